Context: an optimization exercise on an open-source flow, tuned for small area. The choices shown serve that exercise and are no tape-out recipe. The RTL was checked by simulation tests, not by an equivalence proof against the original design. Order is by start time. A run may have started before the one above it ended, and the first run may already hold edits. Some runs may be left out. An edit can pass the tests and still lose a function that they never use. In run 15 the design's own scripts or RTL, not TritonCTS, make the clock network. The flow treats the clock pin as an ideal source. Dropping or thinning the clock tree relies on that and would not hold on a real chip. Power and IR drop assume default switching activity.

$ cat flow/design.v
`timescale 1ns / 1ps
module clock_divider(
    input wire CLK100MHZ,
    input wire reset,
    input wire [7:0] divide,
    input wire count_enable,
    output wire count_end
    );
reg[7:0] count;
assign count_end = (count == 8'h0);
always @(posedge CLK100MHZ) begin
    if(reset) begin
        count[7:0] <= 8'h0;
    end
    else begin
        if(count_enable == 1'b1) begin
            count[7:0] <= count[7:0] - 8'h1;
            if( count[7:0] == 8'h0 ) begin
                count[7:0] <= {1'b0,divide[7:1]} - 8'h1;
            end
        end
        else begin
            count[7:0] <= {1'b0,divide[7:1]} - 8'h1;
        end
    end
end
endmodule
`timescale 1ns / 1ps
module shift_register_out(
    input wire CLK100MHZ,
    input wire reset,
    input wire lsb_first,
    input wire data_load,
    input wire [31:0] data_in,
    input wire write,
    output wire sdo
    );
reg [33:0] data;
assign sdo = (lsb_first)? data[0]:data[33];
always @(posedge CLK100MHZ) begin
    if(reset) begin
        data[33:0] <= 34'h0;
    end
    else begin
        if(write == 1'b1) begin
            data[33:0] <= {1'b0,data_in[31:0],1'b0};
        end
        else if(data_load == 1'b1) begin
            if( lsb_first == 1'b1 ) begin
                data[33:0] <= {1'b0, data[33:1]};
            end
            else begin
                data[33:0] <= {data[32:0], 1'b0};
            end
        end
    end
end
endmodule
`timescale 1ns / 1ps
module shift_register_in(
    input wire CLK100MHZ,
    input wire reset,
    input wire lsb_first,
    input wire data_load,
    input wire sdi,
    input wire clear_register,
    output wire [31:0] data_out
    );
reg[31:0] data;
assign data_out[31:0] = data[31:0];
always@(posedge CLK100MHZ) begin
    if(reset) begin
        data[31:0] <= 32'h0;
    end
    else begin
        if( clear_register == 1'b1) begin
            data[31:0] <= 32'b0;
        end
        else if(data_load == 1'b1) begin
            if(lsb_first == 1'b1) begin
                data[31:0] <= {data[30:0], sdi};
            end
            else begin
                data[31:0] <= {sdi,data[31:1]};
            end
        end
    end
end
endmodule
`timescale 1ns / 1ps
module spi_fsm_module
#(
    parameter NUM_CS = 1
)
(
    input  wire CLK100MHZ,
    input  wire reset,
    input  wire [31:0] spi_config_in,
    input  wire spi_config_selected,
    input  wire [31:0] spi_data_in,
    input  wire spi_data_selected,
    input  wire sdi,
    output wire busy,
    output wire [31:0] spi_data_out,
    output wire data_write,
    output wire sdo,
    output wire cpha,
    output wire cpol,
    output wire cspol,
    output wire slave_en,
    output wire cs_next,
    output wire sck_next,
    output wire[NUM_CS-1:0] cs_val
);
reg config_lsb_first;
reg config_slave_en;
reg config_end_spi;
reg[4:0] config_dummy;
reg[7:0] config_cs;
reg[4:0] config_length;
reg config_cspol;
reg config_cpol;
reg config_cpha;
reg[7:0] clk_div;
reg busy_state;
reg spi_start;
reg [4:0] data_remain;
reg data_load;
reg sck_next_state;
reg cs_next_state;
reg spi_counter_state;
reg write_en;
reg initialize_reg;
reg [31:0] data_buffer;
wire spi_counter_end;
wire reduced_config_cpha;
typedef enum logic [3:0] {IDLE, LOW, HIGH, WAIT_LOW, LAST_HIGH, LAST_LOW, EXTEND_LOW} state_type;
state_type spi_fsm_state;
assign busy = busy_state;
assign cpha = config_cpha;
assign cpol = config_cpol;
assign cspol = config_cspol;
assign slave_en = config_slave_en;
assign cs_next = cs_next_state;
assign sck_next = sck_next_state;
assign cs_val[NUM_CS-1:0] = config_cs[NUM_CS-1:0];
assign reduced_config_cpha = config_cpha ^ config_slave_en;
assign data_write = write_en;
clock_divider clock_divider_0 (
    .CLK100MHZ(CLK100MHZ),
    .reset(reset),
    .divide(clk_div),
    .count_enable(spi_counter_state),
    .count_end(spi_counter_end)
);
shift_register_out shift_register_out_0(
    .CLK100MHZ(CLK100MHZ),
    .reset(reset),
    .lsb_first(config_lsb_first),
    .data_load(data_load),
    .data_in(data_buffer),
    .write(initialize_reg),
    .sdo(sdo)
);
shift_register_in shift_register_in_0(
    .CLK100MHZ(CLK100MHZ),
    .reset(reset),
    .lsb_first(config_lsb_first),
    .data_load(data_load),
    .sdi(sdi),
    .clear_register(initialize_reg),
    .data_out(spi_data_out)
);
always @(posedge CLK100MHZ) begin
    if(reset) begin
        spi_start <= 1'b0;
        data_buffer[31:0] <= 32'h0;
        {config_lsb_first, config_slave_en, config_end_spi, config_dummy, config_cs, config_length, config_cspol, config_cpol, config_cpha, clk_div} <= 32'h0;
    end
    else begin
        if( spi_config_selected & ~busy_state) begin
            {config_lsb_first, config_slave_en, config_end_spi, config_dummy, config_cs, config_length, config_cspol, config_cpol, config_cpha, clk_div} <= spi_config_in;
        end
        spi_start <= spi_data_selected & ~busy_state;
        data_buffer[31:0] <= spi_data_in[31:0];
    end
end
always @(posedge CLK100MHZ) begin
    if(reset) begin
        busy_state <= 1'b0;
        spi_fsm_state <= IDLE;
        data_remain[4:0] <= 5'h0;
        data_load <= 1'b0;
        sck_next_state <= 1'b0;
        cs_next_state <= 1'b0;
        spi_counter_state <= 1'b0;
        write_en <= 1'b0;
        initialize_reg <= 1'b0;
    end
    else begin
        case(spi_fsm_state)
            IDLE:
            begin
                data_remain[4:0] <= config_length[4:0];
                if(spi_start == 1'b1) begin
                    busy_state <= 1'b1;
                    cs_next_state <= 1'b1;
                    if(reduced_config_cpha == 1'b0) begin
                        data_load <= 1'b1;
                        spi_fsm_state <= LOW;
                    end
                    else begin
                        data_load <= 1'b0;
                        spi_fsm_state <= EXTEND_LOW;
                    end
                    spi_counter_state <= 1'b1;
                    sck_next_state <= 1'b0;
                    write_en <= 1'b0;
                    initialize_reg <= 1'b0;
                end
                else begin
                    cs_next_state <= 1'b0;
                    sck_next_state <= 1'b0;
                    busy_state <= spi_data_selected;
                    data_load <= 1'b0;
                    spi_counter_state <= 1'b0;
                    initialize_reg <= 1'b1;
                    write_en <= 1'b0;
                end
            end
            LOW:
            begin
                initialize_reg <= 1'b0;
                if(spi_counter_end == 1'b1) begin
                    if(data_remain[4:0] == 5'h0) begin
                        spi_fsm_state <= LAST_HIGH;
                        sck_next_state <= 1'b1;
                        if( reduced_config_cpha == 1'b1 ) begin
                            data_load <= 1'b1;
                        end
                        else begin
                            data_load <= 1'b0;
                        end
                    end
                    else begin
                        spi_fsm_state <= HIGH;
                        sck_next_state <= 1'b1;
                        if( reduced_config_cpha == 1'b1 ) begin
                            data_load <= 1'b1;
                        end
                        else begin
                            data_load <= 1'b0;
                        end
                    end
                end
                else begin
                    sck_next_state <= 1'b0;
                    data_load <= 1'b0;
                end
            end
            HIGH:
            begin
                if( spi_counter_end == 1'b1 ) begin
                    data_remain[4:0] <= data_remain[4:0] - 5'h1;
                    spi_fsm_state <= LOW;
                    if( reduced_config_cpha == 1'b1 ) begin
                        data_load <= 1'b0;
                    end
                    else begin
                        data_load <= 1'b1;
                    end
                    sck_next_state <= 1'b0;
                end
                else begin
                    sck_next_state <= 1'b1;
                    data_load <= 1'b0;
                end
            end
            WAIT_LOW:
            begin
                data_remain[4:0] <= config_length[4:0];
                if(spi_start == 1'b1) begin
                    busy_state <= 1'b1;
                    if(reduced_config_cpha == 1'b0) begin
                        spi_fsm_state <= LOW;
                        data_load <= 1'b1;
                    end
                    else begin
                        spi_fsm_state <= EXTEND_LOW;
                        data_load <= 1'b0;
                    end
                    write_en <= 1'b0;
                    spi_counter_state <= 1'b1;
                    initialize_reg <= 1'b0;
                    sck_next_state <= 1'b0;
                end
                else begin
                    initialize_reg <= 1'b1;
                    spi_counter_state <= 1'b0;
                    busy_state <= 1'b0;
                    data_load <= 1'b0;
                    write_en <= 1'b0;
                    sck_next_state <= 1'b0;
                end
            end
            LAST_HIGH:
            begin
                if(spi_counter_end == 1'b1) begin
                    spi_fsm_state <= LAST_LOW;
                    if( reduced_config_cpha == 1'b1 ) begin
                        data_load <= 1'b0;
                    end
                    else if( config_slave_en == 1'b0) begin
                        data_load <= 1'b1;
                    end
                    sck_next_state <= 1'b0;
                end
                else begin
                    sck_next_state <= 1'b1;
                    data_load <= 1'b0;
                end
            end
            LAST_LOW:
            begin
                if(spi_counter_end == 1'b1) begin
                    if(config_end_spi == 1'b1) begin
                        sck_next_state <= 1'b0;
                        spi_fsm_state <= IDLE;
                        data_load <= 1'b0;
                        busy_state <= 1'b1;
                        write_en <= config_slave_en;
                        cs_next_state <= 1'b0;
                    end
                    else begin
                        spi_fsm_state <= WAIT_LOW;
                        sck_next_state <= 1'b0;
                        data_load <= 1'b0;
                        busy_state <= 1'b1;
                        write_en <= config_slave_en;
                    end
                end
                else begin
                    sck_next_state <= 1'b0;
                    data_load <= 1'b0;
                end
            end
            EXTEND_LOW:
            begin
                initialize_reg <= 1'b0;
                if(spi_counter_end == 1'b1) begin
                    begin
                        spi_fsm_state <= LOW;
                        sck_next_state <= 1'b0;
                        data_load <= 1'b0;
                    end
                end
                else begin
                    sck_next_state <= 1'b0;
                    data_load <= 1'b0;
                end
            end
        endcase
    end
end
endmodule
`timescale 1ns / 1ps
module spi_multiple_single_output
#(
    parameter NUM_CS = 1
)
(
    input wire CLK100MHZ,
    input wire cpol,
    input wire cspol,
    input wire slave_en,
    input wire cs_next,
    input wire sdo,
    input wire sck_next,
    input wire [NUM_CS - 1:0]cs_val,
    output wire io_out,
    output wire io_oe,
    output wire sck,
    output wire [NUM_CS - 1:0] cs
);
genvar i;
reg sck_buffer;
reg[NUM_CS -1 :0] cs_buffer;
generate
    for (i = 0; i < NUM_CS; i = i + 1) begin : io_buf_gen
        always @(posedge CLK100MHZ) begin
            cs_buffer[i] <= ~ ( cspol ^( cs_next && cs_val[i] ));
        end
    end
endgenerate
assign io_out = sdo;
assign io_oe = ~slave_en;
assign sck = sck_buffer;
assign cs[NUM_CS-1:0] = cs_buffer[NUM_CS-1:0];
always @(posedge CLK100MHZ) begin
    sck_buffer <= sck_next ^ cpol;
end
endmodule
`timescale 1ns / 1ps
module dac8734_spi (
    input  wire        clk,
    input  wire        reset,
    input  wire [31:0] spi_config_in,
    input  wire        spi_config_selected,
    input  wire [31:0] spi_data_in,
    input  wire        spi_data_selected,
    input  wire        sdi,
    output wire        busy,
    output wire [31:0] spi_data_out,
    output wire        data_write,
    output wire        io_out,
    output wire        io_oe,
    output wire        sck,
    output wire [7:0]  cs
);
localparam NUM_CS = 8;
wire sdo;
wire cpha;
wire cpol;
wire cspol;
wire slave_en;
wire cs_next;
wire sck_next;
wire [NUM_CS-1:0] cs_val;
spi_fsm_module #(
    .NUM_CS                              (NUM_CS)
) spi_fsm_inst (
    .CLK100MHZ                           (clk),
    .reset                               (reset),
    .spi_config_in                       (spi_config_in),
    .spi_config_selected                 (spi_config_selected),
    .spi_data_in                         (spi_data_in),
    .spi_data_selected                   (spi_data_selected),
    .sdi                                 (sdi),
    .busy                                (busy),
    .spi_data_out                        (spi_data_out),
    .data_write                          (data_write),
    .sdo                                 (sdo),
    .cpha                                (cpha),
    .cpol                                (cpol),
    .cspol                               (cspol),
    .slave_en                            (slave_en),
    .cs_next                             (cs_next),
    .sck_next                            (sck_next),
    .cs_val                              (cs_val)
);
spi_multiple_single_output #(
    .NUM_CS                              (NUM_CS)
) spi_mso_inst (
    .CLK100MHZ                           (clk),
    .cpol                                (cpol),
    .cspol                               (cspol),
    .slave_en                            (slave_en),
    .cs_next                             (cs_next),
    .sdo                                 (sdo),
    .sck_next                            (sck_next),
    .cs_val                              (cs_val),
    .io_out                              (io_out),
    .io_oe                               (io_oe),
    .sck                                 (sck),
    .cs                                  (cs)
);
endmodule
$ cat flow/constraint.sdc
create_clock -name core_clock -period 10.0 [get_ports {clk}]
set_input_delay 2.0000 -clock core_clock [delete_from_list [all_inputs] [get_ports {clk}]]
set_output_delay 2.0000 -clock core_clock [all_outputs]
set_load 0.01 [all_outputs]
$ cat flow/config.mk
export PLATFORM = sky130hd
export DESIGN_NAME = dac8734_spi
export DESIGN_NICKNAME = dac8734_spi
export VERILOG_FILES = /design/flow/design.v
export SDC_FILE = /design/flow/constraint.sdc
export NUM_CORES = 4
export LEC_CHECK = 0
export CAP_MARGIN = 20
export CORE_MARGIN = 2
export CORE_UTILIZATION = 40
export SLEW_MARGIN = 20
$ cat flow/run.sh
#!/bin/bash
# synth_recipe.tcl (not shown) runs the flow's synth.tcl, then flattens the netlist and writes it again
# the make line also repeats each setting of config.mk as NAME=value (left out here)
make -C /OpenROAD-flow-scripts/flow DESIGN_CONFIG=/design/flow/config.mk WORK_HOME=/design/flow/orfs CLKGATE_MAP_FILE= SYNTH_SCRIPT=/design/flow/synth_recipe.tcl finish
==> impl_metrics.yaml, run 1 <==
power:
  clkPwrFrac_pct: 28.4
  p_switching_mw: 0.808
  ir_drop_mv: 0.130
  p_seq_share_pct: 40.1
  comb_power_share_pct: 31.5
  cellLeakagePower_nw: 2.94
  p_int_mw: 1.48
  power_density_nw_per_um2: 266
  p_sw_share_pct: 35.3
  finalPower_mw: 2.29
routing:
  drtAntennaViolNets: 0
  wl_um: 15300
  vias: 5620
  firstDrtPassIters: 4
  drt_iter0_drc: 356
  wl_per_cell_um: 14.0
  drc: 0
  viasPerCell: 5.14
job:
  maxCapViolations: 0
synthesis:
  syn_avg_cell_area_sq_um: 8.77
  yosys_warnings: 5
  synth_area_leader_cell: "dfxtp_1"
  synth_edf_count: 0
  netlist.area_leader.share_pct: 45.4
  synth_ff_type: "dfxtp_1"
  syn_nets: 864
  synthDistinctLibCells: 57
  ys_seq_elements: 157
  netlist_instances: 790
  async_flop_share_pct: 0
  ys_top_cells_by_area: "dfxtp_1 (45%), mux2i_1 (9.2%), a211oi_1 (7.6%), nor2_1 (6.3%), a21oi_1 (5.6%)"
  syn_area_sq_um: 6930
  synth.yosys.seq_area_share_pct: 45.4
final_layout:
  multi_input_area_sq_um: 3430
  area_delta_synth_final_pct: 24.4
  postLayoutCoreUtil_pct: 50.4
  seq_area_sq_um: 3150
  largest_reg_flops: 34
  regMostFlops: "spi_fsm_inst.shift_register_out_0.data"
  drive_gt1_share_pct: 6.68
  fin_cells: 1093
  layout.nets: 929
  top_regs: "spi_fsm_inst.shift_register_out_0.data x34, spi_fsm_inst.data_buffer x32, spi_fsm_inst.shift_register_in_0.data x32"
  diodes: 0
  fillCellCount: 1604
  finalInstanceArea_sq_um: 8620
grt:
  grt_use_total_pct: 17.0
  grt_pass1_vias: 5192
  antenna_found_initial: 0
  grt_max_degree: 111
  grt_pass1_wl_um: 25200
  grt_overflow_total: 0
clock_network:
  cts_tree: "yes"
  ctsLongestPathBuffers: 2
  cts_buffers: 17
  postCtsSetupRepairBufs: 0
  clk_pin_slew_ns: 0.07
  cts_hold_buf: 0
  clkSinkCount: 157
  clk_latency_ns: 0.43
  cts-root-buf: "clkbuf_16"
  cts_max_level: 4
  ctsResizeCount: 0
place:
  placed_area_sq_um: 8020
  dp_cells: 1061
  place.gp.congestion: 0.836
  dp_hpwl_um: 9900
  io_buffers: 107
  pre_cts_slack_ns: 5.96
sta:
  finalCritPeriodShare_pct: 44.9
  min_period_ns: 4.49
  worst_slew_pin_slew_ns: 1.12
  relSlewSlack_pct: 25.4
  setup_viol_count_final: 0
  hold-worst-slack_ns: 0.434
  maxSlewViolCount: 0
  finClkSkew_ns: 0.00925
  rsz0062_at_grt: "no"
  setup_slack_ns: 5.51
  tns_ns: 0
  fmax_ghz: 0.223
  hold_viol: 0
floorplan:
  rows: 48
  io_pins: 114
  die_h_um: 136
  start_util_pct: 40.5
  die_w_um: 136
  dieArea_sq_um: 18400
  core_area_sq_um: 17100
critical_path:
  arrival_ns: 2.49
  r2r_slack_ns: 7.38
  end_kind: "output port"
  crit_start: "spi_fsm_inst.config_lsb_first"
  path_class: "flop to output port"
  crit_fanout: 68
  r2r-start: "spi_fsm_inst.spi_fsm_state[1]"
  start_kind: "flop"
  critical_path_required_ns: 8.00
hold_path:
  hold_path_startpoint: "spi_fsm_inst.config_cpol"
  hp-class: "flop to flop"
outcome:
  status: "no timing/DRC/antenna violations"
[area by class of cell]
class | instances | area share [%]
clock buffer | 20 | 5.55
clock inverter | 12 | 1.47
inverter | 14 | 0.610
multi-input combinational | 554 | 39.8
sequential | 157 | 36.6
tap | 225 | 3.27
timing repair buffer | 111 | 12.7
[synthesized netlist by cell type (5+ instances only)]
cell type  number
buf_2           8
nand2_1        71
inv_1          14
nor2b_1        34
xor2_1         11
clkbuf_1       44
a21oi_1        77
nand3_1         5
nand2b_1        9
mux2i_1        64
buf_6           5
xnor2_1         8
dfxtp_1       157
o21ai_0        10
buf_1           6
nor3_1          5
nor2_1        116
nor4_1          6
nor3b_1         5
a211oi_1       70
[logic make-up (layout without fill, tap and decap cells)]
family          after synthesis  in the layout  synth area share, %
compound gates              193            193                 18.6
xor+xnor                     19             19                 2.40
fa+ha+maj                     5              5                 1.01
buf+inv                      79            157                 5.09
flops                       157            157                 45.4
mux                          65             65                 9.41
simple gates                272            272                 18.1
[power groups by stage]
| stage | Sequential, mW | Combinational [mW] | Clock [mW] |
|---|---|---|---|
| floorplan | 0.878 | 0.549 | 0 |
| finish | 0.919 | 0.723 | 0.651 |
| detailed placement | 0.932 | 0.721 | 0 |
| global placement | 0.925 | 0.703 | 0 |
| CTS | 0.919 | 0.727 | 0.670 |
| global route | 0.944 | 0.812 | 0.695 |
[final timing paths]
check                                  endpoint  cells past startpoint
hold reg to reg         spi_mso_inst.sck_buffer                      1
setup / recovery                         io_out                      2
hold / removal          spi_mso_inst.sck_buffer                      1
setup reg to reg  spi_fsm_inst.spi_fsm_state[2]                      6
[placed cells by master, fill, tap and decap left out, types with 3 or more instances in the layout]
master,synthesis,layout
dfxtp_1,157,154
nor2_1,116,116
clkdlybuf4s50_1,0,106
a21oi_1,77,77
nand2_1,71,71
a211oi_1,70,70
mux2i_1,64,64
nor2b_1,34,34
clkbuf_16,0,18
inv_1,14,14
xor2_1,11,11
o21ai_0,10,10
nand2b_1,9,9
xnor2_1,8,8
nor4_1,6,6
nor3b_1,5,5
nand3_1,5,5
nor3_1,5,5
buf_4,1,5
a311oi_1,4,4
o22ai_1,4,4
a221oi_1,4,4
ha_1,4,4
inv_6,0,4
clkinv_4,0,4
or3b_2,3,3
or3_1,3,3
and2_1,3,3
or2_2,3,3
o211a_1,3,3
[critical path, cell delays in order (launching register included)]
cell and delay [ns]:
dfxtp_4 1.07, mux2_2 0.42, clkdlybuf4s50_1 0.51
[routing by layer]
| metal | GRT usage, % | up-vias | part of all wire (%) |
|---|---|---|---|
| li1 | - | 2898 | - |
| met1 | 23.1 | 2604 | 49 |
| met3 | 3.89 | 23 | 3.7 |
| met2 | 26.0 | 95 | 45 |
| met4 | 7.23 | 0 | 1.7 |
| met5 | 0 | - | 0 |
==> run 2: changes to the inputs <==
==> flow/design.v (replaced) <==
`timescale 1ns / 1ps
module dac8734_spi (
    input  wire        clk,
    input  wire        reset,
    input  wire [31:0] spi_config_in,
    input  wire        spi_config_selected,
    input  wire [31:0] spi_data_in,
    input  wire        spi_data_selected,
    input  wire        sdi,
    output wire        busy,
    output wire [31:0] spi_data_out,
    output wire        data_write,
    output wire        io_out,
    output wire        io_oe,
    output wire        sck,
    output wire [7:0]  cs
);
localparam [3:0] IDLE0      = 4'b0000,
                 IDLE       = 4'b0010,
                 WAIT0      = 4'b0100,
                 WAIT       = 4'b0110,
                 LOW        = 4'b1000,
                 HIGH       = 4'b1100,
                 LAST_HIGH  = 4'b1110,
                 LAST_LOW   = 4'b1010,
                 EXTEND_LOW = 4'b1001;
reg [3:0] state;
reg       lsb_first, slave_en, end_spi, cspol, cpol, cpha;
reg [7:0] cs_val;
reg [4:0] length;
reg [7:1] clk_div;
reg        busy_state;
reg        spi_start;
reg        data_load;
reg  [4:0] data_remain;
reg  [7:0] count;
reg        sdo;
reg [32:1] tx;
reg [31:0] rx;
reg        sck_buffer;
reg  [7:0] cs_buffer;
wire in_frame  = state[3];
wire init      = ~state[3] & state[1];
wire cs_next   = state[3] | state[2];
wire sck_next  = state[3] & state[2];
wire start     = init & spi_start;
wire rcpha     = cpha ^ slave_en;
wire count_end = (count == 8'h0);
reg [3:0] state_n;
reg       data_load_n;
always @(*) begin
    state_n     = state;
    data_load_n = 1'b0;
    case (state)
        IDLE0, IDLE: begin
            if (start) begin
                state_n     = rcpha ? EXTEND_LOW : LOW;
                data_load_n = ~rcpha;
            end else begin
                state_n     = IDLE;
            end
        end
        WAIT0, WAIT: begin
            if (start) begin
                state_n     = rcpha ? EXTEND_LOW : LOW;
                data_load_n = ~rcpha;
            end else begin
                state_n     = WAIT;
            end
        end
        LOW: if (count_end) begin
            state_n     = (data_remain == 5'h0) ? LAST_HIGH : HIGH;
            data_load_n = rcpha;
        end
        HIGH: if (count_end) begin
            state_n     = LOW;
            data_load_n = ~rcpha;
        end
        LAST_HIGH: if (count_end) begin
            state_n     = LAST_LOW;
            data_load_n = ~rcpha & ~slave_en;
        end
        LAST_LOW: if (count_end) begin
            state_n     = end_spi ? IDLE0 : WAIT0;
        end
        EXTEND_LOW: if (count_end) begin
            state_n     = LOW;
        end
        default: ;
    endcase
end
wire init_n = ~state_n[3] & state_n[1];
always @(posedge clk) begin
    if (reset) begin
        state      <= IDLE0;
        busy_state <= 1'b0;
        data_load  <= 1'b0;
        {lsb_first, slave_en, end_spi, cs_val, length, cspol, cpol, cpha, clk_div} <= 26'h0;
    end else begin
        state     <= state_n;
        data_load <= data_load_n;
        if (~in_frame)
            busy_state <= start | (spi_data_selected & ~state[2]);
        if (spi_config_selected & ~busy_state)
            {lsb_first, slave_en, end_spi, cs_val, length, cspol, cpol, cpha, clk_div} <=
                {spi_config_in[31:29], spi_config_in[23:1]};
    end
end
always @(posedge clk) begin
    spi_start <= spi_data_selected & ~busy_state;
    if (~in_frame)
        data_remain <= length;
    else if (state == HIGH && count_end)
        data_remain <= data_remain - 5'h1;
    if (in_frame & ~count_end)
        count <= count - 8'h1;
    else
        count <= {1'b0, clk_div} - 8'h1;
    if (init_n)
        tx <= spi_data_in;
    else if (data_load)
        tx <= lsb_first ? {1'b0, tx[32:2]} : {tx[31:1], 1'b0};
    sck_buffer <= sck_next ^ cpol;
    cs_buffer  <= ~({8{cspol}} ^ ({8{cs_next}} & cs_val));
end
always @(posedge clk) begin
    if (reset | init) begin
        sdo <= 1'b0;
        rx  <= 32'h0;
    end else if (data_load) begin
        sdo <= lsb_first ? tx[1] : tx[32];
        rx  <= lsb_first ? {rx[30:0], sdi} : {sdi, rx[31:1]};
    end
end
assign busy         = busy_state;
assign spi_data_out = rx;
assign data_write   = slave_en & ~state[3] & ~state[1] & (state[2] | busy_state);
assign io_out       = sdo;
assign io_oe        = ~slave_en;
assign sck          = sck_buffer;
assign cs           = cs_buffer;
endmodule
==> run 2 against run 1 <==
Effect of this change: wire length fell by 23%; critical endpoint is now data_write; cell count decreased by 25%; still clean; critical path depth up 1.
==> impl_metrics.yaml, run 2 <==
outcome:
  status: "no timing/DRC/antenna violations"
critical_path:
  arrival_ns: 1.85
  end_kind: "output port"
  path_class: "flop to output port"
  critical_path_required_ns: 8.00
  r2r-start: "count[1]"
  crit_fanout: 13
  timing.rr.end: "tx[22]"
  start_kind: "flop"
  r2r_slack_ns: 6.86
  ff2ff_path_depth: 5
synthesis:
  synth_edf_count: 37
  syn_nets: 612
  syn_avg_cell_area_sq_um: 10.4
  synth_ff_type: "dfxtp_1"
  yosys_warnings: 1
  ys_top_cells_by_area: "dfxtp_1 (30%), edfxtp_1 (20%), mux2_2 (11%), mux2i_1 (6.4%), nand2_1 (4.6%)"
  ys_seq_elements: 120
  synth_area_leader_cell: "dfxtp_1"
  yosys-top-cells-count: "dfxtp_1 (83), nand2_1 (69), mux2_2 (56)"
  netlist.area_leader.share_pct: 29.6
  async_flop_share_pct: 0
  netlist_instances: 540
  synth.yosys.seq_area_share_pct: 49.5
  post-synth-top-count-cell: "dfxtp_1"
  syn_area_sq_um: 5600
  synthDistinctLibCells: 48
clock_network:
  cts-root-buf: "clkbuf_16"
  cts_hold_buf: 0
  cts_tree: "yes"
  clk_pin_slew_ns: 0.05
  clk_latency_ns: 0.42
  postCtsSetupRepairBufs: 0
  cts_max_level: 4
  clkSinkCount: 120
  ctsResizeCount: 0
  ctsLongestPathBuffers: 2
  cts_buffers: 17
sta:
  rsz0062_at_grt: "no"
  min_period_ns: 3.85
  finalCritPeriodShare_pct: 38.5
  finClkSkew_ns: 0.00969
  tns_ns: 0
  setup_viol_count_final: 0
  hold-worst-slack_ns: 0.449
  hold_viol: 0
  maxSlewViolCount: 0
  worst_slew_pin_slew_ns: 1.00
  relSlewSlack_pct: 33.2
  fmax_ghz: 0.260
  setup_slack_ns: 6.15
routing:
  drtAntennaViolNets: 0
  wl_um: 11800
  vias: 4196
  wl_per_cell_um: 14.4
  firstDrtPassIters: 4
  viasPerCell: 5.11
  drc: 0
  drt_iter0_drc: 198
floorplan:
  io_pins: 114
  rows: 43
  die_h_um: 122
  die_w_um: 122
  start_util_pct: 40.7
  core_area_sq_um: 13800
  dieArea_sq_um: 15000
place:
  dp_cells: 789
  dp_hpwl_um: 7860
  pre_cts_slack_ns: 6.01
  io_buffers: 107
  placed_area_sq_um: 6720
  place.gp.congestion: 0.754
grt:
  grt_max_degree: 68
  grt_pass1_wl_um: 19200
  antenna_found_initial: 0
  grt_overflow_total: 0
  grt_pass1_vias: 3987
  grt_use_total_pct: 16.4
final_layout:
  top_regs: "rx x32, tx x32"
  layout.nets: 701
  diodes: 0
  fin_cells: 821
  layout_common_cells: "clkdlybuf4s50_1 (107), dfxtp_1 (81), nand2_1 (69), mux2_2 (56), nor2_1 (48)"
  postLayoutCoreUtil_pct: 52.8
  finalInstanceArea_sq_um: 7270
  area_delta_synth_final_pct: 29.7
  seq_area_sq_um: 2780
  multi_input_area_sq_um: 2590
  fillCellCount: 1283
  final_common_cell: "clkdlybuf4s50_1"
  drive_gt1_share_pct: 14.8
hold_path:
  hp-class: "flop to flop"
  holdPathEnd: "sck_buffer"
  holdPathStages: 1
  hold_path_startpoint: "cpol"
power:
  cellLeakagePower_nw: 2.49
  finalPower_mw: 1.72
  power_density_nw_per_um2: 236
  ir_drop_mv: 0.100
job:
  maxCapViolations: 0
run 2: changes by cell type in the layout (fill, tap and decap cells not counted), moves of 28 or more:
cell | previous run | this run
nor2b_1 | 34 | 3
nor2_1 | 116 | 48
mux2_2 | 1 | 56
dfxtp_1 | 154 | 81
edfxtp_1 | 0 | 37
mux2i_1 | 64 | 36
a211oi_1 | 70 | 34
a21oi_1 | 77 | 39
run 2: critical path, stage by stage (launching register included):
cell,delay [ns]
dfxtp_1,0.56
nor2_1,0.09
nor4_1,0.18
clkdlybuf4s50_1,0.60
run 2: metal layers:
metal  routed length (um)  vias up  GRT usage, %
met4                  226        0          7.97
met3                  531       17          4.28
met1                 5420     1979          20.8
met2                 5670       89          25.9
li1                     -     2111             -
met5                    0        -             0
run 2: cell type report:
cell class                 count  share of cell area [%]
clock buffer                  28                    6.97
clock inverter                 3                   0.207
inverter                      10                   0.516
multi-input combinational    370                    35.7
sequential                   120                    38.2
tap                          180                    3.10
timing repair buffer         110                    15.3
run 2: worst max-delay path by stage:
stage / start / to / slack, ns / cells after the start
4_1_cts: state[2] / data_write / 6.11 / 3
5_1_grt: state[2] / data_write / 6.00 / 3
3_5_place_dp: reset / rx[26] / 6.01 / 4
6_report: state[2] / data_write / 6.15 / 3
3_3_place_gp: reset / rx[8] / 6.08 / 4
2_1_floorplan: state[3] / data_write / 6.90 / 4
run 2: cell families (layout without fill, tap and decap cells):
logic type,after synthesis,in the layout,synth area share [%]
flip-flops,120,120,49.5
AND/OR/NAND/NOR,151,151,11.9
buffers and inverters,50,151,4.33
AO/OA/AOI/OAI,97,97,11.4
multiplexers,100,100,19.3
XOR/XNOR,19,19,2.97
adder cells (fa/ha/maj),3,3,0.670
run 2: power by group:
part	switching, mW	internal (mW)
clock	0.198	0.340
combinational	0.188	0.239
sequential	0.0924	0.659
total	0.478	1.24
==> run 3: changes to the inputs <==
==> flow/flow/run.sh (new file) <==
#!/bin/bash
# Own layout flow: the standard ORFS flow (standard.sh, unchanged synthesis),
# with smaller port buffers and a leaner clock tree, set through the ORFS
# variables BUFFER_PORTS_ARGS and CTS_ARGS. Each tool's output goes to its own
# log file here; ORFS's per-step logs stay under orfs/logs/.
set -euo pipefail
source flow/knobs.sh
bash standard.sh > standard.log 2>&1
==> flow/flow/knobs.sh (new file) <==
export BUFFER_PORTS_ARGS="-buffer_cell sky130_fd_sc_hd__buf_1"
export CTS_ARGS="-sink_clustering_enable -repair_clock_nets -dont_use_dummy_load"
==> flow/standard.sh (new file) <==
#!/bin/bash
# synth_recipe.tcl (not shown) runs the flow's synth.tcl, then flattens the netlist and writes it again
# the make line also repeats each setting of config.mk as NAME=value (left out here)
make -C /OpenROAD-flow-scripts/flow DESIGN_CONFIG=/design/flow/config.mk WORK_HOME=/design/flow/orfs CLKGATE_MAP_FILE= SYNTH_SCRIPT=/design/flow/synth_recipe.tcl "${@:-finish}"
removed: flow/run.sh
==> run 3 against run 2 <==
Effect of this change: still clean on timing, DRC and antenna; via count is 0.24% lower; critical path depth is 2 higher; sequential share of layout area is 4.6 points higher; final area is 11% lower; first-iteration DRC count is 6.1% higher; largest power group unchanged; highest routed layer unchanged.
==> impl_metrics.yaml, run 3 <==
outcome:
  status: "no timing/DRC/antenna violations"
grt:
  grt_max_degree: 68
  antenna_found_initial: 0
  grt_pass1_vias: 4023
  grt_use_total_pct: 16.4
  grt_overflow_total: 0
  grt_pass1_wl_um: 19200
power:
  p_int_mw: 1.15
  ir_drop_mv: 0.126
  power_density_nw_per_um2: 248
  comb_power_share_pct: 24.2
  p_sw_share_pct: 28.5
  cellLeakagePower_nw: 2.16
  clkPwrFrac_pct: 29.4
  p_seq_share_pct: 46.5
  p_switching_mw: 0.458
final_layout:
  fillCellCount: 1376
  fin_cells: 807
  drive_gt1_share_pct: 14.0
  area_delta_synth_final_pct: 15.7
  top_regs: "rx x32, tx x32"
  layout.nets: 701
  diodes: 0
  final_common_cell: "buf_1"
  layout_common_cells: "buf_1 (107), dfxtp_1 (81), nand2_1 (69), mux2_2 (56), nor2_1 (48)"
clock_network:
  clk_latency_ns: 0.41
  clkSinkCount: 120
  cts_max_level: 4
  cts-root-buf: "clkbuf_16"
  cts_buffers: 17
  ctsLongestPathBuffers: 2
  cts_hold_buf: 0
  clk_pin_slew_ns: 0.05
  cts_tree: "yes"
  postCtsSetupRepairBufs: 0
  ctsResizeCount: 0
floorplan:
  core_area_sq_um: 13800
  rows: 43
  dieArea_sq_um: 15000
  start_util_pct: 40.7
  die_w_um: 122
  die_h_um: 122
  io_pins: 114
synthesis:
  synth_edf_count: 37
  ys_top_cells_by_area: "dfxtp_1 (30%), edfxtp_1 (20%), mux2_2 (11%), mux2i_1 (6.4%), nand2_1 (4.6%)"
  synthDistinctLibCells: 48
  synth_ff_type: "dfxtp_1"
  synth.yosys.seq_area_share_pct: 49.5
  syn_area_sq_um: 5600
  post-synth-top-count-cell: "dfxtp_1"
  netlist.area_leader.share_pct: 29.6
  syn_avg_cell_area_sq_um: 10.4
  netlist_instances: 540
  ys_seq_elements: 120
  synth_area_leader_cell: "dfxtp_1"
  yosys_warnings: 1
  yosys-top-cells-count: "dfxtp_1 (83), nand2_1 (69), mux2_2 (56)"
  syn_nets: 612
  async_flop_share_pct: 0
sta:
  rsz0062_at_grt: "no"
  hold_viol: 0
  maxSlewViolCount: 0
  finalCritPeriodShare_pct: 36.0
  worst_slew_pin_slew_ns: 1.05
  relSlewSlack_pct: 29.9
  tns_ns: 0
  fmax_ghz: 0.278
  min_period_ns: 3.60
  finClkSkew_ns: 0.0128
  setup_viol_count_final: 0
critical_path:
  path_delay_family: "simple AND/OR/NAND/NOR gates"
  timing.rr.end: "tx[24]"
  max_stage_delay_ns: 0.87
  start_kind: "flop"
  r2r-start: "count[1]"
  crit_fanout: 33
  path_buf_inv: 0
  ff2ff_path_depth: 5
  path_class: "flop to flop"
  arrival_ns: 3.63
  critical_path_required_ns: 10.03
  path_cells: "or4_1 > nor2_1 > a32oi_1 > a21oi_4 > or2_2"
  end_kind: "flop"
  worst_path_max_delay_cell: "a21oi_4"
  r2r_slack_ns: 6.40
place:
  io_buffers: 107
  place.gp.congestion: 0.791
  dp_hpwl_um: 7570
  dp_cells: 790
routing:
  drt_iter0_drc: 210
  drc: 0
  vias: 4186
  wl_um: 11500
  viasPerCell: 5.19
  firstDrtPassIters: 4
  drtAntennaViolNets: 0
  wl_per_cell_um: 14.2
hold_path:
  holdPathStages: 2
  hold_path_startpoint: "slave_en"
  hp-class: "flop to flop"
  holdPathEnd: "slave_en"
job:
  maxCapViolations: 0
## run 3: cell counts after synthesis
No cell type changed its count.
## run 3: final cells by class
cell class              count  area, sq um  area share [%]
flip-flops and latches    120         2780            42.8
repair buffers            110          424            6.54
multi-input cells         370         2590            40.0
inverters                  10         37.5           0.579
clock buffers              17          425            6.56
well taps                 180          225            3.47
## run 3: how the worst max path moves through the flow
stage / depth (start not counted) / slack, ns / endpoint / from
floorplan: 4 / 6.90 / data_write / state[3]
CTS: 5 / 6.39 / tx[24] / count[1]
detailed placement: 5 / 6.41 / tx[10] / count[1]
global placement: 5 / 6.46 / tx[9] / count[1]
global route: 5 / 6.17 / tx[8] / count[1]
finish: 5 / 6.40 / tx[24] / count[1]
## run 3: cells by family after synthesis
logic type / share of synthesized area [%]
AOI/OAI and AO/OA: 11.4
xor gates and xnor gates: 2.97
adders and majority gates: 0.670
buffers and inverters: 4.33
DFF: 49.5
muxes: 19.3
and+or+nand+nor: 11.9
## run 3: through the flow
stage | worst slack (ns) | util, % | hold slack [ns] | total power [mW] | cell area [sq um]
floorplan | 6.90 | - | 0.434 | 1.07 | 5600
global placement | 6.46 | 44.0 | 0.443 | 1.13 | 6060
detailed placement | 6.41 | 44.0 | 0.449 | 1.15 | 6060
CTS | 6.39 | 47.1 | 0.456 | 1.63 | 6480
global route | 6.17 | 47.1 | 0.472 | 1.71 | 6480
finish | 6.40 | 47.1 | 0.452 | 1.61 | 6480
## run 3: power by group through the flow
stage / registers (mW) / logic [mW] / clock network, mW
floorplan: 0.720 / 0.347 / 0
global placement: 0.750 / 0.380 / 0
detailed placement: 0.757 / 0.392 / 0
CTS: 0.749 / 0.395 / 0.486
global route: 0.767 / 0.436 / 0.510
finish: 0.748 / 0.389 / 0.473
## run 3: per-layer routing
layer	vias to the layer above	part of all wire, %	global-route usage, %	wire [um]
met2	86	48	25.1	5470
met3	13	4.9	5.48	558
met1	1997	46	21.1	5280
li1	2090	-	-	-
met5	-	0	0	0
met4	0	1.3	6.68	153
## run 3: tightest hold or removal path: cells and delay by family, from the launching register on
family / cells / cell delay, ns
flops: 1 / 0.30
simple gates: 1 / 0.05
compound gates: 1 / 0.05
==> run 4: changes to the inputs <==
==> flow/flow/knobs.sh (replaced) <==
export BUFFER_PORTS_ARGS="-buffer_cell sky130_fd_sc_hd__buf_1"
export CTS_ARGS="-sink_clustering_enable -repair_clock_nets -dont_use_dummy_load -buf_list sky130_fd_sc_hd__clkbuf_8 -sink_clustering_size 40 -sink_clustering_max_diameter 100"
==> run 4 against run 3 <==
Effect of this change: critical endpoint is now data_write; wire length fell by 0.84%; register-to-register slack improved by 0.25 ns; critical path type is now flop to output port; synthesized cell count did not move; final area fell by 2.5%; global-route usage fell by 0.25 points; core utilization fell by 1.2 points; still clean on timing, DRC and antenna; power fell by 9.7%; hold slack improved by 0.0013 ns; fmax rose by 3.9%; non-clock buffer count rose by 1; largest cell class unchanged; clock skew rose by 0.0069 ns.
==> impl_metrics.yaml, run 4 <==
synthesis:
  ys_top_cells_by_area: "dfxtp_1 (30%), edfxtp_1 (20%), mux2_2 (11%), mux2i_1 (6.4%), nand2_1 (4.6%)"
  synth_area_leader_cell: "dfxtp_1"
  async_flop_share_pct: 0
  ys_seq_elements: 120
  netlist_instances: 540
  synthDistinctLibCells: 48
  post-synth-top-count-cell: "dfxtp_1"
  yosys_warnings: 1
  yosys.area_share.simple_pct: 11.9
  synth_edf_count: 37
  synth_ff_type: "dfxtp_1"
  syn_avg_cell_area_sq_um: 10.4
  synth_xor_area_share_pct: 2.97
  netlist.area_leader.share_pct: 29.6
  synth_fa_ha_area_share_pct: 0.670
  yosys-top-cells-count: "dfxtp_1 (83), nand2_1 (69), mux2_2 (56)"
  syn_area_sq_um: 5600
  synth_mux_area_share_pct: 19.3
  synth_compound_area_share_pct: 11.4
  syn_nets: 612
  synth_top_family_by_area: "multiplexers"
  synth.yosys.seq_area_share_pct: 49.5
final_layout:
  finalInstanceArea_sq_um: 6320
  layout.nets: 702
  diodes: 0
  layout_common_cells: "buf_1 (107), dfxtp_1 (81), nand2_1 (69), mux2_2 (56), nor2_1 (48)"
  drive_gt1_share_pct: 14.2
  top_regs: "rx x32, tx x32"
  fillCellCount: 1379
  area_delta_synth_final_pct: 12.7
  final_common_cell: "buf_1"
clock_network:
  cts_max_level: 4
  clk_latency_ns: 0.44
  ctsLongestPathBuffers: 2
  ctsResizeCount: 0
  cts-root-buf: "clkbuf_8"
  clk_pin_slew_ns: 0.06
  cts_hold_buf: 0
  cts_tree: "yes"
  postCtsSetupRepairBufs: 0
  cts_buffers: 17
  clkSinkCount: 120
sta:
  min_period_ns: 3.46
  setup_viol_count_final: 0
  finClkSkew_ns: 0.0197
  worst_slew_pin_slew_ns: 0.991
  rsz0062_at_grt: "no"
  tns_ns: 0
  fmax_ghz: 0.289
  maxSlewViolCount: 0
  hold_viol: 0
  finalCritPeriodShare_pct: 34.6
  relSlewSlack_pct: 33.9
  setup_slack_ns: 6.54
hold_path:
  hold_path_startpoint: "slave_en"
  hp-class: "flop to flop"
routing:
  wl_per_cell_um: 14.1
  drt_iter0_drc: 259
  vias: 4156
  drc: 0
  firstDrtPassIters: 4
  drtAntennaViolNets: 0
  viasPerCell: 5.14
  wl_um: 11400
job:
  maxCapViolations: 0
place:
  placed_area_sq_um: 6060
  pre_cts_slack_ns: 6.41
  io_buffers: 107
  dp_hpwl_um: 7570
  place.gp.congestion: 0.791
floorplan:
  rows: 43
  io_pins: 114
  dieArea_sq_um: 15000
  die_w_um: 122
  start_util_pct: 40.7
  die_h_um: 122
  core_area_sq_um: 13800
critical_path:
  end_kind: "output port"
  ff2ff_path_depth: 6
  r2r_slack_ns: 6.65
  r2r-start: "count[1]"
  cp-endpoint: "data_write"
  timing.rr.end: "tx[24]"
  arrival_ns: 1.46
  critical_path_required_ns: 8.00
  crit_start: "state[2]"
  start_kind: "flop"
  crit_fanout: 13
  path_class: "flop to output port"
power:
  finalPower_mw: 1.45
  cellLeakagePower_nw: 2.08
  power_density_nw_per_um2: 230
  ir_drop_mv: 0.124
grt:
  grt_pass1_vias: 3965
  grt_overflow_total: 0
  grt_pass1_wl_um: 18900
  grt_max_degree: 68
  grt_use_total_pct: 16.1
  antenna_found_initial: 0
outcome:
  status: "no timing/DRC/antenna violations"
==> run 4: changes by cell type in the layout (fill, tap and decap cells not counted), sizes merged <==
cell,change
buf,+1
==> run 4: how the worst min path moves through the flow <==
stage,end,slack (ns),cells after the start
detailed placement,slave_en,0.45,2
finish,slave_en,0.45,2
CTS,slave_en,0.46,2
floorplan,sck_buffer,0.43,1
global route,cs_val[2],0.47,2
global placement,cs_val[2],0.44,2
==> run 4: per-stage QoR <==
stage                     hold slack, ns  std cells  utilization, %
after global placement             0.443        790            44.0
after CTS                          0.457        807            45.7
final                              0.453        808            45.9
after global routing               0.474        808            45.9
after detailed placement           0.449        790            44.0
after floorplan                    0.434        540               -
==> run 4: critical path: stages (launching register included) <==
cell and delay, ns:
dfxtp_1 0.57, nor2_1 0.09, nor4_1 0.17, buf_1 0.20
==> run 4: final cells by class <==
class | count | area [sq um] | area share [%]
inverters | 10 | 37.5 | 0.594
well taps | 180 | 225 | 3.56
clock buffers | 17 | 234 | 3.70
multi-input cells | 370 | 2590 | 41.0
repair buffers | 111 | 452 | 7.15
flip-flops and latches | 120 | 2780 | 44.0
==> run 4: cell families after synthesis <==
kind of cell | Yosys count
flops | 120
fa+ha+maj | 3
simple gates | 151
mux | 100
compound gates | 97
xor+xnor | 19
buf+inv | 50
==> run 4: per-layer routing <==
layer	vias up	GRT usage [%]	share of wire [%]
li1	2097	-	-
met1	1957	20.8	47
met2	90	24.8	46
met3	12	5.48	5.3
met4	0	6.25	1.3
met5	-	0	0
==> run 4: where the power goes <==
group / internal, mW / total [mW] / switching [mW]
registers: 0.658 / 0.746 / 0.0874
logic: 0.210 / 0.400 / 0.190
clock network: 0.149 / 0.308 / 0.159
total: 1.02 / 1.45 / 0.437
==> run 5: changes to the inputs <==
==> flow/flow/knobs.sh (replaced) <==
export BUFFER_PORTS_ARGS="-buffer_cell sky130_fd_sc_hd__buf_1"
export CTS_ARGS="-sink_clustering_enable -repair_clock_nets -dont_use_dummy_load -buf_list sky130_fd_sc_hd__clkbuf_4 -root_buf sky130_fd_sc_hd__clkbuf_8"
==> run 5 against run 4 <==
Effect of this change: still clean; critical path type is now flop to flop; flip-flop and latch count is the same; hold slack gained 0.0042 ns; largest cell class unchanged; largest power group unchanged; clock skew grew 0.012 ns.
==> impl_metrics.yaml, run 5 <==
critical_path:
  ff2ff_path_depth: 5
  path_cells: "or4_1 > nor2_1 > a32oi_1 > a21oi_4 > or2_2"
  path_class: "flop to flop"
  timing.rr.end: "tx[23]"
  cp-endpoint: "tx[23]"
  crit_fanout: 33
  start_kind: "flop"
  critical_path_required_ns: 10.01
  r2r_slack_ns: 6.39
  max_stage_delay_ns: 0.88
  crit_start: "count[1]"
  end_kind: "flop"
  arrival_ns: 3.62
  r2r-start: "count[1]"
  worst_path_max_delay_cell: "a21oi_4"
sta:
  finalCritPeriodShare_pct: 36.1
  fmax_ghz: 0.277
  tns_ns: 0
  relSlewSlack_pct: 28.5
  setup_viol_count_final: 0
  rsz0062_at_grt: "no"
  worst_slew_pin_slew_ns: 1.07
  min_period_ns: 3.61
  finClkSkew_ns: 0.0317
  hold_viol: 0
  maxSlewViolCount: 0
synthesis:
  async_flop_share_pct: 0
  netlist.area_leader.share_pct: 29.6
  synth.yosys.seq_area_share_pct: 49.5
  ys_top_cells_by_area: "dfxtp_1 (30%), edfxtp_1 (20%), mux2_2 (11%), mux2i_1 (6.4%), nand2_1 (4.6%)"
  syn_nets: 612
  ys_seq_elements: 120
  syn_avg_cell_area_sq_um: 10.4
  syn_area_sq_um: 5600
  yosys-top-cells-count: "dfxtp_1 (83), nand2_1 (69), mux2_2 (56)"
  yosys_warnings: 1
  netlist_instances: 540
  synth_area_leader_cell: "dfxtp_1"
  synth_ff_type: "dfxtp_1"
  synth_edf_count: 37
  synthDistinctLibCells: 48
  post-synth-top-count-cell: "dfxtp_1"
final_layout:
  diodes: 0
  area_delta_synth_final_pct: 10.5
  fillCellCount: 1403
  top_regs: "rx x32, tx x32"
  layout.nets: 701
  drive_gt1_share_pct: 14.0
  final_common_cell: "buf_1"
  layout_common_cells: "buf_1 (107), dfxtp_1 (81), nand2_1 (69), mux2_2 (56), nor2_1 (48)"
routing:
  drc: 0
  drtAntennaViolNets: 0
  wl_um: 11300
  vias: 4148
  wl_per_cell_um: 14.0
  viasPerCell: 5.14
  drt_iter0_drc: 244
  firstDrtPassIters: 5
hold_path:
  holdPathStages: 2
  hp-class: "flop to flop"
clock_network:
  postCtsSetupRepairBufs: 0
  clkSinkCount: 120
  ctsLongestPathBuffers: 2
  cts_tree: "yes"
  cts_hold_buf: 0
  clk_latency_ns: 0.41
  ctsResizeCount: 0
  cts-root-buf: "clkbuf_8"
  clk_pin_slew_ns: 0.08
  cts_max_level: 4
  cts_buffers: 17
grt:
  grt_max_degree: 68
  grt_pass1_vias: 3996
  grt_overflow_total: 0
  grt_pass1_wl_um: 19000
  grt_use_total_pct: 16.0
  antenna_found_initial: 0
outcome:
  status: "no timing/DRC/antenna violations"
place:
  io_buffers: 107
  dp_hpwl_um: 7570
  place.gp.congestion: 0.791
floorplan:
  die_h_um: 122
  start_util_pct: 40.7
  rows: 43
  die_w_um: 122
  core_area_sq_um: 13800
  io_pins: 114
  dieArea_sq_um: 15000
power:
  cellLeakagePower_nw: 2.03
  ir_drop_mv: 0.114
  power_density_nw_per_um2: 220
  finalPower_mw: 1.36
job:
  maxCapViolations: 0
==> run 5: where the power goes <==
group | leakage, nW | internal [mW] | switching (mW)
Combinational | 0.900 | 0.200 | 0.188
Clock | 0.0808 | 0.0833 | 0.146
Sequential | 1.05 | 0.657 | 0.0878
==> run 5: area by class of cell <==
class	count	area, sq um	area share, %
Sequential cell	120	2780	44.9
Multi-Input combinational cell	370	2590	41.9
Timing Repair Buffer	110	424	6.85
Tap cell	180	225	3.64
Clock buffer	17	134	2.16
Inverter	10	37.5	0.606
==> run 5: layer usage <==
metal	GRT usage (%)	share of wire, %	up-vias
met5	0	0	-
met4	4.74	0.72	0
met3	5.62	5.1	7
met2	25.1	47	85
met1	20.8	47	1962
li1	-	-	2094
==> run 5: per-stage QoR <==
stage	cell area (sq um)	hold WS, ns	cells	setup slack, ns	utilization (%)
floorplan	5600	0.434	540	6.90	-
global placement	6060	0.443	790	6.46	44.0
detailed placement	6060	0.449	790	6.41	44.0
CTS	6190	0.461	807	6.37	44.9
global route	6190	0.478	807	6.16	44.9
finish	6190	0.458	807	6.39	44.9
==> run 5: worst max-delay path, delay by kind of cell, from the launching register on <==
family / cells / cell delay (ns)
flip-flops: 1 / 0.38
AND/OR/NAND/NOR: 3 / 1.70
AO/OA/AOI/OAI: 2 / 1.12
==> run 5: cells by family after synthesis <==
| group | count (synthesis) | share of synthesized area [%] |
|---|---|---|
| XOR/XNOR | 19 | 2.97 |
| buffers and inverters | 50 | 4.33 |
| multiplexers | 100 | 19.3 |
| flip-flops | 120 | 49.5 |
| AND/OR/NAND/NOR | 151 | 11.9 |
| adder cells (fa/ha/maj) | 3 | 0.670 |
| AO/OA/AOI/OAI | 97 | 11.4 |
==> run 5: how the worst min path moves through the flow <==
stage               slack, ns    endpoint       from
finish                   0.46    slave_en   slave_en
global route             0.48   cs_val[2]  cs_val[2]
CTS                      0.46    slave_en   slave_en
detailed placement       0.45    slave_en   slave_en
global placement         0.44   cs_val[2]  cs_val[2]
floorplan                0.43  sck_buffer       cpol
==> run 6: changes to the inputs <==
--- a/flow/design.v
+++ b/flow/design.v
@@ -35,8 +35,8 @@
 reg  [4:0] data_remain;
 reg  [7:0] count;
 reg        sdo;
-reg [32:1] tx;
-reg [31:0] rx;
+reg [31:0] sr;
+reg  [5:0] nbits;
 reg        sck_buffer;
 reg  [7:0] cs_buffer;
 wire in_frame  = state[3];
@@ -89,7 +89,12 @@
         default: ;
     endcase
 end
-wire init_n = ~state_n[3] & state_n[1];
+wire load_sr = ~in_frame & ~start & (init | ~busy_state);
+integer i;
+reg [31:0] rx_mask;
+always @(*)
+    for (i = 0; i < 32; i = i + 1)
+        rx_mask[i] = lsb_first ? (nbits > i) : (nbits > 31 - i);
 always @(posedge clk) begin
     if (reset) begin
         state      <= IDLE0;
@@ -116,24 +121,25 @@
         count <= count - 8'h1;
     else
         count <= {1'b0, clk_div} - 8'h1;
-    if (init_n)
-        tx <= spi_data_in;
+    if (load_sr)
+        for (i = 0; i < 32; i = i + 1)
+            sr[i] <= spi_data_in[31 - i];
     else if (data_load)
-        tx <= lsb_first ? {1'b0, tx[32:2]} : {tx[31:1], 1'b0};
+        sr <= lsb_first ? {sr[30:0], sdi} : {sdi, sr[31:1]};
     sck_buffer <= sck_next ^ cpol;
     cs_buffer  <= ~({8{cspol}} ^ ({8{cs_next}} & cs_val));
 end
 always @(posedge clk) begin
     if (reset | init) begin
-        sdo <= 1'b0;
-        rx  <= 32'h0;
+        sdo   <= 1'b0;
+        nbits <= 6'h0;
     end else if (data_load) begin
-        sdo <= lsb_first ? tx[1] : tx[32];
-        rx  <= lsb_first ? {rx[30:0], sdi} : {sdi, rx[31:1]};
+        sdo   <= ~nbits[5] & (lsb_first ? sr[31] : sr[0]);
+        nbits <= nbits + 6'h1;
     end
 end
 assign busy         = busy_state;
-assign spi_data_out = rx;
+assign spi_data_out = sr & rx_mask;
 assign data_write   = slave_en & ~state[3] & ~state[1] & (state[2] | busy_state);
 assign io_out       = sdo;
 assign io_oe        = ~slave_en;
==> run 6 against run 5 <==
Effect of this change: still clean on timing, DRC and antenna; register-to-register slack better by 1.4 ns; count of clock-buffer cells in the layout fell by 8; area after synthesis fell by 9.5%; sequential power is 23% lower; non-clock buffer count increased by 2; first-iteration DRC count decreased by 28%; flip-flop and latch count is 26 lower; core utilization up 0.51 points; largest cell class is now multi-input gates; largest power group unchanged; highest routed layer unchanged.
==> impl_metrics.yaml, run 6 <==
floorplan:
  die_w_um: 117
  core_area_sq_um: 12500
  rows: 41
  start_util_pct: 40.5
  dieArea_sq_um: 13600
  io_pins: 114
  die_h_um: 117
synthesis:
  synth.yosys.seq_area_share_pct: 44.4
  ys_top_cells_by_area: "dfxtp_1 (23%), edfxtp_1 (22%), a21oi_1 (8.8%), mux2i_1 (7.7%), nand2_1 (6.3%)"
  synth_edf_count: 37
  yosys_warnings: 1
  syn_area_sq_um: 5070
  ys_seq_elements: 94
  synth_area_leader_cell: "dfxtp_1"
  netlist_instances: 599
  syn_nets: 675
  synth_ff_type: "dfxtp_1"
  post-synth-top-count-cell: "a21oi_1"
  synthDistinctLibCells: 50
  yosys-top-cells-count: "a21oi_1 (89), nand2_1 (85), nor2_1 (72)"
  netlist.area_leader.share_pct: 22.5
  syn_avg_cell_area_sq_um: 8.46
  async_flop_share_pct: 0
job:
  maxCapViolations: 0
sta:
  maxSlewViolCount: 0
  finalCritPeriodShare_pct: 46.6
  finClkSkew_ns: 0.0358
  hold_viol: 0
  setup_slack_ns: 5.34
  rsz0062_at_grt: "no"
  tns_ns: 0
  min_period_ns: 4.66
  relSlewSlack_pct: 38.4
  worst_slew_pin_slew_ns: 0.922
  fmax_ghz: 0.215
  setup_viol_count_final: 0
outcome:
  status: "no timing/DRC/antenna violations"
grt:
  gr-usage-met2_pct: 27.9
  gr-usage-met1_pct: 26.4
  grt_use_total_pct: 19.0
  grt_overflow_total: 0
  grt_use_met3_pct: 4.72
  grt_pass1_wl_um: 20000
  grt_pass1_vias: 4082
  grt.busiest_layer: "met2"
  antenna_found_initial: 0
  grt_max_degree: 66
place:
  pre_cts_slack_ns: 5.74
  dp_cells: 838
  place.gp.congestion: 0.841
  io_buffers: 107
  dp_hpwl_um: 8780
clock_network:
  cts_tree: "yes"
  cts-root-buf: "clkbuf_8"
  ctsLongestPathBuffers: 2
  clk_latency_ns: 0.40
  postCtsSetupRepairBufs: 0
  clk_pin_slew_ns: 0.11
  cts_max_level: 3
  cts_hold_buf: 0
  clkSinkCount: 94
  ctsResizeCount: 0
  cts_buffers: 9
critical_path:
  arrival_ns: 2.66
  end_kind: "output port"
  start_kind: "flop"
  crit_fanout: 23
  ff2ff_path_depth: 6
  critical_path_required_ns: 8.00
  path_class: "flop to output port"
power:
  power_density_nw_per_um2: 182
  ir_drop_mv: 0.0920
  cellLeakagePower_nw: 2.03
routing:
  drt_iter0_drc: 175
  firstDrtPassIters: 7
  drc: 0
  wl_per_cell_um: 15.0
  wl_um: 12700
  drtAntennaViolNets: 0
  vias: 4452
  viasPerCell: 5.26
hold_path:
  hp-class: "flop to flop"
  holdPathStages: 2
final_layout:
  layout_common_cells: "buf_1 (107), a21oi_1 (89), nand2_1 (85), nor2_1 (72), dfxtp_1 (56)"
  regMostFlops: "sr"
  largest_reg_flops: 32
  area_delta_synth_final_pct: 12.2
  fin_cells: 847
  diodes: 0
  final_common_cell: "buf_1"
  postLayoutCoreUtil_pct: 45.5
  drive_gt1_share_pct: 4.00
  layout.nets: 753
[run 6: area by class of cell]
cell class                 count  area, sq um
multi-input combinational    436         2570
clock buffer                   9          124
inverter                      24         90.1
sequential                    94         2250
timing repair buffer         112          439
tap                          172          215
fill                        1304         6830
[run 6: worst max-delay path: stages (launching register included)]
cell	delay, ns
dfxtp_1	0.85
clkinv_1	0.49
nand2_1	0.33
a21oi_1	0.10
mux2i_1	0.23
and2_1	0.15
buf_1	0.15
[run 6: layer usage]
| layer | part of all wire [%] | up-vias |
|---|---|---|
| met5 | 0 | - |
| met4 | 2.0 | 0 |
| met3 | 5.8 | 18 |
| met2 | 44 | 121 |
| met1 | 48 | 2085 |
| li1 | - | 2228 |
[run 6: power by group]
group	internal, mW	switching, mW
registers	0.501	0.0757
clock network	0.0808	0.123
logic	0.102	0.151
[run 6: logic make-up after synthesis]
| group | share of synthesized area (%) |
|---|---|
| compound gates | 18.6 |
| xor+xnor | 3.97 |
| fa+ha+maj | 1.73 |
| buf+inv | 5.28 |
| flops | 44.4 |
| mux | 8.14 |
| simple gates | 17.8 |
[run 6: final timing paths]
check        startpoint                to  slack, ns
max            nbits[5]  spi_data_out[13]       5.34
min           cs_val[1]      cs_buffer[1]       0.46
max reg2reg    state[3]            sr[14]       7.80
min reg2reg   cs_val[1]      cs_buffer[1]       0.46
[run 6: per-stage QoR]
stage / instance area (sq um) / total power, mW / hold WS [ns]
floorplan: 5070 / 0.754 / 0.434
global placement: 5560 / 0.828 / 0.443
detailed placement: 5560 / 0.839 / 0.450
CTS: 5690 / 1.04 / 0.466
global route: 5690 / 1.10 / 0.481
finish: 5690 / 1.03 / 0.464
==> run 7: changes to the inputs <==
--- a/flow/config.mk
+++ b/flow/config.mk
@@ -5,7 +5,8 @@
 export SDC_FILE = /design/flow/constraint.sdc
 export NUM_CORES = 4
 export LEC_CHECK = 0
+export ABC_AREA = 1
 export CAP_MARGIN = 20
 export CORE_MARGIN = 2
-export CORE_UTILIZATION = 40
+export CORE_UTILIZATION = 65
 export SLEW_MARGIN = 20
==> run 7 against run 6 <==
Effect of this change: cell count down 3.0%; critical path depth down 1; power up 32%; critical endpoint is now spi_data_out[31]; final area down 4.2%; combinational power up 96%; highest routed layer unchanged; worst setup slack better by 0.016 ns; largest power group unchanged.
==> impl_metrics.yaml, run 7 <==
sta:
  setup_viol_count_final: 0
  worst_slew_pin_slew_ns: 1.01
  tns_ns: 0
  fmax_ghz: 0.215
  hold-worst-slack_ns: 0.452
  rsz0062_at_grt: "no"
  maxSlewViolCount: 0
  relSlewSlack_pct: 31.9
  hold_viol: 0
  finClkSkew_ns: 0.0231
  setup_slack_ns: 5.35
  finalCritPeriodShare_pct: 46.5
  min_period_ns: 4.65
critical_path:
  worst_path_max_delay_cell: "clkinv_1"
  critical_path_required_ns: 8.00
  start_kind: "flop"
  end_kind: "output port"
  path_buf_inv: 4
  arrival_ns: 2.65
  max_stage_delay_ns: 0.90
  crit_fanout: 39
  path_cells: "buf_4 > clkinv_1 > o211ai_1 > inv_1 > buf_1"
  path_delay_family: "buffers and inverters"
  path_class: "flop to output port"
synthesis:
  synth_area_leader_cell: "dfxtp_1"
  async_flop_share_pct: 0
  yosys.area_share.simple_pct: 24.2
  netlist_instances: 636
  synth_mux_area_share_pct: 0
  syn_avg_cell_area_sq_um: 7.75
  synth_fa_ha_area_share_pct: 1.78
  synth_top_family_by_area: "simple AND/OR/NAND/NOR gates"
  syn_area_sq_um: 4930
  ys_seq_elements: 94
  synth_edf_count: 37
  synth.yosys.seq_area_share_pct: 45.7
  yosys_warnings: 1
  synth_ff_type: "dfxtp_1"
  post-synth-top-count-cell: "nand2_1"
  syn_nets: 712
  netlist.area_leader.share_pct: 23.1
  synth_xor_area_share_pct: 2.49
  yosys-top-cells-count: "nand2_1 (130), nor2_1 (91), dfxtp_1 (57)"
  synthDistinctLibCells: 43
  synth_compound_area_share_pct: 18.4
  ys_top_cells_by_area: "dfxtp_1 (23%), edfxtp_1 (23%), nand2_1 (9.9%), nor2_1 (6.9%), a31oi_1 (4.4%)"
routing:
  top_layer: "met4"
  m1WireLength_um: 5000
  drc: 0
  firstDrtPassIters: 8
  wl_met3_um: 556
  drt_iter0_drc: 311
  wl_per_cell_um: 14.2
  viasPerCell: 5.68
  wl_um: 11700
  dr_wl_met2_um: 5870
  vias: 4669
  drtAntennaViolNets: 0
hold_path:
  hp-class: "flop to flop"
final_layout:
  regMostFlops: "sr"
  fillCellCount: 598
  layout_common_cells: "nand2_1 (130), buf_1 (107), nor2_1 (91), dfxtp_1 (57), inv_1 (51)"
  drive_gt1_share_pct: 5.53
  largest_reg_flops: 32
  finalInstanceArea_sq_um: 5450
  postLayoutCoreUtil_pct: 74.8
  diodes: 0
  final_common_cell: "nand2_1"
  layout.nets: 801
  area_delta_synth_final_pct: 10.6
place:
  dp_hpwl_um: 8400
  place.gp.congestion: 0.938
  pre_cts_slack_ns: 5.99
  placed_area_sq_um: 5330
  io_buffers: 107
grt:
  grt_use_total_pct: 28.1
  antenna_found_initial: 0
  grt_overflow_total: 0
  grt_pass1_wl_um: 19200
  grt_pass1_vias: 4501
  grt_max_degree: 66
clock_network:
  cts_tree: "yes"
  clk_latency_ns: 0.35
  clk_pin_slew_ns: 0.09
  cts_hold_buf: 0
  ctsResizeCount: 0
  cts_buffers: 9
  cts-root-buf: "clkbuf_8"
  ctsLongestPathBuffers: 2
  postCtsSetupRepairBufs: 0
  cts_max_level: 3
  clkSinkCount: 94
job:
  maxCapViolations: 0
floorplan:
  core_area_sq_um: 7290
  die_h_um: 91.1
  start_util_pct: 67.6
  die_w_um: 91.1
  dieArea_sq_um: 8300
  rows: 31
  io_pins: 114
power:
  p_switching_mw: 0.536
  power_density_nw_per_um2: 249
  comb_power_share_pct: 36.4
  ir_drop_mv: 0.182
  clkPwrFrac_pct: 14.6
  p_int_mw: 0.824
  cellLeakagePower_nw: 2.17
  p_sw_share_pct: 39.4
  p_seq_share_pct: 49.1
outcome:
  status: "no timing/DRC/antenna violations"
==> run 7: cell count changes after synthesis, moves of 21 or more <==
cell / before / now
o22ai_1: 0 / 24
a31oi_1: 9 / 35
nand2_1: 85 / 130
o21ai_0: 22 / 43
mux2i_1: 39 / 0
clkbuf_1: 38 / 15
a21oi_1: 89 / 26
inv_1: 21 / 52
==> run 7: per-stage QoR <==
stage	std cells	power, mW
after floorplan	636	1.04
after global placement	813	1.14
after detailed placement	813	1.17
after CTS	822	1.36
after global routing	822	1.45
final	822	1.36
==> run 7: final timing paths <==
path               from                to  slack, ns  cells past startpoint
max           lsb_first  spi_data_out[31]       5.35                      5
min          busy_state         spi_start       0.45                      1
max reg2reg    state[3]            sr[15]       6.60                      8
min reg2reg  busy_state         spi_start       0.45                      1
==> run 7: layout make-up <==
| type | count | area (sq um) | area share (%) |
|---|---|---|---|
| clock buffers | 9 | 124 | 2.27 |
| multi-input cells | 454 | 2320 | 42.5 |
| inverters | 56 | 210 | 3.86 |
| well taps | 99 | 124 | 2.27 |
| repair buffers | 110 | 424 | 7.78 |
| flip-flops and latches | 94 | 2250 | 41.3 |
==> run 7: worst register-to-register path, cell delays in order, from the launching register on <==
cell and delay [ns]:
dfxtp_1 0.84, inv_1 0.41, nand3_2 0.20, inv_2 0.07, nor2_2 0.16, o21ai_4 0.07, buf_4 0.30, nand2_1 0.62
buf_4 0.38
==> run 7: logic make-up (layout without fill, tap and decap cells) <==
logic type | count (synthesis) | after routing
DFF | 94 | 94
AOI/OAI and AO/OA | 152 | 152
adders and majority gates | 7 | 7
and+or+nand+nor | 281 | 281
buffers and inverters | 88 | 175
xor gates and xnor gates | 14 | 14
==> run 7: power groups by stage <==
| stage | clock network [mW] | logic (mW) | registers [mW] |
|---|---|---|---|
| 6_report | 0.198 | 0.495 | 0.667 |
| 5_1_grt | 0.213 | 0.556 | 0.681 |
| 4_1_cts | 0.199 | 0.496 | 0.665 |
| 3_5_place_dp | 0 | 0.492 | 0.673 |
| 3_3_place_gp | 0 | 0.473 | 0.665 |
| 2_1_floorplan | 0 | 0.397 | 0.647 |
==> run 7: layer usage <==
| metal | GRT usage, % | vias to the layer above |
|---|---|---|
| li1 | - | 2331 |
| met1 | 33.3 | 2141 |
| met2 | 51.7 | 177 |
| met3 | 3.15 | 20 |
| met4 | 11.0 | 0 |
| met5 | 0 | - |
==> run 8: changes to the inputs <==
--- a/flow/config.mk
+++ b/flow/config.mk
@@ -8,5 +8,5 @@
 export ABC_AREA = 1
 export CAP_MARGIN = 20
 export CORE_MARGIN = 2
-export CORE_UTILIZATION = 65
+export CORE_UTILIZATION = 40
 export SLEW_MARGIN = 20
==> run 8 against run 7 <==
Effect of this change: wire length grew 6.1%; global-route usage decreased by 9.1 points; worst setup slack gained 0.34 ns; clock skew is 0.0068 ns higher; non-clock buffer count unchanged; register-to-register slack better by 0.02 ns; flip-flop and latch count stayed put; synthesized cell count is the same; power down 0.30%; via count is 0.71% lower; cell count increased by 5.8%; largest power group unchanged.
==> impl_metrics.yaml, run 8 <==
outcome:
  status: "no timing/DRC/antenna violations"
routing:
  wl_per_cell_um: 14.2
  drtAntennaViolNets: 0
  drt_iter0_drc: 267
  viasPerCell: 5.33
  drc: 0
  vias: 4636
  firstDrtPassIters: 5
  wl_um: 12400
place:
  dp_hpwl_um: 8980
  placed_area_sq_um: 5390
  io_buffers: 107
  place.gp.congestion: 0.856
critical_path:
  r2r-start: "state[3]"
  crit_fanout: 10
  critical_path_required_ns: 8.00
  worst_path_max_delay_cell: "dfxtp_1"
  crit_start: "nbits[1]"
  path_buf_inv: 2
  end_kind: "output port"
  arrival_ns: 2.30
  path_cells: "inv_1 > ha_1 > nor2_1 > a21oi_1 > o22ai_1 > buf_1"
  path_class: "flop to output port"
  start_kind: "flop"
  cp_num_cells: 6
  max_stage_delay_ns: 0.56
  ff2ff_path_depth: 8
  path_delay_family: "flip-flops"
clock_network:
  cts-root-buf: "clkbuf_8"
  ctsLongestPathBuffers: 2
  clkSinkCount: 94
  clk_pin_slew_ns: 0.09
  cts_tree: "yes"
  clk_latency_ns: 0.37
  cts_hold_buf: 0
  postCtsSetupRepairBufs: 0
  ctsResizeCount: 0
  cts_buffers: 9
  cts_max_level: 3
sta:
  fmax_ghz: 0.232
  relSlewSlack_pct: 47.3
  rsz0062_at_grt: "no"
  maxSlewViolCount: 0
  hold-worst-slack_ns: 0.443
  tns_ns: 0
  min_period_ns: 4.30
  worst_slew_pin_slew_ns: 0.789
  setup_viol_count_final: 0
  finClkSkew_ns: 0.0298
  hold_viol: 0
  finalCritPeriodShare_pct: 43.0
grt:
  grt_pass1_vias: 4387
  grt_use_total_pct: 19.0
  grt_max_degree: 66
  grt_overflow_total: 0
  antenna_found_initial: 0
  grt_pass1_wl_um: 20300
synthesis:
  synth_mux_area_share_pct: 0
  synth_top_family_by_area: "simple AND/OR/NAND/NOR gates"
  netlist_instances: 636
  post-synth-top-count-cell: "nand2_1"
  synth_area_leader_cell: "dfxtp_1"
  syn_area_sq_um: 4930
  synthDistinctLibCells: 43
  yosys-top-cells-count: "nand2_1 (130), nor2_1 (91), dfxtp_1 (57)"
  ys_seq_elements: 94
  syn_nets: 712
  async_flop_share_pct: 0
  yosys.area_share.simple_pct: 24.2
  synth.yosys.seq_area_share_pct: 45.7
  synth_edf_count: 37
  syn_avg_cell_area_sq_um: 7.75
  synth_xor_area_share_pct: 2.49
  yosys_warnings: 1
  ys_top_cells_by_area: "dfxtp_1 (23%), edfxtp_1 (23%), nand2_1 (9.9%), nor2_1 (6.9%), a31oi_1 (4.4%)"
  synth_compound_area_share_pct: 18.4
  synth_fa_ha_area_share_pct: 1.78
  synth_ff_type: "dfxtp_1"
  netlist.area_leader.share_pct: 23.1
power:
  p_sw_share_pct: 39.3
  p_seq_share_pct: 49.0
  cellLeakagePower_nw: 2.17
  ir_drop_mv: 0.156
  p_switching_mw: 0.533
  finalPower_mw: 1.36
  p_int_mw: 0.823
  power_density_nw_per_um2: 246
  comb_power_share_pct: 36.1
  clkPwrFrac_pct: 14.9
floorplan:
  die_h_um: 115
  start_util_pct: 41.0
  rows: 40
  io_pins: 114
  die_w_um: 115
  dieArea_sq_um: 13200
  core_area_sq_um: 12000
final_layout:
  finalInstanceArea_sq_um: 5510
  largest_reg_flops: 32
  seq_area_sq_um: 2250
  final_common_cell: "nand2_1"
  layout_common_cells: "nand2_1 (129), buf_1 (107), nor2_1 (91), dfxtp_1 (57), inv_1 (51)"
  fillCellCount: 1247
  diodes: 0
  layout.nets: 801
  multi_input_area_sq_um: 2320
  area_delta_synth_final_pct: 11.9
  drive_gt1_share_pct: 5.81
  regMostFlops: "sr"
hold_path:
  hp-class: "flop to flop"
  hold_path_startpoint: "busy_state"
  holdPathStages: 1
job:
  maxCapViolations: 0
-- run 8: layer usage --
| layer | wire [um] | share of wire [%] | GRT usage [%] |
|---|---|---|---|
| met1 | 5570 | 45 | 24.4 |
| met2 | 5860 | 47 | 31.3 |
| met3 | 703 | 5.7 | 4.27 |
| met4 | 243 | 2.0 | 7.23 |
| met5 | 0 | 0 | 0 |
-- run 8: cells by family after synthesis --
| family | count (synthesis) |
|---|---|
| and+or+nand+nor | 281 |
| AOI/OAI and AO/OA | 152 |
| adders and majority gates | 7 |
| DFF | 94 |
| buffers and inverters | 88 |
| xor gates and xnor gates | 14 |
-- run 8: worst register-to-register path, stage by stage, from the launching register on --
cell     delay (ns)
dfxtp_1        0.83
inv_1          0.39
nand3_2        0.19
inv_2          0.07
nor2_2         0.14
o21ai_4        0.07
buf_4          0.30
nand2_1        0.68
buf_4          0.39
-- run 8: layout make-up --
type | count | share of cell area [%]
Tap cell | 147 | 3.34
Multi-Input combinational cell | 454 | 42.1
Timing Repair Buffer | 110 | 7.69
Inverter | 56 | 3.81
Clock buffer | 9 | 2.25
Sequential cell | 94 | 40.8
-- run 8: final timing paths --
check / endpoint / slack, ns
setup / recovery: spi_data_out[13] / 5.70
hold / removal: spi_start / 0.44
setup reg to reg: sr[7] / 6.62
hold reg to reg: spi_start / 0.44
-- run 8: stage by stage --
stage / setup slack [ns] / util [%] / instances
5_1_grt: 5.61 / 45.9 / 870
2_1_floorplan: 6.66 / - / 636
4_1_cts: 5.76 / 45.9 / 870
3_3_place_gp: 5.84 / 44.9 / 861
6_report: 5.70 / 45.9 / 870
3_5_place_dp: 6.18 / 44.9 / 861
-- run 8: power by group through the flow --
stage               registers, mW  logic [mW]  clock network (mW)
floorplan                   0.647       0.397                   0
global placement            0.667       0.483                   0
detailed placement          0.672       0.492                   0
CTS                         0.664       0.495               0.210
global route                0.680       0.561               0.222
finish                      0.664       0.490               0.202
==> run 9: changes to the inputs <==
--- a/flow/design.v
+++ b/flow/design.v
@@ -45,7 +45,7 @@
 wire sck_next  = state[3] & state[2];
 wire start     = init & spi_start;
 wire rcpha     = cpha ^ slave_en;
-wire count_end = (count == 8'h0);
+wire count_end = (count == 8'h1);
 reg [3:0] state_n;
 reg       data_load_n;
 always @(*) begin
@@ -92,9 +92,26 @@
 wire load_sr = ~in_frame & ~start & (init | ~busy_state);
 integer i;
 reg [31:0] rx_mask;
+wire [1:0] p = nbits[4:3];
+wire [2:0] q = nbits[2:0];
+wire [3:0] g = {1'b0, p[1] & p[0], p[1], p[1] | p[0]};
+wire [3:0] e = {p[1] & p[0], p[1] & ~p[0], ~p[1] & p[0], ~p[1] & ~p[0]};
+wire [7:0] t;
+assign t[0] = |q;
+assign t[1] = q[2] | q[1];
+assign t[2] = q[2] | (q[1] & q[0]);
+assign t[3] = q[2];
+assign t[4] = q[2] & (q[1] | q[0]);
+assign t[5] = q[2] & q[1];
+assign t[6] = q[2] & q[1] & q[0];
+assign t[7] = 1'b0;
+wire [3:0] rg = nbits[5] ? 4'hf : lsb_first ? g : {g[0], g[1], g[2], g[3]};
+wire [3:0] re = lsb_first ? e : {e[0], e[1], e[2], e[3]};
+wire [7:0] ct = lsb_first ? t : {t[0], t[1], t[2], t[3], t[4], t[5], t[6], t[7]};
+wire [3:0] rge = rg | re;
 always @(*)
     for (i = 0; i < 32; i = i + 1)
-        rx_mask[i] = lsb_first ? (nbits > i) : (nbits > 31 - i);
+        rx_mask[i] = rge[i / 8] & (rg[i / 8] | ct[i % 8]);
 always @(posedge clk) begin
     if (reset) begin
         state      <= IDLE0;
@@ -120,7 +137,7 @@
     if (in_frame & ~count_end)
         count <= count - 8'h1;
     else
-        count <= {1'b0, clk_div} - 8'h1;
+        count <= {1'b0, clk_div};
     if (load_sr)
         for (i = 0; i < 32; i = i + 1)
             sr[i] <= spi_data_in[31 - i];
==> run 9 against run 8 <==
Effect of this change: still clean on timing, DRC and antenna; flip-flop and latch count did not move; power fell by 3.4%; non-clock buffer count rose by 2; first-iteration DRC count rose by 58%; fmax fell by 7.1%; via count fell by 5.5%; die area fell by 4.7%; clock power barely moved; critical path depth rose by 1; final area fell by 4.2%; critical path type unchanged; largest cell class is now registers; highest routed layer unchanged.
==> impl_metrics.yaml, run 9 <==
outcome:
  status: "no timing/DRC/antenna violations"
routing:
  wl_per_cell_um: 13.8
  wl_um: 11800
  drtAntennaViolNets: 0
  vias: 4380
  firstDrtPassIters: 5
  viasPerCell: 5.15
  drt_iter0_drc: 422
  drc: 0
place:
  placed_area_sq_um: 5160
  pre_cts_slack_ns: 5.74
  io_buffers: 107
  dp_cells: 842
  dp_hpwl_um: 8300
  place.gp.congestion: 0.879
synthesis:
  synth_edf_count: 37
  post-synth-top-count-cell: "nor2_1"
  ys_top_cells_by_area: "dfxtp_1 (24%), edfxtp_1 (24%), nor2_1 (12%), nand2_1 (9.9%), o21ai_0 (8.0%)"
  syn_avg_cell_area_sq_um: 7.63
  synth_ff_type: "dfxtp_1"
  syn_nets: 691
  yosys-top-cells-count: "nor2_1 (146), nand2_1 (124), o21ai_0 (75)"
  ys_seq_elements: 94
  yosys_warnings: 1
  syn_area_sq_um: 4690
  synthDistinctLibCells: 30
  netlist_instances: 615
  synth_area_leader_cell: "dfxtp_1"
  synth.yosys.seq_area_share_pct: 48.0
  netlist.area_leader.share_pct: 24.3
  async_flop_share_pct: 0
critical_path:
  arrival_ns: 2.63
  max_stage_delay_ns: 0.65
  end_kind: "output port"
  path_class: "flop to output port"
  crit_fanout: 43
  r2r_slack_ns: 7.50
  path_delay_family: "buffers and inverters"
  start_kind: "flop"
  path_buf_inv: 4
  worst_path_max_delay_cell: "o21ai_0"
  critical_path_required_ns: 8.00
  path_cells: "buf_4 > inv_1 > buf_4 > o21ai_0 > o21ai_0 > nor2_1 > buf_1"
sta:
  worst_slew_pin_slew_ns: 0.793
  min_period_ns: 4.63
  hold_viol: 0
  setup_slack_ns: 5.37
  setup_viol_count_final: 0
  tns_ns: 0
  rsz0062_at_grt: "no"
  finalCritPeriodShare_pct: 46.3
  maxSlewViolCount: 0
  finClkSkew_ns: 0.0174
  fmax_ghz: 0.216
  hold-worst-slack_ns: 0.459
  relSlewSlack_pct: 46.6
hold_path:
  hp-class: "flop to flop"
power:
  comb_power_share_pct: 33.2
  p_int_mw: 0.804
  p_switching_mw: 0.506
  cellLeakagePower_nw: 1.99
  clkPwrFrac_pct: 15.5
  ir_drop_mv: 0.119
  p_sw_share_pct: 38.6
  power_density_nw_per_um2: 248
  p_seq_share_pct: 51.3
floorplan:
  core_area_sq_um: 11400
  die_w_um: 112
  start_util_pct: 41.1
  die_h_um: 112
  io_pins: 114
  rows: 39
  dieArea_sq_um: 12600
final_layout:
  fin_cells: 851
  regMostFlops: "sr"
  diodes: 0
  area_delta_synth_final_pct: 12.6
  final_common_cell: "nor2_1"
  drive_gt1_share_pct: 2.97
  layout.nets: 786
  largest_reg_flops: 32
  layout_common_cells: "nor2_1 (146), nand2_1 (124), buf_1 (107), o21ai_0 (75), dfxtp_1 (57)"
  finalInstanceArea_sq_um: 5280
grt:
  grt_use_total_pct: 18.7
  grt_pass1_wl_um: 19400
  grt_overflow_total: 0
  antenna_found_initial: 0
  grt_pass1_vias: 4087
  grt_max_degree: 66
clock_network:
  cts_hold_buf: 0
  ctsResizeCount: 0
  clkSinkCount: 94
  cts_tree: "yes"
  clk_latency_ns: 0.36
  ctsLongestPathBuffers: 2
  clk_pin_slew_ns: 0.08
  postCtsSetupRepairBufs: 0
  cts_max_level: 3
  cts-root-buf: "clkbuf_8"
  cts_buffers: 9
job:
  maxCapViolations: 0
run 9: logic make-up (layout without fill, tap and decap cells):
family,count (synthesis),in the layout,share of synthesized area [%]
buf+inv,66,159,6.45
compound gates,140,140,16.3
xor+xnor,15,15,2.80
flops,94,94,48.0
simple gates,293,293,24.5
fa+ha+maj,7,7,1.87
run 9: layer usage:
| layer | vias up | global-route usage (%) | wire, um |
|---|---|---|---|
| li1 | 2220 | - | - |
| met1 | 1959 | 25.3 | 5300 |
| met2 | 181 | 29.8 | 5380 |
| met3 | 20 | 3.73 | 829 |
| met4 | 0 | 7.15 | 243 |
| met5 | - | 0 | 0 |
run 9: path summary, 6_finish.rpt:
path              start         endpoint  cells past startpoint
min          busy_state        spi_start                      1
max           lsb_first  spi_data_out[2]                      7
min reg2reg  busy_state        spi_start                      1
max reg2reg    state[3]            sr[2]                      8
run 9: per-stage QoR:
step | power, mW | utilization, %
global route | 1.42 | 46.3
finish | 1.31 | 46.3
CTS | 1.32 | 46.3
floorplan | 1.01 | -
detailed placement | 1.12 | 45.2
global placement | 1.11 | 45.2
run 9: layout make-up:
| type | count | area [sq um] |
|---|---|---|
| multi-input cells | 455 | 2140 |
| fillers | 1175 | 6140 |
| well taps | 143 | 179 |
| repair buffers | 112 | 439 |
| clock buffers | 9 | 124 |
| inverters | 38 | 143 |
| flip-flops and latches | 94 | 2250 |
run 9: power by group through the flow:
stage	clock network (mW)	registers, mW	logic [mW]
2_1_floorplan	0	0.647	0.365
3_5_place_dp	0	0.678	0.437
6_report	0.203	0.672	0.435
5_1_grt	0.223	0.688	0.505
3_3_place_gp	0	0.676	0.429
4_1_cts	0.209	0.670	0.440
run 9: worst reg2reg max path: cells and delay by family (launching register included):
| kind | cells | cell delay (ns) |
|---|---|---|
| buffers and inverters | 4 | 0.99 |
| flip-flops | 1 | 0.63 |
| AO/OA/AOI/OAI | 1 | 0.07 |
| AND/OR/NAND/NOR | 3 | 0.44 |
==> run 10: changes to the inputs <==
==> flow/flow/knobs.sh (replaced) <==
export BUFFER_PORTS_ARGS="-buffer_cell sky130_fd_sc_hd__buf_1"
export CTS_ARGS="-sink_clustering_enable -repair_clock_nets -dont_use_dummy_load -buf_list sky130_fd_sc_hd__clkbuf_4 -root_buf sky130_fd_sc_hd__clkbuf_8 -sink_clustering_size 24 -sink_clustering_max_diameter 80"
==> run 10 against run 9 <==
Effect of this change: count of clock-buffer cells in the layout unchanged; final area is the same; sequential share of layout area unchanged; clock skew is the same; synthesized cell count unchanged; first-iteration DRC count unchanged; wire length stayed put; still clean on timing, DRC and antenna; sequential power about the same; die area is the same; register-to-register slack hardly changed.
==> impl_metrics.yaml, run 10 <==
outcome:
  status: "no timing/DRC/antenna violations"
hold_path:
  hp-class: "flop to flop"
  holdPathEnd: "spi_start"
  hold_path_startpoint: "busy_state"
  holdPathStages: 1
critical_path:
  end_kind: "output port"
  timing.rr.end: "sr[2]"
  critical_path_required_ns: 8.00
  path_class: "flop to output port"
  start_kind: "flop"
  ff2ff_path_depth: 8
  arrival_ns: 2.63
  r2r-start: "state[3]"
  r2r_slack_ns: 7.50
  crit_fanout: 43
clock_network:
  clk_pin_slew_ns: 0.08
  ctsLongestPathBuffers: 2
  postCtsSetupRepairBufs: 0
  cts_tree: "yes"
  clkSinkCount: 94
  cts_buffers: 9
  clk_latency_ns: 0.36
  ctsResizeCount: 0
  cts_max_level: 3
  cts_hold_buf: 0
  cts-root-buf: "clkbuf_8"
grt:
  grt.busiest_layer: "met2"
  grt_overflow_total: 0
  grt_pass1_wl_um: 19400
  grt_max_degree: 66
  grt_use_met3_pct: 3.73
  gr-usage-met2_pct: 29.8
  grt_use_total_pct: 18.7
  gr-usage-met1_pct: 25.3
  grt_pass1_vias: 4087
  antenna_found_initial: 0
synthesis:
  syn_nets: 691
  synth_ff_type: "dfxtp_1"
  synth_edf_count: 37
  ys_seq_elements: 94
  synthDistinctLibCells: 30
  yosys-top-cells-count: "nor2_1 (146), nand2_1 (124), o21ai_0 (75)"
  ys_top_cells_by_area: "dfxtp_1 (24%), edfxtp_1 (24%), nor2_1 (12%), nand2_1 (9.9%), o21ai_0 (8.0%)"
  synth_area_leader_cell: "dfxtp_1"
  yosys_warnings: 1
  post-synth-top-count-cell: "nor2_1"
  syn_avg_cell_area_sq_um: 7.63
  netlist.area_leader.share_pct: 24.3
  async_flop_share_pct: 0
  synth.yosys.seq_area_share_pct: 48.0
  syn_area_sq_um: 4690
  netlist_instances: 615
power:
  power_density_nw_per_um2: 248
  cellLeakagePower_nw: 1.99
  ir_drop_mv: 0.119
  finalPower_mw: 1.31
floorplan:
  die_w_um: 112
  die_h_um: 112
  core_area_sq_um: 11400
  dieArea_sq_um: 12600
  rows: 39
  io_pins: 114
  start_util_pct: 41.1
routing:
  drt_iter0_drc: 422
  firstDrtPassIters: 5
  wl_um: 11800
  viasPerCell: 5.15
  drc: 0
  vias: 4380
  wl_per_cell_um: 13.8
  drtAntennaViolNets: 0
sta:
  rsz0062_at_grt: "no"
  hold_viol: 0
  fmax_ghz: 0.216
  setup_viol_count_final: 0
  worst_slew_pin_slew_ns: 0.793
  maxSlewViolCount: 0
  tns_ns: 0
  relSlewSlack_pct: 46.6
  min_period_ns: 4.63
  finClkSkew_ns: 0.0174
  finalCritPeriodShare_pct: 46.3
final_layout:
  seq_area_sq_um: 2250
  fin_cells: 851
  fillCellCount: 1175
  layout.nets: 786
  multi_input_area_sq_um: 2140
  largest_reg_flops: 32
  area_delta_synth_final_pct: 12.6
  drive_gt1_share_pct: 2.97
  regMostFlops: "sr"
  layout_common_cells: "nor2_1 (146), nand2_1 (124), buf_1 (107), o21ai_0 (75), dfxtp_1 (57)"
  diodes: 0
  final_common_cell: "nor2_1"
job:
  maxCapViolations: 0
place:
  dp_cells: 842
  dp_hpwl_um: 8300
  io_buffers: 107
  place.gp.congestion: 0.879
run 10: cell counts in the layout (fill, tap and decap cells not counted):
Identical to the previous run, type by type.
run 10: report_power, final:
part	internal, mW	switching [mW]	leakage, nW	total, mW
Clock	0.0810	0.122	0.0647	0.203
Sequential	0.572	0.100	0.842	0.672
Combinational	0.151	0.284	1.08	0.435
run 10: worst max path at each step:
stage               from  cells after the start                to  slack (ns)
3_3_place_gp   lsb_first                      7  spi_data_out[18]        5.74
4_1_cts        lsb_first                      7  spi_data_out[18]        5.34
3_5_place_dp   lsb_first                      7  spi_data_out[18]        5.74
2_1_floorplan   nbits[1]                      6  spi_data_out[13]        6.69
5_1_grt        lsb_first                      7   spi_data_out[2]        5.23
6_report       lsb_first                      7   spi_data_out[2]        5.37
run 10: metal layers:
layer / wire length [um] / up-vias
li1: - / 2220
met1: 5300 / 1959
met2: 5380 / 181
met3: 829 / 20
met4: 243 / 0
met5: 0 / -
run 10: area by class of cell:
cell class / count / area share [%]
multi-input cells: 455 / 40.6
well taps: 143 / 3.39
flip-flops and latches: 94 / 42.6
inverters: 38 / 2.70
clock buffers: 9 / 2.35
repair buffers: 112 / 8.32
run 10: stage by stage:
step / instance area, sq um / utilization, % / worst slack [ns] / hold WS [ns]
3_5_place_dp: 5160 / 45.2 / 5.74 / 0.454
3_3_place_gp: 5160 / 45.2 / 5.74 / 0.443
5_1_grt: 5280 / 46.3 / 5.23 / 0.495
4_1_cts: 5280 / 46.3 / 5.34 / 0.466
6_report: 5280 / 46.3 / 5.37 / 0.459
2_1_floorplan: 4690 / - / 6.69 / 0.429
run 10: cell families (layout without fill, tap and decap cells):
family | count (synthesis) | in the layout | synth area share (%)
buf+inv | 66 | 159 | 6.45
xor+xnor | 15 | 15 | 2.80
simple gates | 293 | 293 | 24.5
compound gates | 140 | 140 | 16.3
flops | 94 | 94 | 48.0
fa+ha+maj | 7 | 7 | 1.87
run 10: critical path, cell delays in order, from the launching register on:
cell and delay (ns):
dfxtp_1 0.32, buf_4 0.39, inv_1 0.11, buf_4 0.29, o21ai_0 0.65, o21ai_0 0.17, nor2_1 0.16, buf_1 0.17
==> run 11: changes to the inputs <==
==> flow/flow/knobs.sh (replaced) <==
export BUFFER_PORTS_ARGS="-buffer_cell sky130_fd_sc_hd__buf_1"
export CTS_ARGS="-sink_clustering_enable -repair_clock_nets -dont_use_dummy_load -buf_list sky130_fd_sc_hd__clkbuf_16 -root_buf sky130_fd_sc_hd__clkbuf_16 -sink_clustering_size 30"
==> run 11 against run 10 <==
Effect of this change: sequential share of layout area fell by 0.80 points; critical endpoint unchanged; final area up 1.9%; first-iteration DRC count rose by 16%; clock power is 42% higher; highest routed layer unchanged; core utilization is 0.89 points higher; largest power group unchanged; global-route usage up 0.27 points; area after synthesis stayed put; count of clock-buffer cells in the layout stayed put; largest cell class unchanged; wire length is essentially flat.
==> impl_metrics.yaml, run 11 <==
final_layout:
  regMostFlops: "sr"
  drive_gt1_share_pct: 2.97
  final_common_cell: "nor2_1"
  layout.nets: 786
  area_delta_synth_final_pct: 14.7
  largest_reg_flops: 32
  fillCellCount: 1174
  fin_cells: 851
  diodes: 0
  postLayoutCoreUtil_pct: 47.1
  layout_common_cells: "nor2_1 (146), nand2_1 (124), buf_1 (107), o21ai_0 (75), dfxtp_1 (57)"
critical_path:
  max_stage_delay_ns: 0.60
  r2r-start: "state[3]"
  path_class: "flop to output port"
  arrival_ns: 2.57
  r2r_slack_ns: 7.51
  cp_num_cells: 7
  path_cells: "buf_4 > inv_1 > buf_4 > o21ai_0 > o21ai_0 > nor2_1 > buf_1"
  critical_path_required_ns: 8.00
  path_delay_family: "buffers and inverters"
  crit_fanout: 43
  end_kind: "output port"
  ff2ff_path_depth: 8
  path_buf_inv: 4
  worst_path_max_delay_cell: "o21ai_0"
  start_kind: "flop"
  timing.rr.end: "sr[2]"
routing:
  viasPerCell: 5.16
  drtAntennaViolNets: 0
  firstDrtPassIters: 5
  wl_um: 11800
  wl_per_cell_um: 13.8
  drc: 0
  drt_iter0_drc: 490
  vias: 4390
place:
  io_buffers: 107
  place.gp.congestion: 0.879
  dp_hpwl_um: 8300
  dp_cells: 842
hold_path:
  holdPathStages: 1
  hp-class: "flop to flop"
  holdPathEnd: "spi_start"
  hold_path_startpoint: "busy_state"
synthesis:
  synth_top_family_by_area: "simple AND/OR/NAND/NOR gates"
  synth_xor_area_share_pct: 2.80
  syn_area_sq_um: 4690
  netlist.area_leader.share_pct: 24.3
  yosys_warnings: 1
  synth_ff_type: "dfxtp_1"
  synth_edf_count: 37
  synth_fa_ha_area_share_pct: 1.87
  synthDistinctLibCells: 30
  yosys-top-cells-count: "nor2_1 (146), nand2_1 (124), o21ai_0 (75)"
  netlist_instances: 615
  syn_nets: 691
  syn_avg_cell_area_sq_um: 7.63
  synth_compound_area_share_pct: 16.3
  ys_seq_elements: 94
  ys_top_cells_by_area: "dfxtp_1 (24%), edfxtp_1 (24%), nor2_1 (12%), nand2_1 (9.9%), o21ai_0 (8.0%)"
  yosys.area_share.simple_pct: 24.5
  synth_area_leader_cell: "dfxtp_1"
  post-synth-top-count-cell: "nor2_1"
  synth_mux_area_share_pct: 0
  async_flop_share_pct: 0
  synth.yosys.seq_area_share_pct: 48.0
sta:
  hold_viol: 0
  min_period_ns: 4.57
  finalCritPeriodShare_pct: 45.7
  relSlewSlack_pct: 47.3
  tns_ns: 0
  maxSlewViolCount: 0
  worst_slew_pin_slew_ns: 0.783
  setup_viol_count_final: 0
  fmax_ghz: 0.219
  rsz0062_at_grt: "no"
  finClkSkew_ns: 0.00925
clock_network:
  cts_hold_buf: 0
  postCtsSetupRepairBufs: 0
  clk_pin_slew_ns: 0.06
  cts_tree: "yes"
  cts_buffers: 9
  cts-root-buf: "clkbuf_16"
  cts_max_level: 3
  ctsResizeCount: 0
  ctsLongestPathBuffers: 2
  clkSinkCount: 94
  clk_latency_ns: 0.34
grt:
  grt_pass1_wl_um: 19500
  grt_pass1_vias: 4083
  grt_use_total_pct: 19.0
  grt_max_degree: 66
  antenna_found_initial: 0
  grt_overflow_total: 0
floorplan:
  dieArea_sq_um: 12600
  io_pins: 114
  die_w_um: 112
  start_util_pct: 41.1
  rows: 39
  core_area_sq_um: 11400
  die_h_um: 112
power:
  cellLeakagePower_nw: 2.04
  finalPower_mw: 1.40
  power_density_nw_per_um2: 260
  ir_drop_mv: 0.146
outcome:
  status: "no timing/DRC/antenna violations"
job:
  maxCapViolations: 0
-- run 11: changes by cell type in the layout (fill, tap and decap cells not counted) --
cell       previous run  this run
clkbuf_8              9         0
clkbuf_16             0         9
-- run 11: worst reg2reg max path, delay by kind of cell, from the launching register on --
kind / cells / cell delay (ns)
buf+inv: 4 / 0.99
flops: 1 / 0.62
simple gates: 3 / 0.45
compound gates: 1 / 0.07
-- run 11: metal layers --
metal / part of all wire [%] / GRT usage [%]
met3: 7.2 / 4.10
met1: 45 / 25.3
met2: 46 / 30.2
met5: 0 / 0
met4: 2.4 / 7.97
-- run 11: area by class of cell --
class | instances | area, sq um | share of cell area (%)
Sequential cell | 94 | 2250 | 41.8
Multi-Input combinational cell | 455 | 2140 | 39.8
Timing Repair Buffer | 112 | 439 | 8.16
Clock buffer | 9 | 225 | 4.18
Tap cell | 143 | 179 | 3.32
Inverter | 38 | 143 | 2.65
-- run 11: kinds of logic (layout without fill, tap and decap cells) --
family	count (synthesis)	after routing
XOR/XNOR	15	15
AND/OR/NAND/NOR	293	293
AO/OA/AOI/OAI	140	140
adder cells (fa/ha/maj)	7	7
buffers and inverters	66	159
flip-flops	94	94
-- run 11: where the power goes --
group          switching, mW  internal, mW  leakage, nW
clock                  0.130         0.159        0.111
sequential             0.100         0.573        0.842
combinational          0.285         0.151         1.08
-- run 11: per-stage QoR --
step / setup slack, ns / area [sq um] / hold slack [ns]
2_1_floorplan: 6.69 / 4690 / 0.429
3_3_place_gp: 5.74 / 5160 / 0.443
3_5_place_dp: 5.74 / 5160 / 0.454
4_1_cts: 5.36 / 5380 / 0.462
5_1_grt: 5.18 / 5380 / 0.490
6_report: 5.43 / 5380 / 0.455
-- run 11: worst max path at each step --
stage	endpoint	slack, ns	from
final	spi_data_out[2]	5.43	lsb_first
after global routing	spi_data_out[2]	5.18	lsb_first
after CTS	spi_data_out[18]	5.36	lsb_first
after detailed placement	spi_data_out[18]	5.74	lsb_first
after global placement	spi_data_out[18]	5.74	lsb_first
after floorplan	spi_data_out[13]	6.69	nbits[1]
==> run 12: changes to the inputs <==
==> flow/flow/knobs.sh (replaced) <==
export BUFFER_PORTS_ARGS="-buffer_cell sky130_fd_sc_hd__buf_1"
export CTS_ARGS="-sink_clustering_enable -repair_clock_nets -dont_use_dummy_load -buf_list {sky130_fd_sc_hd__clkbuf_4 sky130_fd_sc_hd__clkbuf_8} -root_buf sky130_fd_sc_hd__clkbuf_8"
==> run 12 against run 11 <==
Effect of this change: hold slack better by 0.0039 ns; synthesized cell count stayed put; clock power fell by about 30%; global-route usage decreased by 0.27 points; largest cell class unchanged; die area stayed put; first-iteration DRC count down 14%; register-to-register slack about the same; still clean on timing, DRC and antenna; sequential power is essentially flat; clock skew increased by 0.0081 ns; via count is 0.23% lower; fmax is 1.4% lower.
==> impl_metrics.yaml, run 12 <==
synthesis:
  synth_edf_count: 37
  synth_compound_area_share_pct: 16.3
  synthDistinctLibCells: 30
  synth_ff_type: "dfxtp_1"
  netlist.area_leader.share_pct: 24.3
  syn_nets: 691
  syn_avg_cell_area_sq_um: 7.63
  netlist_instances: 615
  yosys-top-cells-count: "nor2_1 (146), nand2_1 (124), o21ai_0 (75)"
  ys_seq_elements: 94
  synth_xor_area_share_pct: 2.80
  synth_area_leader_cell: "dfxtp_1"
  yosys.area_share.simple_pct: 24.5
  async_flop_share_pct: 0
  ys_top_cells_by_area: "dfxtp_1 (24%), edfxtp_1 (24%), nor2_1 (12%), nand2_1 (9.9%), o21ai_0 (8.0%)"
  synth_fa_ha_area_share_pct: 1.87
  syn_area_sq_um: 4690
  synth_mux_area_share_pct: 0
  post-synth-top-count-cell: "nor2_1"
  yosys_warnings: 1
  synth.yosys.seq_area_share_pct: 48.0
  synth_top_family_by_area: "simple AND/OR/NAND/NOR gates"
floorplan:
  core_area_sq_um: 11400
  rows: 39
  io_pins: 114
  die_h_um: 112
  start_util_pct: 41.1
  die_w_um: 112
  dieArea_sq_um: 12600
critical_path:
  worst_path_max_delay_cell: "o21ai_0"
  critical_path_required_ns: 8.00
  r2r_slack_ns: 7.50
  path_cells: "buf_4 > inv_1 > buf_4 > o21ai_0 > o21ai_0 > nor2_1 > buf_1"
  max_stage_delay_ns: 0.65
  timing.rr.end: "sr[2]"
  r2r-start: "state[3]"
  start_kind: "flop"
  crit_fanout: 43
  ff2ff_path_depth: 8
  path_class: "flop to output port"
  end_kind: "output port"
  arrival_ns: 2.63
sta:
  worst_slew_pin_slew_ns: 0.793
  hold-worst-slack_ns: 0.459
  relSlewSlack_pct: 46.6
  finalCritPeriodShare_pct: 46.3
  tns_ns: 0
  min_period_ns: 4.63
  finClkSkew_ns: 0.0174
  rsz0062_at_grt: "no"
  fmax_ghz: 0.216
  hold_viol: 0
  maxSlewViolCount: 0
  setup_viol_count_final: 0
hold_path:
  holdPathStages: 1
  hp-class: "flop to flop"
  hold_path_startpoint: "busy_state"
  holdPathEnd: "spi_start"
place:
  place.gp.congestion: 0.879
  io_buffers: 107
  dp_cells: 842
  dp_hpwl_um: 8300
job:
  maxCapViolations: 0
clock_network:
  ctsLongestPathBuffers: 2
  cts_max_level: 3
  clk_latency_ns: 0.36
  clkSinkCount: 94
  cts_hold_buf: 0
  cts_tree: "yes"
  ctsResizeCount: 0
  cts-root-buf: "clkbuf_8"
  clk_pin_slew_ns: 0.08
  cts_buffers: 9
  postCtsSetupRepairBufs: 0
final_layout:
  diodes: 0
  layout.nets: 786
  final_common_cell: "nor2_1"
  fin_cells: 851
  layout_common_cells: "nor2_1 (146), nand2_1 (124), buf_1 (107), o21ai_0 (75), dfxtp_1 (57)"
  largest_reg_flops: 32
  regMostFlops: "sr"
  drive_gt1_share_pct: 2.97
  area_delta_synth_final_pct: 12.6
routing:
  viasPerCell: 5.15
  drtAntennaViolNets: 0
  vias: 4380
  wl_per_cell_um: 13.8
  drt_iter0_drc: 422
  firstDrtPassIters: 5
  drc: 0
  wl_um: 11800
grt:
  grt_pass1_vias: 4087
  grt_pass1_wl_um: 19400
  grt_overflow_total: 0
  grt_use_total_pct: 18.7
  grt_max_degree: 66
  antenna_found_initial: 0
power:
  ir_drop_mv: 0.119
  cellLeakagePower_nw: 1.99
  power_density_nw_per_um2: 248
outcome:
  status: "no timing/DRC/antenna violations"
-- run 12: cell counts after synthesis --
Identical to the previous run, type by type.
-- run 12: stage by stage --
step / utilization (%) / power, mW / worst slack, ns / instance area [sq um]
floorplan: - / 1.01 / 6.69 / 4690
global placement: 45.2 / 1.11 / 5.74 / 5160
detailed placement: 45.2 / 1.12 / 5.74 / 5160
CTS: 46.3 / 1.32 / 5.34 / 5280
global route: 46.3 / 1.42 / 5.23 / 5280
finish: 46.3 / 1.31 / 5.37 / 5280
-- run 12: worst max-delay path, delay by kind of cell, from the launching register on --
family | cells | cell delay (ns)
AND/OR/NAND/NOR | 1 | 0.16
flip-flops | 1 | 0.32
buffers and inverters | 4 | 0.96
AO/OA/AOI/OAI | 2 | 0.82
-- run 12: kinds of logic (layout without fill, tap and decap cells) --
family                   Yosys count  in the layout
adder cells (fa/ha/maj)            7              7
AND/OR/NAND/NOR                  293            293
AO/OA/AOI/OAI                    140            140
flip-flops                        94             94
buffers and inverters             66            159
XOR/XNOR                          15             15
-- run 12: area by class of cell --
cell class / instances / area, sq um
clock buffers: 9 / 124
fillers: 1175 / 6140
well taps: 143 / 179
flip-flops and latches: 94 / 2250
multi-input cells: 455 / 2140
repair buffers: 112 / 439
inverters: 38 / 143
-- run 12: worst max path at each step --
stage | to | startpoint
floorplan | spi_data_out[13] | nbits[1]
global placement | spi_data_out[18] | lsb_first
detailed placement | spi_data_out[18] | lsb_first
CTS | spi_data_out[18] | lsb_first
global route | spi_data_out[2] | lsb_first
finish | spi_data_out[2] | lsb_first
-- run 12: routing by layer --
layer / global-route usage [%] / wire (um) / part of all wire [%] / up-vias
met1: 25.3 / 5300 / 45 / 1959
met5: 0 / 0 / 0 / -
met3: 3.73 / 829 / 7.1 / 20
li1: - / - / - / 2220
met4: 7.15 / 243 / 2.1 / 0
met2: 29.8 / 5380 / 46 / 181
-- run 12: power breakdown --
| part | leakage [nW] | total (mW) | switching, mW | internal (mW) |
|---|---|---|---|---|
| registers | 0.842 | 0.672 | 0.100 | 0.572 |
| clock network | 0.0647 | 0.203 | 0.122 | 0.0810 |
| logic | 1.08 | 0.435 | 0.284 | 0.151 |
| total | 1.99 | 1.31 | 0.506 | 0.804 |
==> run 13: changes to the inputs <==
--- a/flow/design.v
+++ b/flow/design.v
@@ -44,7 +44,7 @@
 wire cs_next   = state[3] | state[2];
 wire sck_next  = state[3] & state[2];
 wire start     = init & spi_start;
-wire rcpha     = cpha ^ slave_en;
+wire rcpha     = cpha;
 wire count_end = (count == 8'h1);
 reg [3:0] state_n;
 reg       data_load_n;
@@ -125,7 +125,7 @@
             busy_state <= start | (spi_data_selected & ~state[2]);
         if (spi_config_selected & ~busy_state)
             {lsb_first, slave_en, end_spi, cs_val, length, cspol, cpol, cpha, clk_div} <=
-                {spi_config_in[31:29], spi_config_in[23:1]};
+                {spi_config_in[31:29], spi_config_in[23:9], spi_config_in[8] ^ spi_config_in[30], spi_config_in[7:1]};
     end
 end
 always @(posedge clk) begin
==> flow/flow/knobs.sh (replaced) <==
export BUFFER_PORTS_ARGS="-buffer_cell sky130_fd_sc_hd__buf_1"
export CTS_ARGS="-sink_clustering_enable -repair_clock_nets -dont_use_dummy_load -buf_list sky130_fd_sc_hd__clkbuf_4 -root_buf sky130_fd_sc_hd__clkbuf_8"
==> run 13 against run 12 <==
Effect of this change: via count barely moved; critical path type unchanged; flip-flop and latch count did not move; sequential power barely moved; final area fell by 1.1%; register-to-register slack improved by 0.06 ns; power fell by 0.52%; still clean on timing, DRC and antenna; synthesized cell count fell by 2.0%; global-route usage rose by 0.43 points; hold slack got worse by 0.0022 ns; worst setup slack got worse by 0.41 ns; first-iteration DRC count fell by 4.5%.
==> impl_metrics.yaml, run 13 <==
synthesis:
  async_flop_share_pct: 0
  netlist_instances: 603
  syn_area_sq_um: 4610
  synthDistinctLibCells: 29
  syn_avg_cell_area_sq_um: 7.65
  synth_edf_count: 37
  post-synth-top-count-cell: "nor2_1"
  synth.yosys.seq_area_share_pct: 48.8
  synth_ff_type: "dfxtp_1"
  yosys_warnings: 1
  syn_nets: 678
  synth_area_leader_cell: "dfxtp_1"
  netlist.area_leader.share_pct: 24.7
  yosys-top-cells-count: "nor2_1 (134), nand2_1 (118), o21ai_0 (80)"
  ys_top_cells_by_area: "dfxtp_1 (25%), edfxtp_1 (24%), nor2_1 (11%), nand2_1 (9.6%), o21ai_0 (8.7%)"
  ys_seq_elements: 94
place:
  place.gp.congestion: 0.878
  dp_hpwl_um: 8330
  dp_cells: 831
  placed_area_sq_um: 5100
  io_buffers: 107
sta:
  rsz0062_at_grt: "no"
  relSlewSlack_pct: 41.3
  finClkSkew_ns: 0.0170
  min_period_ns: 5.04
  hold_viol: 0
  tns_ns: 0
  fmax_ghz: 0.198
  maxSlewViolCount: 0
  finalCritPeriodShare_pct: 50.4
  hold-worst-slack_ns: 0.457
  worst_slew_pin_slew_ns: 0.872
  setup_viol_count_final: 0
clock_network:
  cts_buffers: 9
  ctsResizeCount: 0
  clkSinkCount: 94
  clk_latency_ns: 0.36
  postCtsSetupRepairBufs: 0
  cts_tree: "yes"
  clk_pin_slew_ns: 0.09
  cts-root-buf: "clkbuf_8"
  cts_max_level: 3
  cts_hold_buf: 0
  ctsLongestPathBuffers: 2
routing:
  wl_um: 11800
  wl_per_cell_um: 14.0
  drtAntennaViolNets: 0
  drt_iter0_drc: 403
  drc: 0
  vias: 4381
  firstDrtPassIters: 7
  viasPerCell: 5.22
final_layout:
  layout_common_cells: "nor2_1 (134), nand2_1 (118), buf_1 (107), o21ai_0 (80), dfxtp_1 (57)"
  final_common_cell: "nor2_1"
  largest_reg_flops: 32
  area_delta_synth_final_pct: 13.3
  fillCellCount: 1215
  drive_gt1_share_pct: 2.58
  layout.nets: 774
  finalInstanceArea_sq_um: 5220
  regMostFlops: "sr"
  fin_cells: 840
  diodes: 0
critical_path:
  crit_fanout: 43
  path_class: "flop to output port"
  start_kind: "flop"
  arrival_ns: 3.04
  end_kind: "output port"
  critical_path_required_ns: 8.00
grt:
  antenna_found_initial: 0
  grt_pass1_wl_um: 19400
  gr-usage-met2_pct: 29.8
  grt.busiest_layer: "met2"
  grt_use_total_pct: 19.2
  grt_use_met3_pct: 4.52
  gr-usage-met1_pct: 25.4
  grt_max_degree: 66
  grt_pass1_vias: 3990
  grt_overflow_total: 0
power:
  finalPower_mw: 1.30
  power_density_nw_per_um2: 250
  cellLeakagePower_nw: 1.96
  ir_drop_mv: 0.122
floorplan:
  rows: 39
  dieArea_sq_um: 12400
  io_pins: 114
  core_area_sq_um: 11300
  die_h_um: 111
  start_util_pct: 40.7
  die_w_um: 111
outcome:
  status: "no timing/DRC/antenna violations"
hold_path:
  hp-class: "flop to flop"
job:
  maxCapViolations: 0
-- run 13: metal layers --
layer	part of all wire [%]	wire, um
met5	0	0
met4	2.9	348
met3	6.7	794
met2	45	5290
met1	46	5370
-- run 13: final cells by class --
class | instances | area (sq um) | share of cell area, %
Sequential cell | 94 | 2250 | 43.1
Multi-Input combinational cell | 441 | 2080 | 39.8
Timing Repair Buffer | 111 | 432 | 8.26
Tap cell | 143 | 179 | 3.43
Inverter | 42 | 158 | 3.02
Clock buffer | 9 | 124 | 2.37
-- run 13: worst paths after layout --
path | start | end | slack [ns] | depth (start not counted)
max | lsb_first | spi_data_out[2] | 4.96 | 7
min | cpol | sck_buffer | 0.46 | 1
max reg2reg | state[3] | sr[8] | 7.56 | 8
min reg2reg | cpol | sck_buffer | 0.46 | 1
-- run 13: kinds of logic (layout without fill, tap and decap cells) --
family	count (synthesis)	after routing	share of synthesized area, %
and+or+nand+nor	276	276	23.3
adders and majority gates	6	6	1.63
buffers and inverters	68	162	6.24
DFF	94	94	48.8
AOI/OAI and AO/OA	142	142	16.8
xor gates and xnor gates	17	17	3.23
-- run 13: critical path, cell delays in order (launching register included) --
cell	delay [ns]
dfxtp_1	0.31
buf_4	0.39
inv_1	0.40
buf_4	0.34
o21ai_0	0.72
o21ai_0	0.18
nor2_1	0.16
buf_1	0.17
-- run 13: through the flow --
stage                     util [%]  setup WS (ns)
final                         46.1           4.96
after global placement        45.0           5.47
after global routing          46.1           4.75
after floorplan                  -           6.69
after CTS                     46.1           5.05
after detailed placement      45.0           5.47
-- run 13: power breakdown --
group | switching [mW] | internal (mW)
clock network | 0.117 | 0.0809
logic | 0.285 | 0.148
registers | 0.0998 | 0.573
total | 0.502 | 0.802
==> run 14: changes to the inputs <==
--- a/flow/config.mk
+++ b/flow/config.mk
@@ -9,4 +9,5 @@
 export CAP_MARGIN = 20
 export CORE_MARGIN = 2
 export CORE_UTILIZATION = 40
+export GPL_TIMING_DRIVEN = 0
 export SLEW_MARGIN = 20
==> run 14 against run 13 <==
Effect of this change: area after synthesis unchanged; critical endpoint unchanged; fmax up 16%; final area up 1.8%; largest cell class unchanged; global-route usage up 0.71 points; still clean; clock skew up 0.0097 ns; combinational power up 7.6%; largest power group unchanged.
==> impl_metrics.yaml, run 14 <==
place:
  dp_cells: 853
  io_buffers: 107
  pre_cts_slack_ns: 6.07
  place.gp.congestion: 0.862
  dp_hpwl_um: 9330
critical_path:
  start_kind: "flop"
  path_delay_family: "compound AO/OA/AOI/OAI gates"
  path_cells: "ha_1 > inv_1 > ha_1 > o21ai_0 > o21ai_0 > nor2_1 > buf_1"
  arrival_ns: 2.36
  r2r-start: "state[1]"
  path_class: "flop to output port"
  crit_start: "nbits[1]"
  crit_fanout: 7
  worst_path_max_delay_cell: "o21ai_0"
  critical_path_required_ns: 8.00
  end_kind: "output port"
  path_buf_inv: 2
  r2r_slack_ns: 7.70
  max_stage_delay_ns: 0.61
routing:
  drc: 0
  drt_iter0_drc: 320
  viasPerCell: 5.19
  wl_per_cell_um: 14.4
  drtAntennaViolNets: 0
  wl_um: 12400
  vias: 4472
  firstDrtPassIters: 5
synthesis:
  syn_area_sq_um: 4610
  netlist_instances: 603
  yosys_warnings: 1
  async_flop_share_pct: 0
  synth_edf_count: 37
  synth_area_leader_cell: "dfxtp_1"
  syn_avg_cell_area_sq_um: 7.65
  syn_nets: 678
  synth.yosys.seq_area_share_pct: 48.8
  yosys-top-cells-count: "nor2_1 (134), nand2_1 (118), o21ai_0 (80)"
  ys_seq_elements: 94
  netlist.area_leader.share_pct: 24.7
  synthDistinctLibCells: 29
  ys_top_cells_by_area: "dfxtp_1 (25%), edfxtp_1 (24%), nor2_1 (11%), nand2_1 (9.6%), o21ai_0 (8.7%)"
  post-synth-top-count-cell: "nor2_1"
  synth_ff_type: "dfxtp_1"
outcome:
  status: "no timing/DRC/antenna violations"
clock_network:
  cts_buffers: 9
  cts-root-buf: "clkbuf_8"
  clk_pin_slew_ns: 0.09
  cts_tree: "yes"
  cts_max_level: 3
  ctsResizeCount: 0
  clkSinkCount: 94
  ctsLongestPathBuffers: 2
  cts_hold_buf: 0
  postCtsSetupRepairBufs: 0
  clk_latency_ns: 0.36
final_layout:
  regMostFlops: "sr"
  final_common_cell: "nor2_1"
  layout_common_cells: "nor2_1 (134), nand2_1 (117), buf_1 (109), o21ai_0 (80), dfxtp_1 (57)"
  diodes: 0
  largest_reg_flops: 32
  drive_gt1_share_pct: 4.03
  area_delta_synth_final_pct: 15.3
  fillCellCount: 1183
  fin_cells: 862
  layout.nets: 796
sta:
  tns_ns: 0
  setup_slack_ns: 5.64
  finalCritPeriodShare_pct: 43.6
  maxSlewViolCount: 0
  fmax_ghz: 0.229
  worst_slew_pin_slew_ns: 0.884
  finClkSkew_ns: 0.0267
  rsz0062_at_grt: "no"
  setup_viol_count_final: 0
  hold-worst-slack_ns: 0.456
  min_period_ns: 4.36
  hold_viol: 0
  relSlewSlack_pct: 40.4
power:
  p_switching_mw: 0.514
  p_sw_share_pct: 38.6
  clkPwrFrac_pct: 14.7
  ir_drop_mv: 0.0908
  comb_power_share_pct: 35.0
  cellLeakagePower_nw: 2.02
  power_density_nw_per_um2: 250
  p_int_mw: 0.818
  p_seq_share_pct: 50.3
floorplan:
  die_w_um: 111
  dieArea_sq_um: 12400
  rows: 39
  core_area_sq_um: 11300
  io_pins: 114
  start_util_pct: 40.7
  die_h_um: 111
grt:
  antenna_found_initial: 0
  grt_overflow_total: 0
  grt_use_total_pct: 19.9
  grt_pass1_vias: 4174
  grt_max_degree: 33
  grt_pass1_wl_um: 19900
hold_path:
  hp-class: "flop to flop"
  hold_path_startpoint: "busy_state"
job:
  maxCapViolations: 0
==> run 14: cell count changes in the layout (fill, tap and decap cells not counted), sizes merged <==
cell / delta
clkbuf: +10
buf: +12
==> run 14: final timing paths <==
check / to / cells after the start
worst max register to register: sr[21] / 7
worst min-delay path: spi_start / 1
worst max-delay path: spi_data_out[2] / 7
worst min register to register: spi_start / 1
==> run 14: per-stage QoR <==
step / utilization, % / area [sq um] / power [mW]
final: 47.0 / 5320 / 1.33
after global routing: 47.0 / 5320 / 1.44
after CTS: 47.0 / 5320 / 1.34
after detailed placement: 45.9 / 5190 / 1.14
after global placement: 45.9 / 5190 / 1.13
after floorplan: - / 4610 / 0.992
==> run 14: worst reg2reg max path: stages (launching register included) <==
cell and delay, ns:
dfxtp_1 0.46, nand3_2 0.14, inv_2 0.12, nor2_2 0.05, o21ai_2 0.10, buf_4 0.21, buf_2 0.24, nand2_2 0.51
==> run 14: power groups by stage <==
stage | combinational (mW) | sequential, mW | clock [mW]
final | 0.466 | 0.671 | 0.196
after global routing | 0.532 | 0.685 | 0.218
after CTS | 0.467 | 0.669 | 0.204
after global placement | 0.453 | 0.673 | 0
after detailed placement | 0.465 | 0.675 | 0
after floorplan | 0.344 | 0.649 | 0
==> run 14: routing by layer <==
metal	vias up	wire length, um	GRT usage (%)
li1	2231	-	-
met1	2069	5600	25.2
met2	145	5720	32.8
met3	27	697	3.97
met4	0	403	9.22
met5	-	0	0
==> run 14: logic make-up (layout without fill, tap and decap cells) <==
kind of cell               Yosys count  in the layout  synth area share [%]
and+or+nand+nor                    276            276                  23.3
AOI/OAI and AO/OA                  142            142                  16.8
DFF                                 94             94                  48.8
buffers and inverters               68            184                  6.24
xor gates and xnor gates            17             17                  3.23
adders and majority gates            6              6                  1.63
==> run 14: area by class of cell <==
| cell class | count | area [sq um] | area share [%] |
|---|---|---|---|
| plain buffers | 26 | 130 | 2.45 |
| multi-input cells | 441 | 2070 | 39.0 |
| clock buffers | 9 | 124 | 2.33 |
| repair buffers | 107 | 402 | 7.55 |
| well taps | 143 | 179 | 3.36 |
| inverters | 42 | 158 | 2.96 |
| flip-flops and latches | 94 | 2250 | 42.3 |
==> run 15: changes to the inputs <==
==> flow/flow/run.sh (replaced) <==
#!/bin/bash
# Own layout flow: the standard ORFS flow (standard.sh, unchanged synthesis),
# with one-cell port buffers (BUFFER_PORTS_ARGS) and a small clock tree built by
# flow/my_cts.tcl (run as ORFS's PRE_CTS_TCL hook) in place of TritonCTS.
# standard.sh's output goes to standard.log here; ORFS's per-step logs stay
# under orfs/logs/.
set -euo pipefail
source flow/knobs.sh
export PRE_CTS_TCL="$PWD/flow/my_cts.tcl"
bash standard.sh > standard.log 2>&1
==> flow/flow/knobs.sh (replaced) <==
export BUFFER_PORTS_ARGS="-buffer_cell sky130_fd_sc_hd__buf_1"
export MY_CTS_GROUPS=4
export MY_CTS_BUF=sky130_fd_sc_hd__clkbuf_16
==> flow/flow/my_cts.tcl (new file) <==
set ncl [expr {[info exists ::env(MY_CTS_GROUPS)] ? $::env(MY_CTS_GROUPS) : 4}]
set bufcell [expr {[info exists ::env(MY_CTS_BUF)] ? $::env(MY_CTS_BUF) : "sky130_fd_sc_hd__clkbuf_8"}]
set block [ord::get_db_block]
set clknet [$block findNet clk]
set pts {}
foreach it [$clknet getITerms] {
  set loc [[$it getInst] getLocation]
  lappend pts [list [lindex $loc 0] [lindex $loc 1] $it]
}
set n [llength $pts]
# k-means: seeds spread along the sinks sorted by x then y
set sorted [lsort -integer -index 0 $pts]
set cents {}
for {set g 0} {$g < $ncl} {incr g} {
  set p [lindex $sorted [expr {($g * $n + $n / 2) / $ncl}]]
  lappend cents [list [lindex $p 0] [lindex $p 1]]
}
if {$ncl == 4} {
  # quadrants: split by median x, then by median y within each half
  set half [expr {$n / 2}]
  set cents {}
  foreach part [list [lrange $sorted 0 [expr {$half - 1}]] [lrange $sorted $half end]] {
    set ys [lsort -integer -index 1 $part]
    set m [llength $ys]
    foreach sub [list [lrange $ys 0 [expr {$m / 2 - 1}]] [lrange $ys [expr {$m / 2}] end]] {
      set sx 0; set sy 0
      foreach p $sub { incr sx [lindex $p 0]; incr sy [lindex $p 1] }
      lappend cents [list [expr {$sx / [llength $sub]}] [expr {$sy / [llength $sub]}]]
    }
  }
}
for {set iter 0} {$iter < 20} {incr iter} {
  set groups {}
  for {set g 0} {$g < $ncl} {incr g} { lappend groups {} }
  foreach p $pts {
    set best 0; set bd -1
    for {set g 0} {$g < $ncl} {incr g} {
      set c [lindex $cents $g]
      set d [expr {abs([lindex $p 0] - [lindex $c 0]) + abs([lindex $p 1] - [lindex $c 1])}]
      if {$bd < 0 || $d < $bd} { set bd $d; set best $g }
    }
    lset groups $best [concat [lindex $groups $best] [list $p]]
  }
  set cents {}
  foreach grp $groups {
    set sx 0; set sy 0
    foreach p $grp { incr sx [lindex $p 0]; incr sy [lindex $p 1] }
    set k [llength $grp]
    if {$k == 0} { set k 1 }
    lappend cents [list [expr {$sx / $k}] [expr {$sy / $k}]]
  }
}
set master [[ord::get_db] findMaster $bufcell]
set g 0
foreach grp $groups c $cents {
  if {[llength $grp] == 0} { continue }
  set inst [odb::dbInst_create $block $master "clkbuf_root_$g"]
  set net [odb::dbNet_create $block "clknet_root_$g"]
  $net setSigType CLOCK
  foreach p $grp {
    set it [lindex $p 2]
    $it disconnect
    $it connect $net
  }
  [$inst findITerm A] connect $clknet
  [$inst findITerm X] connect $net
  $inst setLocation [lindex $c 0] [lindex $c 1]
  $inst setPlacementStatus PLACED
  puts "my_cts: group $g: [llength $grp] sinks"
  incr g
}
puts "my_cts: $n sinks in $g groups driven by $bufcell"
# the tree is built: CTS itself has nothing left to do
rename clock_tree_synthesis {}
proc clock_tree_synthesis {args} { puts "clock_tree_synthesis skipped" }
--- a/flow/config.mk
+++ b/flow/config.mk
@@ -9,5 +9,4 @@
 export CAP_MARGIN = 20
 export CORE_MARGIN = 2
 export CORE_UTILIZATION = 40
-export GPL_TIMING_DRIVEN = 0
 export SLEW_MARGIN = 20
==> run 15 against run 14 <==
Effect of this change: still clean; first-iteration DRC count increased by 42%; flip-flop and latch count unchanged; wire length decreased by 6.8%; final area decreased by 2.2%; register-to-register slack got worse by 0.13 ns; area after synthesis unchanged; global-route usage decreased by 2.0 points; power decreased by 4.5%; sequential power about the same; critical path depth unchanged; critical endpoint is now spi_data_out[1].
==> impl_metrics.yaml, run 15 <==
outcome:
  status: "no timing/DRC/antenna violations"
floorplan:
  die_h_um: 111
  start_util_pct: 40.7
  io_pins: 114
  die_w_um: 111
  core_area_sq_um: 11300
  rows: 39
  dieArea_sq_um: 12400
sta:
  setup_slack_ns: 5.14
  setup_viol_count_final: 0
  min_period_ns: 4.86
  relSlewSlack_pct: 38.8
  rsz0062_at_grt: "no"
  fmax_ghz: 0.206
  maxSlewViolCount: 0
  finalCritPeriodShare_pct: 48.6
  hold_viol: 0
  tns_ns: 0
  finClkSkew_ns: 0.0252
  worst_slew_pin_slew_ns: 0.911
  hold-worst-slack_ns: 0.440
routing:
  drt_iter0_drc: 455
  vias: 4305
  viasPerCell: 5.16
  drtAntennaViolNets: 0
  drc: 0
  wl_um: 11600
  firstDrtPassIters: 5
  wl_per_cell_um: 13.9
clock_network:
  clk_latency_ns: 0.17
  clk_pin_slew_ns: 0.11
  cts_hold_buf: 0
  ctsResizeCount: 0
  postCtsSetupRepairBufs: 0
final_layout:
  multi_input_area_sq_um: 2080
  seq_area_sq_um: 2250
  regMostFlops: "sr"
  diodes: 0
  largest_reg_flops: 32
  layout_common_cells: "nor2_1 (134), nand2_1 (118), buf_1 (107), o21ai_0 (80), dfxtp_1 (57)"
  final_common_cell: "nor2_1"
  finalInstanceArea_sq_um: 5200
  fillCellCount: 1209
  drive_gt1_share_pct: 1.88
  layout.nets: 769
  area_delta_synth_final_pct: 12.8
synthesis:
  netlist.area_leader.share_pct: 24.7
  synth_area_leader_cell: "dfxtp_1"
  netlist_instances: 603
  async_flop_share_pct: 0
  ys_seq_elements: 94
  syn_avg_cell_area_sq_um: 7.65
  synth.yosys.seq_area_share_pct: 48.8
  synthDistinctLibCells: 29
  synth_mux_area_share_pct: 0
  synth_fa_ha_area_share_pct: 1.63
  yosys.area_share.simple_pct: 23.3
  ys_top_cells_by_area: "dfxtp_1 (25%), edfxtp_1 (24%), nor2_1 (11%), nand2_1 (9.6%), o21ai_0 (8.7%)"
  synth_ff_type: "dfxtp_1"
  synth_xor_area_share_pct: 3.23
  syn_area_sq_um: 4610
  synth_top_family_by_area: "simple AND/OR/NAND/NOR gates"
  syn_nets: 678
  yosys_warnings: 1
  yosys-top-cells-count: "nor2_1 (134), nand2_1 (118), o21ai_0 (80)"
  synth_edf_count: 37
  synth_compound_area_share_pct: 16.8
  post-synth-top-count-cell: "nor2_1"
critical_path:
  worst_path_max_delay_cell: "o21ai_0"
  max_stage_delay_ns: 0.73
  timing.rr.end: "sr[0]"
  path_cells: "buf_4 > inv_1 > buf_4 > o21ai_0 > o21ai_0 > nor2_1 > buf_1"
  path_delay_family: "buffers and inverters"
  arrival_ns: 2.86
  path_buf_inv: 4
  critical_path_required_ns: 8.00
  r2r-start: "state[3]"
  ff2ff_path_depth: 8
  crit_fanout: 43
  r2r_slack_ns: 7.57
  path_class: "flop to output port"
  end_kind: "output port"
  start_kind: "flop"
  cp_num_cells: 7
power:
  ir_drop_mv: 0.135
  cellLeakagePower_nw: 1.95
  power_density_nw_per_um2: 245
place:
  dp_hpwl_um: 8330
  place.gp.congestion: 0.878
  pre_cts_slack_ns: 5.47
  io_buffers: 107
  placed_area_sq_um: 5100
grt:
  grt_pass1_wl_um: 19000
  antenna_found_initial: 0
  grt_overflow_total: 0
  grt_max_degree: 66
  grt_use_total_pct: 17.9
  grt_pass1_vias: 3872
hold_path:
  holdPathStages: 2
  hp-class: "flop to flop"
  hold_path_startpoint: "clk_div[5]"
  holdPathEnd: "count[4]"
job:
  maxCapViolations: 0
==> run 15: worst max-delay path by stage <==
| stage | slack (ns) | end | startpoint |
|---|---|---|---|
| floorplan | 6.69 | spi_data_out[13] | nbits[1] |
| global placement | 5.47 | spi_data_out[1] | lsb_first |
| detailed placement | 5.47 | spi_data_out[1] | lsb_first |
| CTS | 5.46 | spi_data_out[1] | lsb_first |
| global route | 4.95 | spi_data_out[10] | lsb_first |
| finish | 5.14 | spi_data_out[1] | lsb_first |
==> run 15: power by group <==
part | total (mW) | internal, mW | switching, mW | leakage [nW]
Clock | 0.169 | 0.0734 | 0.0956 | 0.0493
Combinational | 0.431 | 0.147 | 0.284 | 1.06
Sequential | 0.672 | 0.573 | 0.0990 | 0.842
Total | 1.27 | 0.794 | 0.478 | 1.95
==> run 15: routing by layer <==
layer  track usage (%)  vias up  wire length (um)
met2              29.8      137              5250
met3              2.45       16               787
met1              25.3     1972              5340
li1                  -     2180                 -
met5                 0        -                 0
met4              2.96        0               212
==> run 15: kinds of logic (layout without fill, tap and decap cells) <==
logic type | Yosys count | in the layout
simple gates | 276 | 276
compound gates | 142 | 142
fa+ha+maj | 6 | 6
buf+inv | 68 | 157
xor+xnor | 17 | 17
flops | 94 | 94
==> run 15: worst min-delay path, stage by stage, from the launching register on <==
cell,delay (ns)
dfxtp_1,0.33
nand2_1,0.05
o21ai_0,0.05
==> run 15: final cells by class <==
class                   count  share of cell area, %
flip-flops and latches     94                   43.3
multi-input cells         441                   40.0
repair buffers            111                   8.30
well taps                 143                   3.44
inverters                  42                   3.03
plain buffers               4                   1.92
==> run 15: through the flow <==
stage	cells	util, %	total power [mW]
2_1_floorplan	603	-	0.992
3_3_place_gp	831	45.0	1.10
3_5_place_dp	831	45.0	1.11
4_1_cts	835	45.9	1.24
5_1_grt	835	45.9	1.37
6_report	835	45.9	1.27

static timing again, ports no longer ideal:
In the flow no input, the clock included, has a driving cell. The finished layouts below were timed again as built, in two steps. Step 1, drivers: a clkbuf_16 drives clk and a buf_2 each remaining input, both assumed. Step 2 times the ports against the registers' clock, not the clock port: input delays grow and output delays shrink by t, the midpoint of the rising clock arrivals with the driver on. Slacks: no drivers / after step 1 / after step 2; pairs: no drivers / after step 1.
| run | t, ns | slack for setup (ns) | slew at the worst register clock pin (ns) | worst slew at a driven data input, ns | cell pins on the clock port's net |
|---|---|---|---|---|---|
| run 1 | 0.461 | 5.506 / 5.465 / 5.926 | 0.07 / 0.07 | 0.05 | 1 |
| run 2 | 0.452 | 6.147 / 6.107 / 6.281 | 0.05 / 0.05 | 0.06 | 1 |
| run 3 | 0.447 | 6.404 / 6.404 / 6.404 | 0.05 / 0.05 | 0.06 | 1 |
| run 4 | 0.462 | 6.540 / 6.506 / 6.652 | 0.07 / 0.07 | 0.06 | 1 |
| run 5 | 0.426 | 6.389 / 6.389 / 6.389 | 0.11 / 0.11 | 0.06 | 1 |
| run 6 | 0.413 | 5.339 / 5.305 / 5.719 | 0.11 / 0.11 | 0.05 | 1 |
| run 7 | 0.371 | 5.355 / 5.324 / 5.695 | 0.09 / 0.09 | 0.03 | 1 |
| run 8 | 0.388 | 5.696 / 5.667 / 6.054 | 0.10 / 0.10 | 0.04 | 1 |
| run 9 | 0.384 | 5.369 / 5.339 / 5.722 | 0.09 / 0.09 | 0.04 | 1 |
| run 10 | 0.384 | 5.369 / 5.339 / 5.722 | 0.09 / 0.09 | 0.04 | 1 |
| run 11 | 0.370 | 5.433 / 5.398 / 5.768 | 0.06 / 0.06 | 0.04 | 1 |
| run 12 | 0.384 | 5.369 / 5.339 / 5.722 | 0.09 / 0.09 | 0.04 | 1 |
| run 13 | 0.385 | 4.959 / 4.926 / 5.311 | 0.09 / 0.09 | 0.05 | 1 |
| run 14 | 0.379 | 5.638 / 5.605 / 5.983 | 0.09 / 0.09 | 0.05 | 1 |
| run 15 | 0.235 | 5.139 / 5.060 / 5.296 | 0.11 / 0.11 | 0.05 | 4 |
After both steps setup and hold are still met in every run listed.
